From an optimization exercise on the open Yosys and OpenROAD flow, aimed at small area; shortcuts taken in it are not production practice.
Where RTL was checked, it was by simulation tests only, not by an equivalence proof against the original.
Order is by start time. A run may have started before the one above it ended, and the first run may already hold edits.
Some runs may be left out. An edit can pass the tests and still lose a function that they never use.
Only the layout flow was run in run 3; the RTL was not checked for function there.
Power figures rest on the tool's default switching activity, not on a simulated workload.

`flow/config.mk`:
```
export PLATFORM = sky130hd
export DESIGN_NAME = cmvga
export DESIGN_NICKNAME = cmvga
export VERILOG_FILES = /design/flow/design.v
export SDC_FILE = /design/flow/constraint.sdc
export NUM_CORES = 4
export LEC_CHECK = 0
export CAP_MARGIN = 20
export CORE_MARGIN = 2
export CORE_UTILIZATION = 40
export PLACE_DENSITY = 0.6
export SLEW_MARGIN = 20
```
`flow/design.v`:
```
module CM_Counter
	#(parameter UART_DATA_WIDTH =8,
parameter WORD_WIDTH =16,
parameter c_addr_WIDTH = 4,
parameter c_data_WIDTH = 14,
parameter CONFIG_NOTIFICATION_WIDTH = 4,
parameter CONFIG_STATUS_WIDTH = 8,
parameter CONFIG_ERROR_WIDTH = 4,
parameter STATE_WIDTH =3,
parameter COUNTER_WIDTH = 10,
parameter VGA_NOTIFICATION_WIDTH = 4,
parameter DATA_WIDTH = 12, 
parameter BACKPORCH_WIDTH=8,
parameter FRONTPORCH_WIDTH=10,
parameter QUADRAN_WIDTH = 2,
parameter c_data_CONFIG_WIDTH = 2,
parameter CONFIG_BOUDRATE_WIDTH 	= 3,
parameter CONFIG_PARITY_WIDTH		= 2,
parameter CONFIG_REZOLUTION_WIDTH 	= 2,
parameter CONFIG_QUADRAN_WIDTH 		= 2) 
	(input clk,
	input rst_n,
	input[BACKPORCH_WIDTH-1:0] BackPorch,
	input[FRONTPORCH_WIDTH-1:0] FrontPorch,
	input Sync,
	output  Counter_Valid,
	output  [FRONTPORCH_WIDTH-1:0] CounterP);
	reg							Counter_Valid_reg, Counter_Valid_nxt;	
	reg	[FRONTPORCH_WIDTH-1:0]  	Count_reg, Count_nxt;
	reg [FRONTPORCH_WIDTH-1:0]    Count_intern_reg, Count_intern_nxt;
	always@(posedge clk or negedge rst_n)
	begin
		if(~rst_n)
		begin
			Counter_Valid_reg	<= 1'b0;
			Count_reg		 	<= 'b0;
			Count_intern_reg 	<= 'b0;
		end
		else begin
			Counter_Valid_reg	<= Counter_Valid_nxt;
			Count_reg			<= Count_nxt;
			Count_intern_reg 	<= Count_intern_nxt;
		end
	end
	always@*
	begin
		Count_nxt = Count_reg;
		Count_intern_nxt = Count_intern_reg;
		Counter_Valid_nxt = Counter_Valid_reg;
		if(!Sync)
		begin
			Count_nxt = 'b0;
			Count_intern_nxt = 'b0;
		end
		else begin
			Count_intern_nxt = Count_intern_reg + 1'b1;
			if((Count_intern_reg < FrontPorch) & (Count_intern_reg > BackPorch))
			begin
				Count_nxt = Count_reg + 1'b1;
				Counter_Valid_nxt = 1'b1;
			end
			else begin
				Counter_Valid_nxt = 1'b0;
				Count_nxt = 'b0;
			end
		end
	end
	assign Counter_Valid = Counter_Valid_reg;
	assign CounterP		 = Count_reg;
endmodule
module CM_Config_Manager
	#(parameter UART_DATA_WIDTH =8,
parameter WORD_WIDTH =16,
parameter c_addr_WIDTH = 4,
parameter c_data_WIDTH = 14,
parameter CONFIG_NOTIFICATION_WIDTH = 4,
parameter CONFIG_STATUS_WIDTH = 8,
parameter CONFIG_ERROR_WIDTH = 4,
parameter STATE_WIDTH =3,
parameter COUNTER_WIDTH = 10,
parameter VGA_NOTIFICATION_WIDTH = 4,
parameter DATA_WIDTH = 12, 
parameter BACKPORCH_WIDTH=8,
parameter FRONTPORCH_WIDTH=10,
parameter QUADRAN_WIDTH = 2,
parameter c_data_CONFIG_WIDTH = 2,
parameter CONFIG_BOUDRATE_WIDTH 	= 3,
parameter CONFIG_PARITY_WIDTH		= 2,
parameter CONFIG_REZOLUTION_WIDTH 	= 2,
parameter CONFIG_QUADRAN_WIDTH 		= 2,
	  parameter ADDR_WIDTH = 4,
parameter [ADDR_WIDTH-1:0] ADDR_VGA_CONFIG 		=  4'b1011,
parameter [ADDR_WIDTH-1:0] ADDR_VGA_QUADRAN		=  4'b1010,
parameter [ADDR_WIDTH-1:0] ADDR_VGA_COLOR 		=  4'b1000,
parameter ADDR_UART_BOUDRATE 				=  4'b0100,
parameter [ADDR_WIDTH-1:0] ADDR_UART_PARITY = 4'b1001,
parameter [ADDR_WIDTH-1:0] ADDR_UART_STOP 	= 4'b0110,
	  parameter [BACKPORCH_WIDTH-1:0] V_BackPorch_RD      =  'b11110,    
	  parameter [BACKPORCH_WIDTH-1:0] V_BackPorch_R8x6    =  'b10110,    
    parameter [BACKPORCH_WIDTH-1:0] V_BackPorch_R10x7   =  'b11100,    
	  parameter [BACKPORCH_WIDTH-1:0] H_BackPorch_RD      =  'b00101111,    
    parameter [BACKPORCH_WIDTH-1:0] H_BackPorch_R8x6    =  'b01010111,    
    parameter [BACKPORCH_WIDTH-1:0] H_BackPorch_R10x7   =  'b10011111,    
	parameter [FRONTPORCH_WIDTH-1:0] V_FrontPorch_RD     =  10'b0111011111,     
	parameter [FRONTPORCH_WIDTH-1:0] V_FrontPorch_R8x6   =  10'b1001010111,	    
    parameter [FRONTPORCH_WIDTH-1:0] V_FrontPorch_R10x7  =  10'b1011111111,     
	parameter [FRONTPORCH_WIDTH-1:0] H_FrontPorch_RD     =  10'b1001111111,    
    parameter [FRONTPORCH_WIDTH-1:0] H_FrontPorch_R8x6   =  10'b1100011111,    
    parameter [FRONTPORCH_WIDTH-1:0] H_FrontPorch_R10x7  =  10'b1111111111,    
	parameter DEFAULT_CONFIG = 8'b01000000,
	parameter NOTIFICATION_PARITY_START = 4,
	parameter NOTIFICATION_STOP_POSITION = 2, 
	parameter BOUDRATE2400   = 3'b000, 
	parameter BOUDRATE4800   = 3'b001, 
    parameter BOUDRATE9600   = 3'b010, 
    parameter BOUDRATE19200  = 3'b011, 
    parameter BOUDRATE57600  = 3'b100, 
    parameter BOUDRATE112000 = 3'b101,
	parameter PARITYOFF  = 2'b00,
	parameter PARITYODD  = 2'b11,            
    parameter PARITYEVEN = 2'b10, 
	parameter R6X4  = 2'b00,
	parameter R8X6  = 2'b01,
	parameter R10X7 = 2'b10,
	parameter FAILED_CONFIGURATION_ADDRESS = 4'b0011,
	parameter FAILED_BAUDRATE_CONFIGURATION = 4'b0100,
	parameter FAILED_PARITYBIT_CONFIGURATION = 4'b0101,
	parameter FAILED_QUADRAN_CONFIGURATION = 4'b0110,
	parameter FAILED_RESOLUTION_CONFIGURATION = 4'b0111,
	parameter CORRECT_BAUDRATE_CONFIGURATION = 4'b1100,
	parameter CORRECT_PARITYBIT_CONFIGURATION = 4'b1101,
	parameter CORRECT_STOPBIT_CONFIGURATION = 4'b1110,
	parameter CORRECT_RESOLUTION_CONFIGURATION = 4'b1111,
	parameter CONFIG_BOUDRATE = 2'b00,
	parameter CONFIG_PARITY = 2'b01,
	parameter CONFIG_STOP_BIT = 2'b10,
	parameter CONFIG_REZOLUTON = 2'b11,
	parameter CONFIG_QUADRAN= 2'b10,
	parameter ADDR_MODULE_START=14,
	parameter ADDR_MODULE_STOP=13,
	parameter ADDR_REG_START=12,
	parameter ADDR_REG_STOP=11,
	parameter DATA_BOUDRATE_START=10,
	parameter DATA_STOP=8,
	parameter DATA_PARITY_START=9,
	parameter DATA_REZOLUTION_START=9,
	parameter DATA_QUADRAN_START=9,
	parameter IDLE 			= 3'b000,
	parameter READ 			= 3'b001,
	parameter PROCESS 	    = 3'b011,
	parameter DELIVER_DATA  = 3'b100,
	parameter WAIT			= 3'b101,
	parameter ERR 		    = 3'b111,
	parameter FIRST_HALF_WORD_START  = 15,
	parameter FIRST_HALF_WORD_STOP 	 = 8,
	parameter SECOND_HALF_WORD_START = 7,
	parameter SECOND_HALF_WORD_STOP  = 0,
	parameter STATE0SPLIT 			 = 2'b00,
	parameter STATE2VERTICAL_SPLIT	 = 2'b01,
	parameter STATE2HORIZONTAL_SPLIT = 2'b10,
	parameter STATE4SPLIT 	    	 = 2'b11,
	parameter QLEFTUP 	 = 2'b00,
	parameter QRIGHTUP 	 = 2'b01,
	parameter QLEFTDOWN	 = 2'b10,
	parameter QRIGHTDOWN = 2'b11,
	parameter  Left_UP_debug 		= 12'b111101111001,
	parameter  Left_DOWN_debug 	= 12'b011111111001,
	parameter  Right_UP_debug 		= 12'b111101100000,
	parameter  Right_DOWN_debug 	=12'b011111110000,
	parameter STATE0SPLIT_CHANGE 		= 4'b1000,
	parameter STATE2VERTICAL_CHANGE 	= 4'b1001,
	parameter STATE2HORIZONTAL_CHANGE 	= 4'b1010,
	parameter STATE4SPLIT_CHANGE 		= 4'b1011)
	(input clk, 
	input rst_n,
	input Empty,
	input c_ready,
	input [UART_DATA_WIDTH-1:0] RXD_Data,
	output [c_addr_WIDTH-1:0] c_addr,
	output [c_data_WIDTH-1:0] c_data,
	output c_valid,
	output [CONFIG_STATUS_WIDTH-1:0] Config_Status,
	output [CONFIG_NOTIFICATION_WIDTH-1:0] Config_Notification,
	output Config_Notification_Valid,
	output [CONFIG_ERROR_WIDTH-1:0] Config_Error,
	output Error_Valid);
	reg [STATE_WIDTH-1:0] State_reg, State_nxt;
	reg Err_reg, Err_nxt;
	reg [WORD_WIDTH-1:0] RXD_Data_reg, RXD_Data_nxt;
	reg [c_addr_WIDTH-1:0] c_addr_reg, c_addr_nxt;
	reg [c_data_WIDTH-1:0] c_data_reg, c_data_nxt;
	reg c_valid_reg, c_valid_nxt;
	reg [CONFIG_STATUS_WIDTH-1:0] Config_Status_reg, Config_Status_nxt;
	reg [CONFIG_NOTIFICATION_WIDTH-1:0] Config_Notification_reg, Config_Notification_nxt;
	reg Config_Notification_Valid_reg, Config_Notification_Valid_nxt;
	reg [CONFIG_ERROR_WIDTH-1:0] Config_Error_reg, Config_Error_nxt;
	reg Error_Valid_reg, Error_Valid_nxt;
	always@(posedge clk or negedge rst_n)
	begin
		if(~rst_n)
		begin
			State_reg						<= IDLE;
			Err_reg 						<= 0;			
			RXD_Data_reg 					<= 0;
			c_addr_reg   					<= 0;
			c_data_reg   					<= 0;
			c_valid_reg 					<= 0;			
			Config_Status_reg    			<= DEFAULT_CONFIG;
			Config_Notification_reg 		<= 0;
			Config_Notification_Valid_reg 	<= 0;
			Config_Error_reg 				<= 0;
			Error_Valid_reg 				<= 0;
		end
		else
		begin
			State_reg						<= State_nxt;
			Err_reg 						<= Err_nxt;			
			RXD_Data_reg 					<= RXD_Data_nxt;
			c_addr_reg   					<= c_addr_nxt;
			c_data_reg   					<= c_data_nxt;
			c_valid_reg 					<= c_valid_nxt;			
			Config_Status_reg				<= Config_Status_nxt;
			Config_Notification_reg 		<= Config_Notification_nxt;
			Config_Notification_Valid_reg 	<= Config_Notification_Valid_nxt;
			Config_Error_reg 				<= Config_Error_nxt;
			Error_Valid_reg 				<= Error_Valid_nxt;
		end
	end
	always@*
	begin
		State_nxt 					= State_reg;
		Err_nxt 						= 0;
		RXD_Data_nxt 					= RXD_Data_reg;
		c_addr_nxt   					= c_addr_reg;
		c_data_nxt   					= c_data_reg;
		c_valid_nxt 					= 0;
		Config_Status_nxt 				= Config_Status_reg;
		Config_Notification_nxt 		= Config_Notification_reg;
		Config_Notification_Valid_nxt 	= 0;
		Config_Error_nxt 				= Config_Error_reg;
		Error_Valid_nxt 				= 0;	
		case(State_reg)
			IDLE:
			begin
				if(Empty)
				begin
					State_nxt=IDLE;
				end
				else begin
					State_nxt=READ;
					RXD_Data_nxt={RXD_Data,8'b0}; 
				end
			end
			READ:
			begin
				if(Empty)
				begin
					State_nxt = READ;	
				end
				else begin
					State_nxt = PROCESS;	
					RXD_Data_nxt={RXD_Data_reg[FIRST_HALF_WORD_START:FIRST_HALF_WORD_STOP], RXD_Data};
				end
			end
			PROCESS:
			begin
				if(RXD_Data_reg[WORD_WIDTH-1])  
				begin
					case(RXD_Data_reg[ADDR_MODULE_START:ADDR_REG_STOP])
						ADDR_UART_BOUDRATE:
						begin
							c_addr_nxt = ADDR_UART_BOUDRATE;
							case(RXD_Data_reg[DATA_BOUDRATE_START:DATA_STOP])
								BOUDRATE2400,BOUDRATE4800,BOUDRATE9600,BOUDRATE19200,BOUDRATE57600,BOUDRATE112000: begin
									c_data_nxt[CONFIG_BOUDRATE_WIDTH-1:0] = RXD_Data_reg[DATA_BOUDRATE_START:DATA_STOP];
									Config_Status_nxt[CONFIG_STATUS_WIDTH-1:NOTIFICATION_PARITY_START+1]= RXD_Data_reg[DATA_BOUDRATE_START:DATA_STOP];
									Config_Notification_Valid_nxt = 1;
									Config_Notification_nxt = CORRECT_BAUDRATE_CONFIGURATION;
								end
								default: begin
									Config_Error_nxt = FAILED_BAUDRATE_CONFIGURATION;
									Err_nxt = 1;
								end
							endcase
						end						
						ADDR_UART_PARITY:
						begin
							c_addr_nxt = ADDR_UART_PARITY;
							case(RXD_Data_reg[DATA_PARITY_START:DATA_STOP])
								PARITYOFF, PARITYODD, PARITYEVEN: begin
									c_data_nxt[CONFIG_PARITY_WIDTH-1:0] = RXD_Data_reg[DATA_PARITY_START:DATA_STOP];
									Config_Status_nxt[NOTIFICATION_PARITY_START-1:NOTIFICATION_STOP_POSITION+1]= RXD_Data_reg[DATA_PARITY_START:DATA_STOP];
									Config_Notification_Valid_nxt = 1;
									Config_Notification_nxt = CORRECT_PARITYBIT_CONFIGURATION;
								end
								default: begin
									Config_Error_nxt = FAILED_PARITYBIT_CONFIGURATION;
									Err_nxt = 1;
								end
							endcase
						end
						ADDR_UART_STOP: begin
							c_addr_nxt = ADDR_UART_STOP;
							c_data_nxt[0]=RXD_Data_reg[DATA_STOP];
							Config_Status_nxt[NOTIFICATION_STOP_POSITION]= RXD_Data_reg[DATA_STOP];
							Config_Notification_nxt = CORRECT_STOPBIT_CONFIGURATION;
							Config_Notification_Valid_nxt = 1;
						end
						ADDR_VGA_CONFIG: begin
							c_addr_nxt = ADDR_VGA_CONFIG;
							case(RXD_Data_reg[DATA_REZOLUTION_START:DATA_STOP])
								R6X4, R8X6, R10X7: begin
									c_data_nxt[CONFIG_REZOLUTION_WIDTH-1:0] = RXD_Data_reg[DATA_REZOLUTION_START:DATA_STOP];
									Config_Status_nxt[NOTIFICATION_STOP_POSITION-1:0] = RXD_Data_reg[DATA_REZOLUTION_START:DATA_STOP];
									Config_Notification_Valid_nxt = 1;
									Config_Notification_nxt = CORRECT_RESOLUTION_CONFIGURATION;																
								end
								default: begin
									Config_Error_nxt = FAILED_RESOLUTION_CONFIGURATION;
									Err_nxt = 1;
								end
							endcase
						end
						ADDR_VGA_QUADRAN:
						begin
							c_addr_nxt = ADDR_VGA_QUADRAN;
							case(RXD_Data_reg[DATA_QUADRAN_START:DATA_STOP])
								STATE0SPLIT, STATE2HORIZONTAL_SPLIT, STATE2VERTICAL_SPLIT: begin
									c_data_nxt[CONFIG_QUADRAN_WIDTH:0] = RXD_Data_reg[DATA_QUADRAN_START:DATA_STOP];
								end
								default: begin
									Config_Error_nxt = FAILED_QUADRAN_CONFIGURATION;
									Err_nxt = 1;
								end
							endcase
						end
						default: begin
							Err_nxt = 1;
							Config_Error_nxt = FAILED_CONFIGURATION_ADDRESS;
						end
					endcase
				end
				else begin
					if(RXD_Data_reg[WORD_WIDTH-2])
					begin
						Err_nxt = 1;
						Config_Error_nxt = FAILED_CONFIGURATION_ADDRESS; 		
					end
					else begin
						c_addr_nxt = ADDR_VGA_COLOR;
						c_data_nxt = RXD_Data_reg[WORD_WIDTH-3:0]; 
					end
				end
				State_nxt=WAIT;
			end
			WAIT: begin
				if(Err_reg)
					State_nxt=ERR;
				else
					State_nxt=DELIVER_DATA;
			end
			DELIVER_DATA: begin
				if(c_ready === 1'b1)
				begin
					c_valid_nxt = 1;
					Config_Notification_Valid_nxt = 1;
					State_nxt=IDLE;
				end
				else begin
					State_nxt = DELIVER_DATA;
				end
			end
			ERR: begin
				State_nxt=IDLE;
				Error_Valid_nxt = 1;
			end
		endcase
	end
	assign c_addr  						= c_addr_reg;
	assign c_data  						= c_data_reg;
	assign c_valid 						= c_valid_reg;
	assign Config_Status				= Config_Status_reg;
	assign Config_Notification 			= Config_Notification_reg;
	assign Config_Notification_Valid	= Config_Notification_Valid_reg;
	assign Config_Error 				= Config_Error_reg;
	assign Error_Valid 					= Error_Valid_reg;
endmodule
module CM_Assign_Data
	#(parameter UART_DATA_WIDTH =8,
parameter WORD_WIDTH =16,
parameter c_addr_WIDTH = 4,
parameter c_data_WIDTH = 14,
parameter CONFIG_NOTIFICATION_WIDTH = 4,
parameter CONFIG_STATUS_WIDTH = 8,
parameter CONFIG_ERROR_WIDTH = 4,
parameter STATE_WIDTH =3,
parameter COUNTER_WIDTH = 10,
parameter VGA_NOTIFICATION_WIDTH = 4,
parameter DATA_WIDTH = 12, 
parameter BACKPORCH_WIDTH=8,
parameter FRONTPORCH_WIDTH=10,
parameter QUADRAN_WIDTH = 2,
parameter c_data_CONFIG_WIDTH = 2,
parameter CONFIG_BOUDRATE_WIDTH 	= 3,
parameter CONFIG_PARITY_WIDTH		= 2,
parameter CONFIG_REZOLUTION_WIDTH 	= 2,
parameter CONFIG_QUADRAN_WIDTH 		= 2,
	  parameter [BACKPORCH_WIDTH-1:0] V_BackPorch_RD      =  'b11110,    
	  parameter [BACKPORCH_WIDTH-1:0] V_BackPorch_R8x6    =  'b10110,    
    parameter [BACKPORCH_WIDTH-1:0] V_BackPorch_R10x7   =  'b11100,    
	  parameter [BACKPORCH_WIDTH-1:0] H_BackPorch_RD      =  'b00101111,    
    parameter [BACKPORCH_WIDTH-1:0] H_BackPorch_R8x6    =  'b01010111,    
    parameter [BACKPORCH_WIDTH-1:0] H_BackPorch_R10x7   =  'b10011111,    
	parameter [FRONTPORCH_WIDTH-1:0] V_FrontPorch_RD     =  10'b0111011111,     
	parameter [FRONTPORCH_WIDTH-1:0] V_FrontPorch_R8x6   =  10'b1001010111,	    
    parameter [FRONTPORCH_WIDTH-1:0] V_FrontPorch_R10x7  =  10'b1011111111,     
	parameter [FRONTPORCH_WIDTH-1:0] H_FrontPorch_RD     =  10'b1001111111,    
    parameter [FRONTPORCH_WIDTH-1:0] H_FrontPorch_R8x6   =  10'b1100011111,    
    parameter [FRONTPORCH_WIDTH-1:0] H_FrontPorch_R10x7  =  10'b1111111111,    
	parameter DEFAULT_CONFIG = 8'b01000000,
	parameter NOTIFICATION_PARITY_START = 4,
	parameter NOTIFICATION_STOP_POSITION = 2, 
	parameter BOUDRATE2400   = 3'b000, 
	parameter BOUDRATE4800   = 3'b001, 
    parameter BOUDRATE9600   = 3'b010, 
    parameter BOUDRATE19200  = 3'b011, 
    parameter BOUDRATE57600  = 3'b100, 
    parameter BOUDRATE112000 = 3'b101,
	parameter PARITYOFF  = 2'b00,
	parameter PARITYODD  = 2'b11,            
    parameter PARITYEVEN = 2'b10, 
	parameter R6X4  = 2'b00,
	parameter R8X6  = 2'b01,
	parameter R10X7 = 2'b10,
	parameter FAILED_CONFIGURATION_ADDRESS = 4'b0011,
	parameter FAILED_BAUDRATE_CONFIGURATION = 4'b0100,
	parameter FAILED_PARITYBIT_CONFIGURATION = 4'b0101,
	parameter FAILED_QUADRAN_CONFIGURATION = 4'b0110,
	parameter FAILED_RESOLUTION_CONFIGURATION = 4'b0111,
	parameter CORRECT_BAUDRATE_CONFIGURATION = 4'b1100,
	parameter CORRECT_PARITYBIT_CONFIGURATION = 4'b1101,
	parameter CORRECT_STOPBIT_CONFIGURATION = 4'b1110,
	parameter CORRECT_RESOLUTION_CONFIGURATION = 4'b1111,
	parameter CONFIG_BOUDRATE = 2'b00,
	parameter CONFIG_PARITY = 2'b01,
	parameter CONFIG_STOP_BIT = 2'b10,
	parameter CONFIG_REZOLUTON = 2'b11,
	parameter CONFIG_QUADRAN= 2'b10,
	parameter ADDR_MODULE_START=14,
	parameter ADDR_MODULE_STOP=13,
	parameter ADDR_REG_START=12,
	parameter ADDR_REG_STOP=11,
	parameter DATA_BOUDRATE_START=10,
	parameter DATA_STOP=8,
	parameter DATA_PARITY_START=9,
	parameter DATA_REZOLUTION_START=9,
	parameter DATA_QUADRAN_START=9,
	parameter IDLE 			= 3'b000,
	parameter READ 			= 3'b001,
	parameter PROCESS 	    = 3'b011,
	parameter DELIVER_DATA  = 3'b100,
	parameter WAIT			= 3'b101,
	parameter ERR 		    = 3'b111,
	parameter FIRST_HALF_WORD_START  = 15,
	parameter FIRST_HALF_WORD_STOP 	 = 8,
	parameter SECOND_HALF_WORD_START = 7,
	parameter SECOND_HALF_WORD_STOP  = 0,
	parameter STATE0SPLIT 			 = 2'b00,
	parameter STATE2VERTICAL_SPLIT	 = 2'b01,
	parameter STATE2HORIZONTAL_SPLIT = 2'b10,
	parameter STATE4SPLIT 	    	 = 2'b11,
	parameter QLEFTUP 	 = 2'b00,
	parameter QRIGHTUP 	 = 2'b01,
	parameter QLEFTDOWN	 = 2'b10,
	parameter QRIGHTDOWN = 2'b11,
	parameter  Left_UP_debug 		= 12'b111101111001,
	parameter  Left_DOWN_debug 	= 12'b011111111001,
	parameter  Right_UP_debug 		= 12'b111101100000,
	parameter  Right_DOWN_debug 	=12'b011111110000,
	parameter STATE0SPLIT_CHANGE 		= 4'b1000,
	parameter STATE2VERTICAL_CHANGE 	= 4'b1001,
	parameter STATE2HORIZONTAL_CHANGE 	= 4'b1010,
	parameter STATE4SPLIT_CHANGE 		= 4'b1011,
	  parameter ADDR_WIDTH = 4,
parameter [ADDR_WIDTH-1:0] ADDR_VGA_CONFIG 		=  4'b1011,
parameter [ADDR_WIDTH-1:0] ADDR_VGA_QUADRAN		=  4'b1010,
parameter [ADDR_WIDTH-1:0] ADDR_VGA_COLOR 		=  4'b1000,
parameter ADDR_UART_BOUDRATE 				=  4'b0100,
parameter [ADDR_WIDTH-1:0] ADDR_UART_PARITY = 4'b1001,
parameter [ADDR_WIDTH-1:0] ADDR_UART_STOP 	= 4'b0110)
	(input clk,
	input rst_n,
	input [c_addr_WIDTH-1:0] c_addr,
	input [c_data_WIDTH-1:0] c_data,
	input 					 c_valid,
	input Vertical_Split,
	input Horizontal_Split,
	input VGA_debug,
	input 						Counter_X_Valid,
	input [COUNTER_WIDTH-1:0] 	Counter_X,
	input 					 	Counter_Y_Valid,
	input [COUNTER_WIDTH-1:0]	Counter_Y,
	output 					  c_ready,
	output [VGA_NOTIFICATION_WIDTH-1:0] VGA_Notification,
	output 								VGA_Notification_Valid,
	output [DATA_WIDTH-1:0]   Data_VGA,
	output [BACKPORCH_WIDTH-1:0]  H_BackPorch,
	output [FRONTPORCH_WIDTH-1:0] H_FrontPorch,
	output [BACKPORCH_WIDTH-1:0]  V_BackPorch,
	output [FRONTPORCH_WIDTH-1:0] V_FrontPorch);
	reg c_ready_reg, c_ready_nxt;
	reg	VGA_Notification_Valid_reg, VGA_Notification_Valid_nxt;
	reg [VGA_NOTIFICATION_WIDTH-1:0] VGA_Notification_reg, VGA_Notification_nxt;
	reg [DATA_WIDTH-1:0]   Data_VGA_reg, Data_VGA_nxt;
	reg [BACKPORCH_WIDTH-1:0]  H_BackPorch_reg, H_BackPorch_nxt;
	reg [FRONTPORCH_WIDTH-1:0] H_FrontPorch_reg, H_FrontPorch_nxt;
	reg [BACKPORCH_WIDTH-1:0]  V_BackPorch_reg, V_BackPorch_nxt;
	reg [FRONTPORCH_WIDTH-1:0] V_FrontPorch_reg, V_FrontPorch_nxt;
	reg [DATA_WIDTH-1:0] Left_UP_reg, Left_UP_nxt;
	reg [DATA_WIDTH-1:0] Left_DOWN_reg, Left_DOWN_nxt;
	reg [DATA_WIDTH-1:0] Right_UP_reg, Right_UP_nxt;
	reg [DATA_WIDTH-1:0] Right_DOWN_reg, Right_DOWN_nxt;
	reg [COUNTER_WIDTH-1:0] HalfX_reg, HalfX_nxt;
	reg [COUNTER_WIDTH-1:0] HalfY_reg, HalfY_nxt;
	reg [QUADRAN_WIDTH-1:0] Current_Qudran_Config_reg, Current_Qudran_Config_nxt;
	reg [QUADRAN_WIDTH-1:0] Previous_Qudran_Config_reg, Previous_Qudran_Config_nxt;
	always@(posedge clk or negedge rst_n)
	begin
		if(~rst_n)
		begin		
			c_ready_reg <= 1; 
			VGA_Notification_Valid_reg <= 0;
			VGA_Notification_reg   <= 0;
			Data_VGA_reg 	 <= 0;
			Left_UP_reg 	<= 0;
			Left_DOWN_reg	<= 0;
			Right_UP_reg 	<= 0;
			Right_DOWN_reg  <= 0;
			Current_Qudran_Config_reg  <= STATE0SPLIT;
			Previous_Qudran_Config_reg <= STATE0SPLIT;
			H_BackPorch_reg  <= H_BackPorch_RD;
			H_FrontPorch_reg <= H_FrontPorch_RD;
			V_BackPorch_reg  <= V_BackPorch_RD;
			V_FrontPorch_reg <= V_FrontPorch_RD;
			HalfX_reg <= H_FrontPorch_RD>>1;
			HalfY_reg <= V_FrontPorch_RD>>1;
		end
		else begin
			c_ready_reg <= c_ready_nxt;
			VGA_Notification_Valid_reg <= VGA_Notification_Valid_nxt;
			VGA_Notification_reg   <= VGA_Notification_nxt;
			Data_VGA_reg 	 <= Data_VGA_nxt;
			H_BackPorch_reg  <= H_BackPorch_nxt;
			H_FrontPorch_reg <= H_FrontPorch_nxt;
			V_BackPorch_reg  <=  V_BackPorch_nxt;
			V_FrontPorch_reg <= V_FrontPorch_nxt;
			Left_UP_reg 	<= Left_UP_nxt;
			Left_DOWN_reg	<= Left_DOWN_nxt;
			Right_UP_reg 	<= Right_UP_nxt;
			Right_DOWN_reg  <= Right_DOWN_nxt;
			HalfX_reg <= HalfX_nxt;
			HalfY_reg <= HalfY_nxt;
			Current_Qudran_Config_reg  <= Current_Qudran_Config_nxt;
			Previous_Qudran_Config_reg <= Previous_Qudran_Config_nxt;
		end
	end
	always@*
	begin
		c_ready_nxt = 1;
		VGA_Notification_Valid_nxt  = 0;
		VGA_Notification_nxt    = VGA_Notification_reg;
		Data_VGA_nxt 	  = Data_VGA_reg;
		H_BackPorch_nxt   = H_BackPorch_reg;
		H_FrontPorch_nxt  = H_FrontPorch_reg;
		V_BackPorch_nxt   =  V_BackPorch_reg;
		V_FrontPorch_nxt  = V_FrontPorch_reg;
		Left_UP_nxt 	 = Left_UP_reg;
		Left_DOWN_nxt	 = Left_DOWN_reg;
		Right_UP_nxt 	 = Right_UP_reg;
		Right_DOWN_nxt   = Right_DOWN_reg;
		HalfX_nxt = HalfX_reg;
		HalfY_nxt = HalfY_reg;
		Current_Qudran_Config_nxt  = Current_Qudran_Config_reg;
		Previous_Qudran_Config_nxt = Previous_Qudran_Config_reg;
		if(VGA_debug)
		begin
			if(Counter_X_Valid && Counter_Y_Valid)
			begin
				if(Counter_X < HalfX_reg && Counter_Y < HalfY_reg)  
				begin
					Data_VGA_nxt=Left_UP_debug;
				end
				else begin
					if(Counter_X < HalfX_reg && Counter_Y >= HalfY_reg)  
					begin
						Data_VGA_nxt=Left_DOWN_debug;
					end
					else begin
						if(Counter_X >= HalfX_reg && Counter_Y >= HalfY_reg)  
						begin
							Data_VGA_nxt=Right_DOWN_debug;
						end
						else begin
							if(Counter_X >= HalfX_reg && Counter_Y < HalfY_reg)  
							begin
								Data_VGA_nxt=Right_UP_debug;
							end
						end
					end
				end
			end
		end
		else begin
			if(c_addr == ADDR_VGA_CONFIG && c_valid == 1'b1) 
			begin	
				case (c_data[c_data_CONFIG_WIDTH-1:0])	
					R6X4: begin
						H_BackPorch_nxt  = H_BackPorch_RD;
						H_FrontPorch_nxt = H_FrontPorch_RD;
						V_BackPorch_nxt  = V_BackPorch_RD;
						V_FrontPorch_nxt = V_FrontPorch_RD;
						HalfX_nxt = H_FrontPorch_RD>>1;
						HalfY_nxt = V_FrontPorch_RD>>1;
						c_ready_nxt = 0;
					end
					R8X6: begin
						H_BackPorch_nxt  = H_BackPorch_R8x6;
						H_FrontPorch_nxt = H_FrontPorch_R8x6;
						V_BackPorch_nxt  = V_BackPorch_R8x6;
						V_FrontPorch_nxt = V_FrontPorch_R8x6;
						HalfX_nxt = H_FrontPorch_R8x6>>1;
						HalfY_nxt = V_FrontPorch_R8x6>>1;
						c_ready_nxt = 0;
					end
					R10X7: begin
						H_BackPorch_nxt  = H_BackPorch_R10x7;
						H_FrontPorch_nxt = H_FrontPorch_R10x7;
						V_BackPorch_nxt  = V_BackPorch_R10x7;
						V_FrontPorch_nxt = V_FrontPorch_R10x7;
						HalfX_nxt = H_FrontPorch_R10x7>>1;
						HalfY_nxt = V_FrontPorch_R10x7>>1;
						c_ready_nxt = 0;
					end	
				endcase
			end
			if(c_addr == ADDR_VGA_COLOR && c_valid == 1'b1) 
			begin
				case(c_data[c_data_WIDTH-1:c_data_WIDTH-2])  
					QLEFTUP: begin
						Left_UP_nxt = c_data[c_data_WIDTH-3:0];
					end					
					QRIGHTUP: begin
						Right_UP_nxt = c_data[c_data_WIDTH-3:0]; 
					end
					QLEFTDOWN: begin
						Left_DOWN_nxt = c_data[c_data_WIDTH-3:0]; 
					end
					QRIGHTDOWN: begin
						Right_DOWN_nxt = c_data[c_data_WIDTH-3:0]; 
					end
				endcase
				c_ready_nxt = 0;
			end
			if(Horizontal_Split | Vertical_Split)
			begin
				Current_Qudran_Config_nxt = {Horizontal_Split,Vertical_Split};
				Previous_Qudran_Config_nxt = Current_Qudran_Config_reg;
			end
			else begin
				if((c_addr == ADDR_VGA_QUADRAN) & (c_valid == 1'b1)) 
				begin
					Current_Qudran_Config_nxt = c_data[c_data_CONFIG_WIDTH-1:0];
					Previous_Qudran_Config_nxt = Current_Qudran_Config_reg;
					c_ready_nxt = 0;
				end
			end
			if(Previous_Qudran_Config_reg != Current_Qudran_Config_reg)
			begin
				case(Current_Qudran_Config_reg)
					STATE0SPLIT: begin
						VGA_Notification_nxt = STATE0SPLIT_CHANGE;
					end
					STATE2VERTICAL_SPLIT: begin
						VGA_Notification_nxt = STATE2VERTICAL_CHANGE;
					end
					STATE2HORIZONTAL_SPLIT: begin
						VGA_Notification_nxt = STATE2HORIZONTAL_CHANGE;
					end
					STATE4SPLIT: begin
						VGA_Notification_nxt = STATE4SPLIT_CHANGE;
					end
				endcase
				VGA_Notification_Valid_nxt = 1;
			end
			if(Counter_X_Valid && Counter_Y_Valid)
			begin
				case(Current_Qudran_Config_reg)
					STATE0SPLIT: begin
						Data_VGA_nxt=Left_UP_reg;
					end
					STATE2VERTICAL_SPLIT: begin
						if(Counter_X < HalfX_reg)  
						begin
							Data_VGA_nxt=Left_UP_reg;
						end
						else begin
							Data_VGA_nxt=Right_UP_reg;
						end
					end
					STATE2HORIZONTAL_SPLIT: begin
						if(Counter_Y < HalfY_reg)  
						begin
							Data_VGA_nxt=Left_UP_reg;
						end
						else begin
							Data_VGA_nxt=Left_DOWN_reg;
						end
					end
					STATE4SPLIT: begin
						if((Counter_X < HalfX_reg) && (Counter_Y < HalfY_reg))  
						begin
							Data_VGA_nxt=Left_UP_reg;
						end
						else begin
							if((Counter_X < HalfX_reg) && (Counter_Y >= HalfY_reg))  
							begin
								Data_VGA_nxt=Left_DOWN_reg;
							end
							else begin
								if((Counter_X >= HalfX_reg) && (Counter_Y < HalfY_reg))  
								begin
									Data_VGA_nxt=Right_UP_reg;
								end
								else begin
									Data_VGA_nxt=Right_DOWN_reg;
								end
							end
						end
					end
				endcase
			end				
		end
	end
	assign c_ready = c_ready_reg;
	assign VGA_Notification_Valid = VGA_Notification_Valid_reg;
	assign VGA_Notification = VGA_Notification_reg;
	assign Data_VGA = Data_VGA_reg;
	assign H_BackPorch = H_BackPorch_reg;
	assign H_FrontPorch = H_FrontPorch_reg;
	assign V_BackPorch = V_BackPorch_reg;
	assign V_FrontPorch = V_FrontPorch_reg;
endmodule
module CM
#(parameter UART_DATA_WIDTH =8,
parameter WORD_WIDTH =16,
parameter c_addr_WIDTH = 4,
parameter c_data_WIDTH = 14,
parameter CONFIG_NOTIFICATION_WIDTH = 4,
parameter CONFIG_STATUS_WIDTH = 8,
parameter CONFIG_ERROR_WIDTH = 4,
parameter STATE_WIDTH =3,
parameter COUNTER_WIDTH = 10,
parameter VGA_NOTIFICATION_WIDTH = 4,
parameter DATA_WIDTH = 12, 
parameter BACKPORCH_WIDTH=8,
parameter FRONTPORCH_WIDTH=10,
parameter QUADRAN_WIDTH = 2,
parameter c_data_CONFIG_WIDTH = 2,
parameter CONFIG_BOUDRATE_WIDTH 	= 3,
parameter CONFIG_PARITY_WIDTH		= 2,
parameter CONFIG_REZOLUTION_WIDTH 	= 2,
parameter CONFIG_QUADRAN_WIDTH 		= 2)
   (input clk,
	input rst_n,
	input Empty,
	input c_ready,
	input [UART_DATA_WIDTH-1:0] RXD_Data,
	input Vertical_Split,
	input Horizontal_Split,
	input VGA_debug,
	input HSync,
	input VSync,
	output [c_addr_WIDTH-1:0] c_addr,
	output [c_data_WIDTH-1:0] c_data,
	output c_valid,
	output [CONFIG_STATUS_WIDTH-1:0] Config_Status,
	output [CONFIG_NOTIFICATION_WIDTH-1:0] Config_Notification,
	output Config_Notification_Valid,
	output [CONFIG_ERROR_WIDTH-1:0] Config_Error,
	output Error_Valid,
	output [VGA_NOTIFICATION_WIDTH-1:0] VGA_Notification,
	output 								VGA_Notification_Valid,
	output [DATA_WIDTH-1:0]   Data_VGA);
	wire [BACKPORCH_WIDTH-1:0]  H_BackPorch;
	wire [FRONTPORCH_WIDTH-1:0] H_FrontPorch;
	wire [BACKPORCH_WIDTH-1:0]  V_BackPorch;
	wire [FRONTPORCH_WIDTH-1:0] V_FrontPorch;
	wire						Counter_X_Valid;
	wire [COUNTER_WIDTH-1:0] 	Counter_X;
	wire 					 	Counter_Y_Valid;
	wire [COUNTER_WIDTH-1:0]	Counter_Y;
	wire 					    c_ready_Assign;
	CM_Config_Manager configCM(.clk(clk),
							.rst_n(rst_n),
							.Empty(Empty),
							.c_ready(c_ready & c_ready_Assign),
							.RXD_Data(RXD_Data),
							.c_addr(c_addr),
							.c_data(c_data),
							.c_valid(c_valid),
							.Config_Status(Config_Status),
							.Config_Notification(Config_Notification),
							.Config_Notification_Valid(Config_Notification_Valid),
							.Config_Error(Config_Error),
							.Error_Valid(Error_Valid));
	CM_Assign_Data assignCM(.clk(clk),
						.rst_n(rst_n),
						.c_addr(c_addr),
						.c_data(c_data),
						.c_valid(c_valid),
						.Vertical_Split(Vertical_Split),
						.Horizontal_Split(Horizontal_Split),
						.VGA_debug(VGA_debug),
						.Counter_X_Valid(Counter_X_Valid),
						.Counter_X(Counter_X),
						.Counter_Y_Valid(Counter_Y_Valid),
						.Counter_Y(Counter_Y),
						.c_ready(c_ready_Assign),
						.VGA_Notification(VGA_Notification),
						.VGA_Notification_Valid(VGA_Notification_Valid),
						.Data_VGA(Data_VGA),
						.H_BackPorch(H_BackPorch),
						.H_FrontPorch(H_FrontPorch),
						.V_BackPorch(V_BackPorch),
						.V_FrontPorch(V_FrontPorch));
	CM_Counter counterH(.clk(clk),
				 .rst_n(rst_n),
				 .BackPorch(H_BackPorch),
				 .FrontPorch(H_FrontPorch), 
				 .Sync(HSync),
				 .Counter_Valid(Counter_X_Valid),
				 .CounterP(Counter_X));
	CM_Counter counterV(.clk(clk),
				 .rst_n(rst_n),
				 .BackPorch(V_BackPorch),
				 .FrontPorch(V_FrontPorch), 
				 .Sync(VSync),
				 .Counter_Valid(Counter_Y_Valid),
				 .CounterP(Counter_Y));
endmodule
module VGA_Config
	#(parameter CONFIG_WIDTH  	=  2,
parameter COLOR_WIDTH   	=  4,
parameter VL_MARGIN_WIDTH 	=  6,
parameter PULSE_WIDTH   	=  8,
parameter HL_MARGIN_WIDTH 	=  9,
parameter VR_MARGIN_WIDTH 	= 10,
parameter HR_MARGIN_WIDTH 	= 11,
parameter REZ_MAX_WIDTH 	= 12,
parameter DATA_WIDTH    	= 12
 ,
	parameter [VL_MARGIN_WIDTH-1:0] V_Left_Margin_RD      =  6'b100001,    
	parameter [VL_MARGIN_WIDTH-1:0] V_Left_Margin_R8x6    =  6'b011011,    
    parameter [VL_MARGIN_WIDTH-1:0] V_Left_Margin_R10x7   =  6'b100011,    
	parameter [HL_MARGIN_WIDTH-1:0] H_Left_Margin_RD      =  9'b010010000,    
    parameter [HL_MARGIN_WIDTH-1:0] H_Left_Margin_R8x6    =  9'b011010100,    
    parameter [HL_MARGIN_WIDTH-1:0] H_Left_Margin_R10x7   =  9'b100101000,    
	parameter [VR_MARGIN_WIDTH-1:0] V_Right_Margin_RD     =  10'b1000000001,     
	parameter [VR_MARGIN_WIDTH-1:0] V_Right_Margin_R8x6   =  10'b1001110011,	 
    parameter [VR_MARGIN_WIDTH-1:0] V_Right_Margin_R10x7  =  10'b1100100011,    
	parameter [HR_MARGIN_WIDTH-1:0] H_Right_Margin_RD     =  11'b01100010000,    
    parameter [HR_MARGIN_WIDTH-1:0] H_Right_Margin_R8x6   =  11'b01111111000,    
    parameter [HR_MARGIN_WIDTH-1:0] H_Right_Margin_R10x7  =  11'b10100101000,    
	parameter [PULSE_WIDTH-1:0] H_Sync_Pulse_RD    =  8'b01011110,   
	parameter [PULSE_WIDTH-1:0] V_Sync_Pulse_RD    =  8'b00000000,   
	parameter [PULSE_WIDTH-1:0] H_Sync_Pulse_R8x6  =  8'b01111110,   
    parameter [PULSE_WIDTH-1:0] V_Sync_Pulse_R8x6  =  8'b00000010,   
	parameter [PULSE_WIDTH-1:0] H_Sync_Pulse_R10x7 =  8'b10000110,   
	parameter [PULSE_WIDTH-1:0] V_Sync_Pulse_R10x7 =  8'b00000100,   
    parameter [REZ_MAX_WIDTH-1:0] V_Count_Max_RD    =  12'b001000001100,    
    parameter [REZ_MAX_WIDTH-1:0] H_Count_Max_RD    =  12'b001100100000,    
    parameter [REZ_MAX_WIDTH-1:0] V_Count_Max_R8x6  =  12'b001001110100,    
    parameter [REZ_MAX_WIDTH-1:0] H_Count_Max_R8x6  =  12'b010000100000,    
	parameter [REZ_MAX_WIDTH-1:0] V_Count_Max_R10x7 =  12'b001100100110,    
    parameter [REZ_MAX_WIDTH-1:0] H_Count_Max_R10x7 =  12'b101010000000,     
	  parameter ADDR_WIDTH = 4,
parameter [ADDR_WIDTH-1:0] ADDR_VGA_CONFIG 		=  4'b1011,
parameter [ADDR_WIDTH-1:0] ADDR_VGA_QUADRAN		=  4'b1010,
parameter [ADDR_WIDTH-1:0] ADDR_VGA_COLOR 		=  4'b1000,
parameter ADDR_UART_BOUDRATE 				=  4'b0100,
parameter [ADDR_WIDTH-1:0] ADDR_UART_PARITY = 4'b1001,
parameter [ADDR_WIDTH-1:0] ADDR_UART_STOP 	= 4'b0110)
	(input clk,
	input rst_n,
	input Valid,
	input [ADDR_WIDTH-1:0] Addr,
	input [CONFIG_WIDTH-1:0] Data,
	output Load_config,
	output Load_next,
	output [PULSE_WIDTH-1:0]   		H_sync_pulse,
	output [PULSE_WIDTH-1:0]   		V_sync_pulse,
	output [REZ_MAX_WIDTH-1:0]  	H_count_max,
	output [REZ_MAX_WIDTH-1:0]  	V_count_max,
	output [HL_MARGIN_WIDTH-1:0] 	H_left_margin,
	output [HR_MARGIN_WIDTH-1:0] 	H_right_margin,
	output [VL_MARGIN_WIDTH-1:0] 	V_left_margin,
	output [VR_MARGIN_WIDTH-1:0] 	V_right_margin);
	reg 							Load_reg, Load_nxt;
	reg		[HL_MARGIN_WIDTH-1:0]		H_Left_Margin_reg, H_Left_Margin_nxt;
	reg 	[VL_MARGIN_WIDTH-1:0]		V_Left_Margin_reg, V_Left_Margin_nxt;
	reg		[HR_MARGIN_WIDTH-1:0] 		H_Right_Margin_reg, H_Right_Margin_nxt;
	reg		[VR_MARGIN_WIDTH-1:0] 		V_Right_Margin_reg, V_Right_Margin_nxt;
	reg     [PULSE_WIDTH-1:0]  		H_Sync_Pulse_reg, H_Sync_Pulse_nxt;
	reg     [PULSE_WIDTH-1:0]  		V_Sync_Pulse_reg, V_Sync_Pulse_nxt;
	reg     [REZ_MAX_WIDTH-1:0] 	H_Count_Max_reg, H_Count_Max_nxt;
	reg     [REZ_MAX_WIDTH-1:0]  	V_Count_Max_reg, V_Count_Max_nxt;
	always@(posedge clk or negedge rst_n)
	begin
		if(~rst_n)
		begin
			Load_reg    		<= 1;
			H_Left_Margin_reg   <= H_Left_Margin_RD;
			V_Left_Margin_reg   <= V_Left_Margin_RD;
			H_Right_Margin_reg  <= H_Right_Margin_RD;
			V_Right_Margin_reg	<= V_Right_Margin_RD;
			H_Sync_Pulse_reg  	<= H_Sync_Pulse_RD;
			V_Sync_Pulse_reg  	<= V_Sync_Pulse_RD;
			H_Count_Max_reg 	<= H_Count_Max_RD;
			V_Count_Max_reg 	<= V_Count_Max_RD;
		end
		else
		begin
			Load_reg    		<= Load_nxt;
			H_Left_Margin_reg   <= H_Left_Margin_nxt;
			V_Left_Margin_reg   <= V_Left_Margin_nxt;
			H_Right_Margin_reg  <= H_Right_Margin_nxt;
			V_Right_Margin_reg	<= V_Right_Margin_nxt;
			H_Sync_Pulse_reg  	<= H_Sync_Pulse_nxt;
			V_Sync_Pulse_reg  	<= V_Sync_Pulse_nxt;
			H_Count_Max_reg 	<= H_Count_Max_nxt;
			V_Count_Max_reg 	<= V_Count_Max_nxt;
		end
	end
	always @*
	begin
		H_Left_Margin_nxt   = H_Left_Margin_reg;
		V_Left_Margin_nxt   = V_Left_Margin_reg;
		H_Right_Margin_nxt  = H_Right_Margin_reg;
		V_Right_Margin_nxt	= V_Right_Margin_reg;
		H_Sync_Pulse_nxt  	= H_Sync_Pulse_reg;
		V_Sync_Pulse_nxt  	= V_Sync_Pulse_reg;
		H_Count_Max_nxt 	= H_Count_Max_reg;
		V_Count_Max_nxt 	= V_Count_Max_reg;
		Load_nxt    		= 0;
		if(Addr == ADDR_VGA_CONFIG && Valid == 1'b1)
		begin	
			case (Data)	
				2'b00:
				begin
					H_Left_Margin_nxt   = H_Left_Margin_RD;
					V_Left_Margin_nxt   = V_Left_Margin_RD;
					H_Right_Margin_nxt  = H_Right_Margin_RD;
					V_Right_Margin_nxt	= V_Right_Margin_RD;
					H_Sync_Pulse_nxt  	= H_Sync_Pulse_RD;
					V_Sync_Pulse_nxt  	= V_Sync_Pulse_RD;
					H_Count_Max_nxt 	= H_Count_Max_RD;
					V_Count_Max_nxt 	= V_Count_Max_RD;
					Load_nxt    		= 1;
				end
				2'b01:
				begin
					H_Left_Margin_nxt 	= H_Left_Margin_R8x6;
					V_Left_Margin_nxt	= V_Left_Margin_R8x6;
					H_Right_Margin_nxt	= H_Right_Margin_R8x6;
					V_Right_Margin_nxt 	= V_Right_Margin_R8x6;
					H_Sync_Pulse_nxt 	= H_Sync_Pulse_R8x6; 
					V_Sync_Pulse_nxt 	= V_Sync_Pulse_R8x6; 
					H_Count_Max_nxt 	= H_Count_Max_R8x6;
					V_Count_Max_nxt 	= V_Count_Max_R8x6;
					Load_nxt			= 1;
				end
				2'b10:
				begin
					H_Left_Margin_nxt 	= H_Left_Margin_R10x7;
					V_Left_Margin_nxt	= V_Left_Margin_R10x7;
					H_Right_Margin_nxt	= H_Right_Margin_R10x7;
					V_Right_Margin_nxt 	= V_Right_Margin_R10x7;
					H_Sync_Pulse_nxt 	= H_Sync_Pulse_R10x7; 
					V_Sync_Pulse_nxt 	= V_Sync_Pulse_R10x7; 
					H_Count_Max_nxt 	= H_Count_Max_R10x7;
					V_Count_Max_nxt 	= V_Count_Max_R10x7;
					Load_nxt			= 1;
				end	
			endcase
		end
		else
		begin
			H_Left_Margin_nxt   = H_Left_Margin_reg;
			V_Left_Margin_nxt   = V_Left_Margin_reg;
			H_Right_Margin_nxt  = H_Right_Margin_reg;
			V_Right_Margin_nxt	= V_Right_Margin_reg;
			H_Sync_Pulse_nxt  	= H_Sync_Pulse_reg;
			V_Sync_Pulse_nxt  	= V_Sync_Pulse_reg;
			H_Count_Max_nxt 	= H_Count_Max_reg;
			V_Count_Max_nxt 	= V_Count_Max_reg; 
			Load_nxt    		= 0;
		end
		if(Load_reg == 1)
			Load_nxt = 0;
	end
	assign Load_config   	= Load_reg;
	assign Load_next   	= Load_nxt;
	assign H_count_max   	= H_Count_Max_reg;
	assign H_sync_pulse  	= H_Sync_Pulse_reg;
	assign V_count_max   	= V_Count_Max_reg;
	assign V_sync_pulse  	= V_Sync_Pulse_reg;
	assign H_left_margin 	= H_Left_Margin_reg;
	assign H_right_margin   = H_Right_Margin_reg;
	assign V_left_margin 	= V_Left_Margin_reg;
	assign V_right_margin  	= V_Right_Margin_reg;
	endmodule
module VGA_Counter
	#(parameter CONFIG_WIDTH  	=  2,
parameter COLOR_WIDTH   	=  4,
parameter VL_MARGIN_WIDTH 	=  6,
parameter PULSE_WIDTH   	=  8,
parameter HL_MARGIN_WIDTH 	=  9,
parameter VR_MARGIN_WIDTH 	= 10,
parameter HR_MARGIN_WIDTH 	= 11,
parameter REZ_MAX_WIDTH 	= 12,
parameter DATA_WIDTH    	= 12
 )
	(input clk,
	input rst_n,
	input clr,
	input en,
	input [PULSE_WIDTH-1:0] Sync_pulse,
	input [REZ_MAX_WIDTH-1:0] Count_max,
	output  Counter_sync,
	output  Counter_sync_next,
	output  [REZ_MAX_WIDTH-1:0] CounterP);
	reg							Sync_State_reg, Sync_State_nxt;	
	reg	[REZ_MAX_WIDTH-1:0]  	Count_reg, Count_nxt;
	always@(posedge clk or negedge rst_n)
	begin
		if(~rst_n)
		begin
			Sync_State_reg	<= 0;
			Count_reg		<= 0;
		end
		else if(clr)
		begin
			Sync_State_reg	<= 0;
			Count_reg		<= 0;
		end
		else if(en)
		begin
			Sync_State_reg	<= Sync_State_nxt;
			Count_reg		<= Count_nxt;
		end
	end
	always@*
	begin
		Sync_State_nxt 	= Sync_State_reg;
		Count_nxt 		= Count_reg;
		if(Count_reg < Count_max)
		begin
			Count_nxt = Count_reg + 1;
			if(Count_reg > Sync_pulse)
				Sync_State_nxt = 1;
			else
				Sync_State_nxt = 0;
		end
		else
		begin 
			Count_nxt 	   = 0;
			Sync_State_nxt = 0;
		end
	end
	assign Counter_sync	= Sync_State_reg;
	assign Counter_sync_next	= Sync_State_nxt;
	assign CounterP		= Count_reg;
endmodule
module VGA_Assign_color
	#(parameter CONFIG_WIDTH  	=  2,
parameter COLOR_WIDTH   	=  4,
parameter VL_MARGIN_WIDTH 	=  6,
parameter PULSE_WIDTH   	=  8,
parameter HL_MARGIN_WIDTH 	=  9,
parameter VR_MARGIN_WIDTH 	= 10,
parameter HR_MARGIN_WIDTH 	= 11,
parameter REZ_MAX_WIDTH 	= 12,
parameter DATA_WIDTH    	= 12
 )
	(input clk,
	input rst_n,
	input  [DATA_WIDTH-1:0]     	Data,
	input  [REZ_MAX_WIDTH-1:0]  	Count_h,
	input  [REZ_MAX_WIDTH-1:0]  	Count_v,
	input  [HL_MARGIN_WIDTH-1:0] 	H_left_margin,
	input  [HR_MARGIN_WIDTH-1:0] 	H_right_margin,
	input  [VL_MARGIN_WIDTH-1:0] 	V_left_margin,
	input  [VR_MARGIN_WIDTH-1:0] 	V_right_margin,
	output [COLOR_WIDTH-1:0] 	RED,
	output [COLOR_WIDTH-1:0] 	GREEN,
	output [COLOR_WIDTH-1:0] 	BLUE);
	reg   Active_reg, Active_nxt;
	always@(posedge clk or negedge rst_n)
	begin
		if(~rst_n)
		begin
			Active_reg   <= 0;
		end
		else begin
			Active_reg   <= Active_nxt;
		end
	end
	always@*
	begin
		if(Count_h>=H_left_margin && Count_h<=H_right_margin && Count_v>=V_left_margin && Count_v<=V_right_margin)
			Active_nxt = 1;
		else
			Active_nxt = 0;	
	end
	assign RED   = Active_reg?Data[3:0] :4'b0000;
    assign GREEN = Active_reg?Data[7:4] :4'b0000;
    assign BLUE  = Active_reg?Data[11:8]:4'b0000;
endmodule
module VGA
	#(parameter CONFIG_WIDTH  	=  2,
parameter COLOR_WIDTH   	=  4,
parameter VL_MARGIN_WIDTH 	=  6,
parameter PULSE_WIDTH   	=  8,
parameter HL_MARGIN_WIDTH 	=  9,
parameter VR_MARGIN_WIDTH 	= 10,
parameter HR_MARGIN_WIDTH 	= 11,
parameter REZ_MAX_WIDTH 	= 12,
parameter DATA_WIDTH    	= 12
 )
	(input clk,
	input rst_n,
	input c_valid,
	input [3:0] c_addr,
	input [CONFIG_WIDTH-1:0] c_data,
	input [DATA_WIDTH-1:0]  data_in,
	output 	c_ready,
	output  HSync,
	output  VSync,
	output [COLOR_WIDTH-1:0] RED,
	output [COLOR_WIDTH-1:0] GREEN,
	output [COLOR_WIDTH-1:0] BLUE);
	wire Load_config;
	wire Load_next;
	wire Counter_clr;
	wire HSync_next;
	wire HSync_rise;
	wire [HL_MARGIN_WIDTH-1:0] 	H_left_margin;
	wire [HR_MARGIN_WIDTH-1:0] 	H_right_margin;
	wire [VL_MARGIN_WIDTH-1:0] 	V_left_margin;
	wire [VR_MARGIN_WIDTH-1:0] 	V_right_margin;
	wire [REZ_MAX_WIDTH-1:0] H_count_max;
	wire [PULSE_WIDTH-1:0]   H_sync_pulse;
	wire [REZ_MAX_WIDTH-1:0] V_count_max;
	wire [PULSE_WIDTH-1:0]   V_sync_pulse;
	wire  [REZ_MAX_WIDTH-1:0]  	Count_h;
	wire  [REZ_MAX_WIDTH-1:0]  	Count_v;
	VGA_Config config1(	.clk(clk), 
					.rst_n(rst_n),
					.Valid(c_valid),
					.Addr(c_addr),
					.Data(c_data),
					.Load_config(Load_config),
					.Load_next(Load_next),
					.H_left_margin(H_left_margin),
					.H_right_margin(H_right_margin),
					.V_left_margin(V_left_margin),
					.V_right_margin(V_right_margin),
					.H_count_max(H_count_max),
					.H_sync_pulse(H_sync_pulse),
					.V_count_max(V_count_max),
					.V_sync_pulse(V_sync_pulse));
	assign Counter_clr = Load_next | Load_config;
	assign HSync_rise  = HSync_next & ~HSync & ~Counter_clr;
	VGA_Counter CounterH(.clk(clk),
					.rst_n(rst_n),
					.clr(Counter_clr),
					.en(1'b1),
					.Sync_pulse(H_sync_pulse),
					.Count_max(H_count_max), 
					.Counter_sync(HSync),
					.Counter_sync_next(HSync_next),
					.CounterP(Count_h));
	VGA_Counter CounterV(.clk(clk),
					.rst_n(rst_n),
					.clr(Counter_clr),
					.en(HSync_rise),
					.Sync_pulse(V_sync_pulse),
					.Count_max(V_count_max), 
					.Counter_sync(VSync),
					.Counter_sync_next(),
					.CounterP(Count_v));
	VGA_Assign_color assgncolor(.clk(clk),
							.rst_n(rst_n),
							.Data(data_in),
							.Count_h(Count_h),
							.Count_v(Count_v),
							.H_left_margin(H_left_margin),
							.H_right_margin(H_right_margin),
							.V_left_margin(V_left_margin),
							.V_right_margin(V_right_margin),
							.RED(RED),
							.GREEN(GREEN),
							.BLUE(BLUE));
    assign c_ready = ~Load_config;
endmodule
module cmvga(
	input clk,
	input rst_n,
	input Empty,
	input [7:0] RXD_Data,
	input c_ready_ext,
	input Vertical_Split,
	input Horizontal_Split,
	input VGA_debug,
	output HSYNC,
	output VSYNC,
	output [3:0] RED,
	output [3:0] GREEN,
	output [3:0] BLUE,
	output [3:0] c_addr,
	output [13:0] c_data,
	output c_valid,
	output [7:0] Config_Status,
	output [3:0] Config_Notification,
	output Config_Notification_Valid,
	output [3:0] Config_Error,
	output Error_Valid,
	output [3:0] VGA_Notification,
	output VGA_Notification_Valid);
	wire [11:0] Data_VGA;
	wire c_ready_vga;
	CM cm(.clk(clk), .rst_n(rst_n),
		.Empty(Empty), .RXD_Data(RXD_Data),
		.c_ready(c_ready_ext & c_ready_vga), .c_addr(c_addr),
		.c_data(c_data), .c_valid(c_valid),
		.Vertical_Split(Vertical_Split), .Horizontal_Split(Horizontal_Split),
		.VGA_debug(VGA_debug),
		.HSync(HSYNC), .VSync(VSYNC),
		.Config_Status(Config_Status),
		.Config_Notification(Config_Notification), .Config_Notification_Valid(Config_Notification_Valid),
		.Config_Error(Config_Error), .Error_Valid(Error_Valid),
		.VGA_Notification(VGA_Notification), .VGA_Notification_Valid(VGA_Notification_Valid),
		.Data_VGA(Data_VGA));
	VGA vga(.clk(clk), .rst_n(rst_n),
		.data_in(Data_VGA),
		.c_valid(c_valid), .c_addr(c_addr),
		.c_data(c_data[1:0]), .c_ready(c_ready_vga),
		.RED(RED), .GREEN(GREEN), .BLUE(BLUE),
		.HSync(HSYNC), .VSync(VSYNC));
endmodule
```
`flow/run.sh`:
```
#!/bin/bash
# synth_recipe.tcl (not shown) runs the flow's synth.tcl, then flattens the netlist and writes it again
# the make line also repeats each setting of config.mk as NAME=value (left out here)
make -C /OpenROAD-flow-scripts/flow DESIGN_CONFIG=/design/flow/config.mk WORK_HOME=/design/flow/orfs CLKGATE_MAP_FILE= SYNTH_SCRIPT=/design/flow/synth_recipe.tcl finish
```
`flow/constraint.sdc`:
```
create_clock -name core_clock -period 10.0 [get_ports {clk}]
set_input_delay 2.0000 -clock core_clock [delete_from_list [all_inputs] [get_ports {clk}]]
set_output_delay 2.0000 -clock core_clock [all_outputs]
set_load 0.01 [all_outputs]
```
==> run notes, run 1 <==
The filler-free cell count of the finished design came out at 1433. The number of placed instances with taps included is 1392. Entering global routing, the biggest net connects 96 pins. The number of global-route vias before repair came out at 7732. The number of antenna-violating nets in the routed design is 0. The total wirelength of the detailed-routed design came out at 23980 microns.

The final number of hold-violating endpoints is 0. The worst relative slew slack came out at 0.3091. Dividing total power by cell area gives a power density of 201.6 mW/mm^2. Setup repair after global routing left no endpoint under its margin. The parity-gate share of the synthesized area counting xor and xnor cells is 0.03627.

In this run, the number of DRC markers left after iteration 0 of detailed routing was 406. The HPWL after detailed placement is 16980 microns. The root buffer cell chosen for the clock tree is sky130_fd_sc_hd__clkbuf_16. The count of buffers added on input and output ports is 67. The worst setup path is captured at a flip-flop. The worst-case register-to-register setup slack came out at 6.96 ns. For the final database, setup skew stands at 0.02364 ns.

The insertion delay of the later-clocked pin in the worst-skew pair came out at 0.53 ns. The post-layout instance area came out at 0.01237 sq mm. The top cell types in the final layout, fill and taps aside, are sky130_fd_sc_hd__dfrtp_1, sky130_fd_sc_hd__nor2_1, sky130_fd_sc_hd__nand2_1. The post-cts hold buffer count is 0. The die is 167.0 microns wide.

The signal arrival time at the worst endpoint came out at 4.49 ns. The total power draw is 2.494 mW. The type of the worst setup path is in -> reg. The clock-pin slew reported for the worst setup and hold paths after clock tree synthesis is 0.06 ns.

The number of enable flip-flop cells after synthesis is 0. In this run the worst setup path terminates at cm.assignCM.Left_UP_reg[2]. For this design, the sink count on the clock tree is 205. The number of flip-flops under the largest register name is 16.

The final number of setup-violating endpoints is 0. The adder and majority cell fraction of the synthesized area is 0.07653. The post-placement cell area came out at 0.01159 sq mm. The synthesized area divided by synthesized cell count came out at 10.45 sq um. The fraction of the mapped netlist area in simple logic gates came out at 0.1611.

The static leakage power is 5.679 nW. The share of post-route cells with drive strength above 1 came out at 0.09389. The number of warnings reported in the yosys synthesis log came out at 6. Dividing the final minimum period by the clock period gives 0.4087. The number of vias in the routed layout is 7653. The area of the core is 0.02606 sq mm. The cell depth of the worst flop-to-flop path is 8.

After clock tree synthesis, the setup repair step added 0 buffers. In this run the number of H-tree levels came out at 1. The count of mapped cells out of synthesis is 1017.

In this run the worst path has a maximum fanout of 14. The sum of negative setup slack is 0 ns. The number of core rows came out at 59. TritonCTS built the clock tree. The detailed-router iteration count before antenna repair is 4. The effective utilization at floorplan is 0.4078.

The number of clock buffers inserted by TritonCTS came out at 24. The total number of nets in the final design came out at 1163. For this run, the total global-route usage over all layers was measured as 0.1776.

The path class of the tightest hold or removal check is reg -> reg. Leaving out fill and tap cells, the most frequent cell in the layout is sky130_fd_sc_hd__dfrtp_1. In the final routed layout, each cell accounts on average for 16.73 microns. The endpoint required time on the critical path came out at 10.40 ns.

The initial antenna violation count is 2. The ratio of routed vias to standard cells came out at 5.341. The top-level I/O count came out at 71. The area overhead of the layout relative to synthesis came out at 16.41%.

Summed over all layers, the global routing overflow is 0. The post-layout minimum cycle time is 4.087 ns. The number of filler instances in the final layout came out at 2422.

The count of distinct cell types in the synthesized netlist came out at 75. The worst setup path is launched from an input pin. The die covers 0.02789 sq mm.

The fraction of the mapped netlist area in compound gates came to 0.1164. The multiplexer fraction of the synthesized cell area came out at 0.09196. The first-pass GRT wire length is 41130 microns. The endpoint identified for the worst register-to-register timing path is cm.assignCM.Data_VGA_reg[11].

In this run the deepest clock path goes through 3 buffers. The netlist area before placement came out at 0.01063 sq mm. The peak supply drop came out at 155.6 uV. The final-report max-slew violation count came out at 0. The sequential element share of the synthesized area came out at 0.4838. The flow ran to the end and the layout has no timing, DRC or antenna violations.

For this run, design rule violations remaining after detail routing come to 0. Tracing the worst setup path back leads to its startpoint at VGA_debug. The worst register-to-register path begins at cm.assignCM.H_BackPorch_reg[3]. The transition time at the pin with the least slew margin is 1.032 ns. The final weighted congestion in routability-driven placement came out at 0.8899. After synthesis, the share of flip-flops with an asynchronous set or reset is 1.000. At the end of the flow the core is filled with cells to 0.4747. The most used flip-flop cell after synthesis is sky130_fd_sc_hd__dfrtp_1. The post-cts resize count came out at 0. The main combinational cell family by area after synthesis is simple AND/OR/NAND/NOR gates. For this run, the top clock speed supported by timing is 244.7 MHz. The overall die height is 167.0 microns. Across the run, the number of max-cap violations was 0. Counting flops and latches in the post-synthesis netlist gives 205.
==> worst max-delay path, stage by stage <==
cell	delay, ns
sky130_fd_sc_hd__clkdlybuf4s50_1	0.71
sky130_fd_sc_hd__nor4_2	0.47
sky130_fd_sc_hd__nor3b_2	0.90
sky130_fd_sc_hd__mux2_1	0.40
==> through the flow <==
stage                     hold WS, ns  setup slack [ns]
after floorplan                0.4315             6.627
after global placement         0.4523             5.416
after detailed placement       0.4559             5.313
after CTS                      0.4659             5.866
after global routing           0.4755             5.776
final                          0.4585             5.913
==> final cells by class <==
cell class                      count  area (sq um)  share of cell area
Inverter                           51         191.4             0.01547
Timing Repair Buffer               70         696.9             0.05634
Clock inverter                      5         66.31            0.005361
Tap cell                          335         419.2             0.03388
Clock buffer                       35         711.9             0.05755
Sequential cell                   205          5141              0.4156
Multi-Input combinational cell    731          5141              0.4156
Antenna cell                        1         2.502           0.0002023
==> report_power, final <==
group | total [mW] | leakage, nW | internal, mW | switching, mW
Combinational | 0.499 | 2.61 | 0.243 | 0.256
Clock | 0.861 | 0.376 | 0.516 | 0.345
Sequential | 1.13 | 2.69 | 0.967 | 0.166
Total | 2.49 | 5.68 | 1.73 | 0.767
==> routing by layer <==
metal  wire length (microns)  track usage  vias up
met2                   10670       0.2764      129
met5                      13            0        -
met4                     463      0.04685        2
li1                        -            -     3732
met3                    1243      0.03874       42
met1                   11590       0.2516     3748
==> worst min-delay path by stage <==
stage	cells after the start	slack (ns)	start	endpoint
after global placement	2	0.45	cm.configCM.RXD_Data_reg[4]	cm.configCM.RXD_Data_reg[4]
after global routing	1	0.48	cm.counterH.Count_reg[0]	cm.counterH.Count_reg[0]
final	1	0.46	cm.counterH.Count_reg[0]	cm.counterH.Count_reg[0]
after CTS	1	0.47	cm.counterH.Count_reg[0]	cm.counterH.Count_reg[0]
after detailed placement	2	0.46	cm.configCM.RXD_Data_reg[4]	cm.configCM.RXD_Data_reg[4]
after floorplan	2	0.43	cm.configCM.RXD_Data_reg[7]	cm.configCM.RXD_Data_reg[7]
==> cell usage after synthesis, types with 9 or more instances <==
cell,number,share of area
sky130_fd_sc_hd__mux2i_1,20,0.019
sky130_fd_sc_hd__xor2_1,19,0.016
sky130_fd_sc_hd__a21oi_1,27,0.013
sky130_fd_sc_hd__dfrtp_1,196,0.46
sky130_fd_sc_hd__mux2_1,47,0.050
sky130_fd_sc_hd__clkbuf_1,21,0.0074
sky130_fd_sc_hd__xnor2_1,25,0.021
sky130_fd_sc_hd__nand3_1,51,0.024
sky130_fd_sc_hd__inv_1,50,0.018
sky130_fd_sc_hd__or3_1,11,0.0065
sky130_fd_sc_hd__nor2_1,96,0.034
sky130_fd_sc_hd__dfstp_2,9,0.022
sky130_fd_sc_hd__o21ai_1,20,0.0094
sky130_fd_sc_hd__o21ai_0,37,0.017
sky130_fd_sc_hd__and2_1,24,0.014
sky130_fd_sc_hd__nor3_1,16,0.0075
sky130_fd_sc_hd__and3_1,14,0.0082
sky130_fd_sc_hd__mux2_2,22,0.023
sky130_fd_sc_hd__ha_1,65,0.077
sky130_fd_sc_hd__nand2_1,86,0.030
==> cell families after synthesis <==
kind of cell / after synthesis
flip-flops: 205
AND/OR/NAND/NOR: 348
adder cells (fa/ha/maj): 65
other: 1
buffers and inverters: 83
XOR/XNOR: 44
AO/OA/AOI/OAI: 182
multiplexers: 89
==> run 2, diff against run 1 <==
==> flow/design.v (replaced) <==
module cmvga(
	input clk,
	input rst_n,
	input Empty,
	input [7:0] RXD_Data,
	input c_ready_ext,
	input Vertical_Split,
	input Horizontal_Split,
	input VGA_debug,
	output HSYNC,
	output VSYNC,
	output [3:0] RED,
	output [3:0] GREEN,
	output [3:0] BLUE,
	output [3:0] c_addr,
	output [13:0] c_data,
	output c_valid,
	output [7:0] Config_Status,
	output [3:0] Config_Notification,
	output Config_Notification_Valid,
	output [3:0] Config_Error,
	output Error_Valid,
	output [3:0] VGA_Notification,
	output VGA_Notification_Valid);
	localparam [2:0] S_IDLE  = 3'd0,
	                 S_READ  = 3'd1,
	                 S_PROC  = 3'd2,
	                 S_WNOT  = 3'd3,   
	                 S_WSIL  = 3'd4,   
	                 S_WERR  = 3'd5,   
	                 S_DELIV = 3'd6,
	                 S_ERR   = 3'd7;
	reg [2:0]  st;
	reg        cval, ev;
	reg [15:0] rxd;
	reg [3:0]  caddr;
	reg [13:0] cdata;
	reg [2:0]  cs_baud;
	reg        cs_par, cs_stop;
	reg [1:0]  cs_res;
	reg        cn_hi;
	reg [1:0]  cn_lo;
	reg [2:0]  ce;
	always @(posedge clk) begin
		if (st == S_IDLE && !Empty)
			rxd[15:8] <= RXD_Data;
		if (st == S_READ && !Empty)
			rxd[7:0] <= RXD_Data;
	end
	always @(posedge clk or negedge rst_n) begin
		if (!rst_n) begin
			st      <= S_IDLE;
			cval    <= 1'b0;
			ev      <= 1'b0;
			caddr   <= 4'b0000;
			cdata   <= 14'd0;
			cs_baud <= 3'b010;
			cs_par  <= 1'b0;
			cs_stop <= 1'b0;
			cs_res  <= 2'b00;
			cn_hi   <= 1'b0;
			cn_lo   <= 2'b00;
			ce      <= 3'b000;
		end else begin
			cval <= 1'b0;
			ev   <= 1'b0;
			case (st)
				S_IDLE:  if (!Empty) st <= S_READ;
				S_READ:  if (!Empty) st <= S_PROC;
				S_PROC: begin
					st <= S_WERR;
					if (rxd[15]) begin
						case (rxd[14:11])
							4'b0100: begin
								caddr <= 4'b0100;
								if (rxd[10:8] <= 3'd5) begin
									cdata[2:0] <= rxd[10:8];
									cs_baud <= rxd[10:8];
									cn_hi <= 1'b1; cn_lo <= 2'b00;
									st <= S_WNOT;
								end else
									ce <= 3'd4;
							end
							4'b1001: begin
								caddr <= 4'b1001;
								if (rxd[9:8] != 2'b01) begin
									cdata[1:0] <= rxd[9:8];
									cs_par <= rxd[8];
									cn_hi <= 1'b1; cn_lo <= 2'b01;
									st <= S_WNOT;
								end else
									ce <= 3'd5;
							end
							4'b0110: begin
								caddr <= 4'b0110;
								cdata[0] <= rxd[8];
								cs_stop <= rxd[8];
								cn_hi <= 1'b1; cn_lo <= 2'b10;
								st <= S_WNOT;
							end
							4'b1011: begin
								caddr <= 4'b1011;
								if (rxd[9:8] != 2'b11) begin
									cdata[1:0] <= rxd[9:8];
									cs_res <= rxd[9:8];
									cn_hi <= 1'b1; cn_lo <= 2'b11;
									st <= S_WNOT;
								end else
									ce <= 3'd7;
							end
							4'b1010: begin
								caddr <= 4'b1010;
								if (rxd[9:8] != 2'b11) begin
									cdata[2:0] <= {1'b0, rxd[9:8]};
									st <= S_WSIL;
								end else
									ce <= 3'd6;
							end
							default: ce <= 3'd3;
						endcase
					end else if (rxd[14]) begin
						ce <= 3'd3;
					end else begin
						caddr <= 4'b1000;
						cdata <= rxd[13:0];
						st <= S_WSIL;
					end
				end
				S_WNOT, S_WSIL: st <= S_DELIV;
				S_WERR: st <= S_ERR;
				S_DELIV: if (c_ready_ext) begin
					cval <= 1'b1;
					st <= S_IDLE;
				end
				S_ERR: begin
					ev <= 1'b1;
					st <= S_IDLE;
				end
			endcase
		end
	end
	assign c_addr = caddr;
	assign c_data = cdata;
	assign c_valid = cval;
	assign Config_Status = {cs_baud, 1'b0, cs_par, cs_stop, cs_res};
	assign Config_Notification = {cn_hi, cn_hi, cn_lo};
	assign Config_Notification_Valid = cval | (st == S_WNOT);
	assign Config_Error = {1'b0, ce};
	assign Error_Valid = ev;
	wire bus_res   = cval & caddr[1] & caddr[0];
	wire bus_col   = cval & caddr[3] & ~caddr[1] & ~caddr[0];
	wire bus_quad  = cval & caddr[3] & caddr[1] & ~caddr[0];
	reg [1:0]  vres;           
	reg        load;
	reg [11:0] hcnt;
	reg [9:0]  vcnt;
	reg        hs, vs, act;
	wire load_nxt = bus_res;
	wire clr = load | load_nxt;
	reg [11:0] h_max, h_sp1, h_lm, h_rm;
	reg [9:0]  v_max, v_sp1, v_lm, v_rm;
	reg [7:0]  h_off;
	always @* begin
		case (vres)
			2'b01: begin
				h_max = 12'd1056; h_sp1 = 12'd127; h_lm = 12'd212; h_rm = 12'd1016;
				v_max = 10'd628;  v_sp1 = 10'd3;   v_lm = 10'd27;  v_rm = 10'd627;
				h_off = 8'd128;
			end
			2'b10: begin
				h_max = 12'd2688; h_sp1 = 12'd135; h_lm = 12'd296; h_rm = 12'd1320;
				v_max = 10'd806;  v_sp1 = 10'd5;   v_lm = 10'd35;  v_rm = 10'd803;
				h_off = 8'd136;
			end
			default: begin
				h_max = 12'd800;  h_sp1 = 12'd95;  h_lm = 12'd144; h_rm = 12'd784;
				v_max = 10'd524;  v_sp1 = 10'd1;   v_lm = 10'd33;  v_rm = 10'd513;
				h_off = 8'd96;
			end
		endcase
	end
	wire h_end = (hcnt == h_max);
	wire h_rise = (hcnt == h_sp1);
	wire en_v = h_rise & ~clr;
	wire v_end = (vcnt == v_max);
	always @(posedge clk) begin
		if (clr | h_end)
			hcnt <= 12'd0;
		else
			hcnt <= hcnt + 12'd1;
		if (clr)
			vcnt <= 10'd0;
		else if (en_v)
			vcnt <= v_end ? 10'd0 : vcnt + 10'd1;
	end
	always @(posedge clk or negedge rst_n) begin
		if (!rst_n) begin
			vres <= 2'b00;
			load <= 1'b1;
			hs   <= 1'b0;
			vs   <= 1'b0;
			act  <= 1'b0;
		end else begin
			if (bus_res)
				vres <= cdata[1:0];
			load <= load_nxt;
			hs <= ~clr & (hs ? ~h_end : h_rise);
			if (clr)
				vs <= 1'b0;
			else if (en_v)
				vs <= vs ? ~v_end : (vcnt == v_sp1);
			act <= ~load & (hcnt >= h_lm) & (hcnt <= h_rm)
			             & (vcnt >= v_lm) & (vcnt <= v_rm);
		end
	end
	assign HSYNC = hs;
	assign VSYNC = vs;
	reg [1:0] cmres;          
	reg [9:0] cx, cy, iy;
	reg       vx, vy;
	reg [9:0] x_bp, x_fp, y_bp, y_fp, x_half, y_half;
	always @* begin
		case (cmres)
			2'b01: begin
				x_bp = 10'd87;  x_fp = 10'd799;  y_bp = 10'd22; y_fp = 10'd599;
				x_half = 10'd399; y_half = 10'd299;
			end
			2'b10: begin
				x_bp = 10'd159; x_fp = 10'd1023; y_bp = 10'd28; y_fp = 10'd767;
				x_half = 10'd511; y_half = 10'd383;
			end
			default: begin
				x_bp = 10'd47;  x_fp = 10'd639;  y_bp = 10'd30; y_fp = 10'd479;
				x_half = 10'd319; y_half = 10'd239;
			end
		endcase
	end
	wire [9:0] ix = hcnt[9:0] - {2'b00, h_off};
	wire in_x = (ix > x_bp) & (ix < x_fp);
	wire in_y = (iy > y_bp) & (iy < y_fp);
	always @(posedge clk) begin
		cx <= (hs & in_x) ? cx + 10'd1 : 10'd0;
		cy <= (vs & in_y) ? cy + 10'd1 : 10'd0;
		iy <= vs ? iy + 10'd1 : 10'd0;
	end
	always @(posedge clk or negedge rst_n) begin
		if (!rst_n) begin
			vx <= 1'b0;
			vy <= 1'b0;
		end else begin
			if (hs) vx <= in_x;
			if (vs) vy <= in_y;
		end
	end
	reg [11:0] col0, col1, col2, col3, dvga;
	reg [1:0]  cur;
	reg        diff;
	reg        vn_hi;
	reg [1:0]  vn_lo;
	reg        vnv;
	wire xl = cx < x_half;
	wire yl = cy < y_half;
	wire right = ~xl & (cur[0] | VGA_debug);
	wire down  = ~yl & (cur[1] | VGA_debug);
	reg [11:0] pick;
	always @* begin
		case ({VGA_debug, down, right})
			3'b000: pick = col0;
			3'b001: pick = col1;
			3'b010: pick = col2;
			3'b011: pick = col3;
			3'b100: pick = 12'hF79;
			3'b101: pick = 12'hF60;
			3'b110: pick = 12'h7F9;
			default: pick = 12'h7F0;
		endcase
	end
	wire sw = Horizontal_Split | Vertical_Split;
	wire [1:0] qnew = sw ? {Horizontal_Split, Vertical_Split} : cdata[1:0];
	wire qupd = ~VGA_debug & (sw | bus_quad);
	always @(posedge clk or negedge rst_n) begin
		if (!rst_n) begin
			cmres <= 2'b00;
			col0 <= 12'd0; col1 <= 12'd0; col2 <= 12'd0; col3 <= 12'd0;
			dvga <= 12'd0;
			cur <= 2'b00;
			diff <= 1'b0;
			vn_hi <= 1'b0;
			vn_lo <= 2'b00;
			vnv <= 1'b0;
		end else begin
			if (~VGA_debug & bus_res)
				cmres <= cdata[1:0];
			if (~VGA_debug & bus_col) begin
				case (cdata[13:12])
					2'b00: col0 <= cdata[11:0];
					2'b01: col1 <= cdata[11:0];
					2'b10: col2 <= cdata[11:0];
					2'b11: col3 <= cdata[11:0];
				endcase
			end
			if (qupd) begin
				cur <= qnew;
				diff <= (qnew != cur);
			end
			vnv <= ~VGA_debug & diff;
			if (~VGA_debug & diff) begin
				vn_hi <= 1'b1;
				vn_lo <= cur;
			end
			if (vx & vy)
				dvga <= pick;
		end
	end
	assign VGA_Notification = {vn_hi, 1'b0, vn_lo};
	assign VGA_Notification_Valid = vnv;
	assign RED   = act ? dvga[3:0]  : 4'b0000;
	assign GREEN = act ? dvga[7:4]  : 4'b0000;
	assign BLUE  = act ? dvga[11:8] : 4'b0000;
endmodule
==> run 2 against run 1 <==
Still clean. Register-to-register slack got worse by 0.92 ns. Final area fell by 11%. Count of clock-buffer cells in the layout fell by 18. Critical path depth did not move. First-iteration DRC count fell by 23%. Sequential power barely moved. Sequential share of layout area fell by 2.1 points. Maximum frequency fell by 2.2%. Global-route usage rose by 0.22 points. Die area fell by 10%. Via count fell by 9.6%. Area after synthesis fell by 11%.
==> run notes, run 2 <==
Outcome: complete, no violations (unchanged). The routed length on met3 came out at 909 microns (was 1243 microns). The total number of nets in the final design is 1058 (was 1163).

The share of post-route cells with drive strength above 1 came out at 0.1223 (was 0.09389). The endpoint of the lowest-slack register-to-register path was vx (was cm.assignCM.Data_VGA_reg[11]). The power per cell area was 240.9 mW/mm^2 (was 201.6 mW/mm^2). The clock-pin slew reported for the worst setup and hold paths after clock tree synthesis is 0.08 ns (was 0.06 ns).

The share of Yosys cell area claimed by the top area cell type came out at 0.2928 (was 0.4616). The count of unresolved DRC violations after routing is 0 (unchanged). The post-cts hold buffer count is 0 (unchanged). The routed length on met1 was 10470 microns (was 11590 microns). The area overhead of the layout relative to synthesis came out at 16.33% (was 16.41%). The first-pass GRT wire length came to 35370 microns (was 41130 microns). The clock tree from TritonCTS is yes (unchanged). The part of the cycle the worst path needs was 0.4177 (was 0.4087).

The quantity of I/O buffers inserted on ports came to 67 (unchanged). The number of warnings reported in the yosys synthesis log came out at 1 (was 6). The number of global-route vias before repair came to 6846 (was 7732).

The worst-case register-to-register setup slack came out at 6.04 ns (was 6.96 ns). The number of antenna-violating nets in the routed design is 0 (unchanged). Top area cells in the synthesized netlist: sky130_fd_sc_hd__dfrtp_1, sky130_fd_sc_hd__dfxtp_1, sky130_fd_sc_hd__mux2_2 (was sky130_fd_sc_hd__dfrtp_1, sky130_fd_sc_hd__ha_1, sky130_fd_sc_hd__mux2_1). The number of clock buffers inserted by TritonCTS is 17 (was 24). The number of clock sinks seen by CTS came out at 181 (was 205). The detailed-route wire length per cell is 16.02 microns (was 16.73 microns).

The signal arrival time at the worst endpoint came to 4.50 ns (was 4.49 ns). The root cell of the clock tree was sky130_fd_sc_hd__clkbuf_16 (unchanged). The peak supply drop is 108.3 uV (was 155.6 uV). The final number of setup-violating endpoints came out at 0 (unchanged). The number of core rows is 56 (was 59).

The final-report max-slew violation count was 0 (unchanged). The global router's overall resource usage is 0.1798 (was 0.1776). The total power draw came out at 2.658 mW (was 2.494 mW). The top-level I/O count came to 71 (unchanged). The total wirelength of the detailed-routed design is 21270 microns (was 23980 microns). Leading post-synthesis cells by instance count: sky130_fd_sc_hd__dfrtp_1, sky130_fd_sc_hd__nor2_1, sky130_fd_sc_hd__nand2_1 (unchanged). The top cell type by total area after synthesis is sky130_fd_sc_hd__dfrtp_1 (unchanged).

The worst relative slew slack is 0.3556 (was 0.3091). The area of the core was 0.02340 sq mm (was 0.02606 sq mm). The pin count of the biggest net entering global routing came to 76 (was 96). The synthesized area divided by synthesized cell count is 10.07 sq um (was 10.45 sq um). The leading register cell type out of synthesis was sky130_fd_sc_hd__dfrtp_1 (unchanged).

The reg-to-reg startpoint is vres[0] (was cm.assignCM.H_BackPorch_reg[3]). The die extent in x came out at 158 microns (was 167.0 microns). The deepest clock path buffer count came out at 2 (was 3). The register bit total from synthesis came out at 181 (was 205). The cell with the most instances after synthesis is sky130_fd_sc_hd__dfrtp_1 (unchanged). The number of flip-flops under the largest register name came out at 16 (unchanged). The cell depth of the worst flop-to-flop path came out at 13 (was 8). The global-route congestion overflow total was 0 (unchanged). The maximum operating frequency came to 239.4 MHz (was 244.7 MHz). The post-cts resize count is 0 (unchanged). The floorplan die area is 0.02496 sq mm (was 0.02789 sq mm). The transition time at the pin with the least slew margin was 0.9666 ns (was 1.032 ns). The post-CTS setup-driven buffer insertion count is 0 (unchanged). The insertion delay of the later-clocked pin in the worst-skew pair is 0.44 ns (was 0.53 ns). The timing endpoint of the critical path is col0[7] (was cm.assignCM.Left_UP_reg[2]). The endpoint required time on the critical path is 10.32 ns (was 10.40 ns). Commonest non-fill, non-tap cells in the layout: sky130_fd_sc_hd__dfrtp_1, sky130_fd_sc_hd__nor2_1, sky130_fd_sc_hd__clkdlybuf4s50_1 (was sky130_fd_sc_hd__dfrtp_1, sky130_fd_sc_hd__nor2_1, sky130_fd_sc_hd__nand2_1). The maximum fanout count along the critical path is 20 (was 14).

The sum of negative setup slack is 0 ns (unchanged). The HPWL reported at the end of detailed placement came out at 15430 microns (was 16980 microns). The post-layout minimum cycle time is 4.177 ns (was 4.087 ns). The static leakage power was 4.814 nW (was 5.679 nW). RSZ-0062 raised after global routing: false (unchanged). The class of the tightest hold or removal check is reg -> reg (unchanged).

The number of filler instances in the final layout came out at 2268 (was 2422). The number of vias in the routed layout came out at 6918 (was 7653). The ratio of routed vias to standard cells came to 5.213 (was 5.341). The max-cap violation count came out at 0 (unchanged). The number of enable flip-flop cells after synthesis came out at 16 (was 0). The count of distinct cell types in the synthesized netlist was 83 (was 75). The violation count after the first detailed-route iteration came out at 311 (was 406). The count of mapped cells out of synthesis came to 942 (was 1017). The final weighted congestion in routability-driven placement came to 0.7984 (was 0.8899).

The effective utilization at floorplan came to 0.4054 (was 0.4078). The beginning of the critical path was VGA_debug (unchanged). The sequential element share of the synthesized area is 0.4587 (was 0.4838).

The total met2 wirelength after detailed routing came out at 9621 microns (was 10670 microns). The startpoint type of the worst setup path is an input pin (unchanged). The detailed-router iteration count before antenna repair is 5 (was 4). The share of synthesized registers carrying an async set or reset is 0.6243 (was 1.000). The final number of hold-violating endpoints is 0 (unchanged). The type of the worst setup path is in -> reg (unchanged). The overall die height came out at 158 microns (was 167.0 microns).

The depth of the CTS H-tree is 4 (was 1). The worst setup skew after layout is 0.01013 ns (was 0.02364 ns). The leading cell type in the layout, fill and taps excluded is sky130_fd_sc_hd__dfrtp_1 (unchanged). The initial antenna violation count is 2 (unchanged).

The highest metal layer with signal wires is met5 (unchanged). The capturing element type of the critical path is a flip-flop (unchanged). The netlist area before placement is 0.009487 sq mm (was 0.01063 sq mm).
==> run 2: cell types whose count changed after synthesis, sizes merged, moves of 16 or more <==
cell / change
dfxtp: +52
nand2: -22
o21ai: -21
dfrtp: -85
a21oi: +17
nand3: -18
edfxtp: +16
==> run 2: metrics by stage <==
stage | worst slack (ns) | area [sq um] | instances | util | hold WS [ns]
final | 5.823 | 11040 | 1327 | 0.4716 | 0.4643
after detailed placement | 5.363 | 10390 | 1293 | 0.4441 | 0.4512
after floorplan | 6.634 | 9494 | 944 | - | 0.4260
after CTS | 5.831 | 11030 | 1325 | 0.4713 | 0.4677
after global routing | 5.600 | 11030 | 1325 | 0.4713 | 0.4848
after global placement | 5.448 | 10390 | 1293 | 0.4441 | 0.4425
==> run 2: metal layers <==
metal	vias to the layer above	track usage
met5	-	0
met1	3315	0.2501
met3	21	0.04626
met4	2	0.05191
li1	3469	-
met2	111	0.2770
==> run 2: logic make-up (layout without fill, tap and decap cells) <==
group	count (synthesis)	in the layout	share of synthesized area
other cells	1	5	0.0003953
fa+ha+maj	50	50	0.06595
mux	80	80	0.09298
simple gates	316	316	0.1697
buf+inv	86	148	0.03996
compound gates	171	171	0.1196
xor+xnor	57	57	0.05262
flops	181	181	0.4587
==> run 2: report_power, final <==
part	internal (mW)	total, mW	switching, mW	leakage (nW)
combinational	0.422	0.846	0.424	2.47
clock	0.349	0.703	0.354	0.305
sequential	0.907	1.11	0.202	2.04
total	1.68	2.66	0.980	4.81
==> run 2: worst min-delay path by stage <==
stage | from | end | slack [ns] | cells after the start
finish | cy[0] | cy[0] | 0.46 | 1
global route | cy[0] | cy[0] | 0.48 | 1
CTS | cy[0] | cy[0] | 0.47 | 1
detailed placement | cy[0] | cy[0] | 0.45 | 1
global placement | cy[0] | cy[0] | 0.44 | 1
floorplan | cy[0] | cy[0] | 0.43 | 1
==> run 2: critical path, cell delays in order <==
cell and delay, ns:
sky130_fd_sc_hd__clkdlybuf4s50_1 0.78, sky130_fd_sc_hd__nor3_1 0.51, sky130_fd_sc_hd__nor3b_2 0.79, sky130_fd_sc_hd__mux2_2 0.41
==> run 2: layout make-up <==
type | instances | area [sq um] | area share
Sequential cell | 181 | 4352 | 0.3943
Clock inverter | 15 | 211.5 | 0.01916
Tap cell | 319 | 399.1 | 0.03617
Inverter | 43 | 161.4 | 0.01463
Timing Repair Buffer | 73 | 713.2 | 0.06463
Antenna cell | 2 | 5.005 | 0.0004535
Clock buffer | 17 | 425.4 | 0.03855
Multi-Input combinational cell | 677 | 4768 | 0.4321
==> run 3, diff against run 2 <==
--- a/flow/design.v
+++ b/flow/design.v
@@ -254,4 +254,6 @@
 	end
 	reg [11:0] col0, col1, col2, col3, dvga;
+	reg [3:0]  cw;
+	reg        dz;
 	reg [1:0]  cur;
 	reg        diff;
@@ -264,4 +266,5 @@
 	wire down  = ~yl & (cur[1] | VGA_debug);
 	reg [11:0] pick;
+	reg        pick_w;
 	always @* begin
 		case ({VGA_debug, down, right})
@@ -275,13 +278,28 @@
 			default: pick = 12'h7F0;
 		endcase
+		case ({down, right})
+			2'b00: pick_w = cw[0];
+			2'b01: pick_w = cw[1];
+			2'b10: pick_w = cw[2];
+			default: pick_w = cw[3];
+		endcase
 	end
 	wire sw = Horizontal_Split | Vertical_Split;
 	wire [1:0] qnew = sw ? {Horizontal_Split, Vertical_Split} : cdata[1:0];
 	wire qupd = ~VGA_debug & (sw | bus_quad);
+	wire colw = ~VGA_debug & bus_col;
+	wire dload = vx & vy;
+	always @(posedge clk) begin
+		if (colw & (cdata[13:12] == 2'b00)) col0 <= cdata[11:0];
+		if (colw & (cdata[13:12] == 2'b01)) col1 <= cdata[11:0];
+		if (colw & (cdata[13:12] == 2'b10)) col2 <= cdata[11:0];
+		if (colw & (cdata[13:12] == 2'b11)) col3 <= cdata[11:0];
+		if (dload) dvga <= pick;
+	end
 	always @(posedge clk or negedge rst_n) begin
 		if (!rst_n) begin
 			cmres <= 2'b00;
-			col0 <= 12'd0; col1 <= 12'd0; col2 <= 12'd0; col3 <= 12'd0;
-			dvga <= 12'd0;
+			cw <= 4'b0000;
+			dz <= 1'b1;
 			cur <= 2'b00;
 			diff <= 1'b0;
@@ -292,12 +310,8 @@
 			if (~VGA_debug & bus_res)
 				cmres <= cdata[1:0];
-			if (~VGA_debug & bus_col) begin
-				case (cdata[13:12])
-					2'b00: col0 <= cdata[11:0];
-					2'b01: col1 <= cdata[11:0];
-					2'b10: col2 <= cdata[11:0];
-					2'b11: col3 <= cdata[11:0];
-				endcase
-			end
+			if (colw)
+				cw[cdata[13:12]] <= 1'b1;
+			if (dload)
+				dz <= ~VGA_debug & ~pick_w;
 			if (qupd) begin
 				cur <= qnew;
@@ -309,12 +323,11 @@
 				vn_lo <= cur;
 			end
-			if (vx & vy)
-				dvga <= pick;
 		end
 	end
+	wire show = act & ~dz;
 	assign VGA_Notification = {vn_hi, 1'b0, vn_lo};
 	assign VGA_Notification_Valid = vnv;
-	assign RED   = act ? dvga[3:0]  : 4'b0000;
-	assign GREEN = act ? dvga[7:4]  : 4'b0000;
-	assign BLUE  = act ? dvga[11:8] : 4'b0000;
+	assign RED   = show ? dvga[3:0]  : 4'b0000;
+	assign GREEN = show ? dvga[7:4]  : 4'b0000;
+	assign BLUE  = show ? dvga[11:8] : 4'b0000;
 endmodule
--- a/flow/config.mk
+++ b/flow/config.mk
@@ -9,4 +9,5 @@
 export CORE_MARGIN = 2
 export CORE_UTILIZATION = 40
+export CTS_BUF_LIST = sky130_fd_sc_hd__clkbuf_8
 export PLACE_DENSITY = 0.6
 export SLEW_MARGIN = 20
==> run 3 against run 2 <==
Synthesized cell count fell by 7.7%. Count of clock-buffer cells in the layout did not move. Global-route usage fell by 0.84 points. Non-clock buffer count fell by 2. Largest cell class is now sequential cells. Power fell by 18%. Cell count fell by 5.5%. Utilization fell by 1.4 points. Routed wire length fell by 5.7%. Sequential power barely moved. Critical endpoint is now dvga[7]. First-iteration DRC count rose by 16%.
==> run notes, run 3 <==
Outcome: complete, no violations (unchanged). Worst-path cell chain: clkdlybuf4s50_1 -> nor2_1 -> a21oi_1 -> a2bb2oi_2 -> buf_4 -> mux2i_1 -> a22o_1 -> a221oi_2 (was clkdlybuf4s50_1 -> nor3_1 -> nor3b_2 -> mux2_2). The number of enable flip-flop cells after synthesis is 76 (was 16).

The quantity of I/O buffers inserted on ports came out at 67 (unchanged). The post-layout minimum cycle time is 4.170 ns (was 4.177 ns). The total number of nets in the final design is 987 (was 1058). The clock-pin slew reported for the worst setup and hold paths after clock tree synthesis came out at 0.10 ns (was 0.08 ns). The overall die height was 157.3 microns (was 158 microns). The cell internal power dissipation was 1.432 mW (was 1.678 mW). The worst setup skew after layout came out at 0.01351 ns (was 0.01013 ns). The count of unresolved DRC violations after routing is 0 (unchanged).

The part of the cycle the worst path needs came to 0.4170 (was 0.4177). The area of the core came out at 0.02326 sq mm (was 0.02340 sq mm). The insertion delay of the later-clocked pin in the worst-skew pair is 0.46 ns (was 0.44 ns).

The first-pass GRT wire length was 33400 microns (was 35370 microns). The violation count after the first detailed-route iteration is 362 (was 311). The net switching power was 0.7555 mW (was 0.9798 mW). Leading post-synthesis cells by instance count: sky130_fd_sc_hd__edfxtp_1, sky130_fd_sc_hd__nor2_1, sky130_fd_sc_hd__dfrtp_1 (was sky130_fd_sc_hd__dfrtp_1, sky130_fd_sc_hd__nor2_1, sky130_fd_sc_hd__nand2_1). The final number of setup-violating endpoints came out at 0 (unchanged).

The power per cell area is 205.6 mW/mm^2 (was 240.9 mW/mm^2). The max-cap violation count is 0 (unchanged). The register bit total from synthesis is 186 (was 181). The transition time at the pin with the least slew margin came out at 0.9899 ns (was 0.9666 ns). The largest incremental delay on the critical path is 0.81 ns (was 0.79 ns). The pin count of the biggest net entering global routing came out at 59 (was 76). The share of post-route cells with drive strength above 1 is 0.08449 (was 0.1223). The sum of negative setup slack came to 0 ns (unchanged).

The antenna diode count came out at 0 (was 2). The number of antenna-violating nets in the routed design was 0 (unchanged). The maximum operating frequency came to 239.8 MHz (was 239.4 MHz). The leading register cell type out of synthesis is sky130_fd_sc_hd__edfxtp_1 (was sky130_fd_sc_hd__dfrtp_1). The worst-case register-to-register setup slack was 6.14 ns (was 6.04 ns). The endpoint of the lowest-slack register-to-register path was cx[9] (was vx).

The number of flip-flops under the largest register name is 16 (unchanged). The detailed-router iteration count before antenna repair came out at 5 (unchanged). The final number of hold-violating endpoints came out at 0 (unchanged).

The multi-input logic area is 0.004274 sq mm (was 0.004768 sq mm). The number of placed instances with taps included came out at 1222 (was 1293). Top area cells in the synthesized netlist: sky130_fd_sc_hd__edfxtp_1, sky130_fd_sc_hd__dfrtp_1, sky130_fd_sc_hd__dfxtp_1 (was sky130_fd_sc_hd__dfrtp_1, sky130_fd_sc_hd__dfxtp_1, sky130_fd_sc_hd__mux2_2). The depth of the CTS H-tree is 4 (unchanged). The beginning of the worst hold path is iy[0] (was cy[0]).

Commonest non-fill, non-tap cells in the layout: sky130_fd_sc_hd__nor2_1, sky130_fd_sc_hd__edfxtp_1, sky130_fd_sc_hd__clkdlybuf4s50_1 (was sky130_fd_sc_hd__dfrtp_1, sky130_fd_sc_hd__nor2_1, sky130_fd_sc_hd__clkdlybuf4s50_1). The top-level I/O count is 71 (unchanged). The static leakage power is 4.223 nW (was 4.814 nW). The signal arrival time at the worst endpoint came out at 4.35 ns (was 4.50 ns). The number of buffer and inverter instances along the worst setup path is 2 (was 1). The die extent in x is 157.3 microns (was 158 microns).

The post-placement cell area was 0.01029 sq mm (was 0.01039 sq mm). The post-CTS setup-driven buffer insertion count is 0 (unchanged). The final-report max-slew violation count came out at 0 (unchanged). The total wirelength of the detailed-routed design is 20050 microns (was 21270 microns).

The post-cts resize count is 0 (unchanged). The top cell type by total area after synthesis is sky130_fd_sc_hd__edfxtp_1 (was sky130_fd_sc_hd__dfrtp_1). The detailed-route wire length per cell came to 15.98 microns (was 16.02 microns). The number of vias in the routed layout came out at 6539 (was 6918).

The number of core rows came out at 56 (unchanged). The post-cts hold buffer count is 0 (unchanged). The maximum fanout count along the critical path came out at 21 (was 20). The ratio of routed vias to standard cells is 5.215 (was 5.213). The top cell family by delay on the critical path was buffers and inverters (was simple AND/OR/NAND/NOR gates). The reg-to-reg startpoint is vres[0] (unchanged). The global router's overall resource usage is 0.1715 (was 0.1798). The clock power share is 0.210 (was 0.265). The share of Yosys cell area claimed by the top area cell type is 0.2427 (was 0.2928). The endpoint required time on the critical path came out at 10.18 ns (was 10.32 ns).

The capturing element type of the critical path is a flip-flop (unchanged). The number of cells on the worst hold path is 1 (unchanged). The total power draw was 2.188 mW (was 2.658 mW). The deepest clock path buffer count is 2 (unchanged).

The sink of the worst hold path is iy[0] (was cy[0]). The synthesized area divided by synthesized cell count came out at 10.82 sq um (was 10.07 sq um). The floorplan die area is 0.02475 sq mm (was 0.02496 sq mm). The setup slack after layout came out at 5.830 ns (was 5.823 ns). The final weighted congestion in routability-driven placement came out at 0.8126 (was 0.7984).

The count of distinct cell types in the synthesized netlist came to 82 (was 83). The share of synthesized registers carrying an async set or reset is 0.3118 (was 0.6243). The peak supply drop came out at 117.0 uV (was 108.3 uV). The effective utilization at floorplan came to 0.4042 (was 0.4054).

The type of the worst setup path is in -> reg (unchanged). The sequential element share of the synthesized area came out at 0.5083 (was 0.4587). The class of the tightest hold or removal check was reg -> reg (unchanged). The sequential cell area came out at 0.004778 sq mm (was 0.004352 sq mm).

The number of clock sinks seen by CTS is 186 (was 181). RSZ-0062 raised after global routing: false (unchanged). The clock tree from TritonCTS was yes (unchanged). The initial antenna violation count was 2 (unchanged). The share of the core filled with cells in the final layout is 0.4575 (was 0.4716). The share of total power consumed by net switching came out at 0.3453 (was 0.3686). The worst relative slew slack was 0.3376 (was 0.3556). The worst hold-check slack came out at 0.4770 ns (was 0.4643 ns). The cell depth of the worst flop-to-flop path is 13 (unchanged). The filler-free cell count of the finished design was 1254 (was 1327).

The sequential share of power is 0.501 (was 0.417). The global-route congestion overflow total is 0 (unchanged). The area overhead of the layout relative to synthesis came out at 13.19% (was 16.33%). The post-placement worst setup slack came to 5.352 ns (was 5.363 ns). The post-layout instance area is 0.01064 sq mm (was 0.01104 sq mm).

The number of filler instances in the final layout is 2250 (was 2268). The netlist area before placement came to 0.009402 sq mm (was 0.009487 sq mm). The number of warnings reported in the yosys synthesis log came out at 1 (unchanged). The HPWL reported at the end of detailed placement is 14290 microns (was 15430 microns).

The root cell of the clock tree is sky130_fd_sc_hd__clkbuf_8 (was sky130_fd_sc_hd__clkbuf_16). The logic gate share of total power came out at 0.290 (was 0.318). The number of clock buffers inserted by TritonCTS came to 17 (unchanged). The number of global-route vias before repair is 6409 (was 6846). The slowest stage cell on the critical path is sky130_fd_sc_hd__clkdlybuf4s50_1 (was sky130_fd_sc_hd__nor3b_2). The count of mapped cells out of synthesis was 869 (was 942).

The startpoint type of the worst setup path is an input pin (unchanged).
run 3: cells by family (layout without fill, tap and decap cells):
group | count (synthesis) | after routing | share of synthesized area
DFF | 186 | 186 | 0.5083
other | 1 | 3 | 0.0003989
buffers and inverters | 76 | 140 | 0.03846
xor gates and xnor gates | 54 | 54 | 0.05031
AOI/OAI and AO/OA | 145 | 145 | 0.1046
and+or+nand+nor | 311 | 311 | 0.1763
adders and majority gates | 51 | 51 | 0.06774
muxes | 45 | 45 | 0.05390
run 3: cell type report:
class                      instances  area share
clock buffer                      17     0.02199
clock inverter                    15     0.01140
inverter                          37     0.01305
multi-input combinational        609      0.4016
sequential                       186      0.4490
tap                              319     0.03751
timing repair buffer              71     0.06537
run 3: power by group through the flow:
stage	combinational [mW]	sequential [mW]	clock, mW
global placement	0.626	1.12	0
global route	0.710	1.12	0.507
CTS	0.637	1.10	0.474
finish	0.634	1.10	0.459
floorplan	0.416	1.06	0
detailed placement	0.632	1.11	0
run 3: worst max path at each step:
stage,startpoint,to,slack [ns],cells after the start
2_1_floorplan,VGA_debug,col0[0],6.09,3
3_3_place_gp,VGA_debug,dvga[7],5.44,8
3_5_place_dp,VGA_debug,dvga[7],5.35,8
4_1_cts,act,RED[3],5.76,3
5_1_grt,VGA_debug,dvga[7],5.61,8
6_report,VGA_debug,dvga[7],5.83,8
run 3: routing by layer:
metal	vias up	global-route usage	routed length, microns
met1	3155	0.2462	9923
li1	3238	-	-
met3	15	0.04543	964
met5	-	0	27
met4	4	0.04372	146
met2	127	0.2574	8983
run 3: worst reg2reg max path: cells and delay by family (launching register included):
kind / cells / cell delay, ns
DFF: 1 / 0.38
adders and majority gates: 3 / 1.26
AOI/OAI and AO/OA: 6 / 1.68
and+or+nand+nor: 2 / 0.17
buffers and inverters: 2 / 0.23
==> run 4, diff against run 3 <==
--- a/flow/design.v
+++ b/flow/design.v
@@ -23,4 +23,43 @@
 	output [3:0] VGA_Notification,
 	output VGA_Notification_Valid);
+	wire bus_res, bus_col, bus_quad;
+	wire [9:0] ix;
+	wire hs, vs, act, vx, vy, xl, yl;
+	cm_cmd u_cmd(.clk(clk), .rst_n(rst_n), .Empty(Empty), .RXD_Data(RXD_Data),
+		.c_ready_ext(c_ready_ext), .c_addr(c_addr), .c_data(c_data), .c_valid(c_valid),
+		.Config_Status(Config_Status), .Config_Notification(Config_Notification),
+		.Config_Notification_Valid(Config_Notification_Valid),
+		.Config_Error(Config_Error), .Error_Valid(Error_Valid),
+		.bus_res(bus_res), .bus_col(bus_col), .bus_quad(bus_quad));
+	vga_tim u_vga(.clk(clk), .rst_n(rst_n), .bus_res(bus_res), .cdata(c_data[1:0]),
+		.hs(hs), .vs(vs), .act(act), .ix(ix));
+	cm_pos u_pos(.clk(clk), .rst_n(rst_n), .res_wr(bus_res & ~VGA_debug), .cdata(c_data[1:0]),
+		.hs(hs), .vs(vs), .ix(ix), .vx(vx), .vy(vy), .xl(xl), .yl(yl));
+	cm_dat u_dat(.clk(clk), .rst_n(rst_n), .VGA_debug(VGA_debug),
+		.Horizontal_Split(Horizontal_Split), .Vertical_Split(Vertical_Split),
+		.bus_col(bus_col), .bus_quad(bus_quad), .cdata(c_data),
+		.vx(vx), .vy(vy), .xl(xl), .yl(yl), .act(act),
+		.RED(RED), .GREEN(GREEN), .BLUE(BLUE),
+		.VGA_Notification(VGA_Notification), .VGA_Notification_Valid(VGA_Notification_Valid));
+	assign HSYNC = hs;
+	assign VSYNC = vs;
+endmodule
+module cm_cmd(
+	input clk,
+	input rst_n,
+	input Empty,
+	input [7:0] RXD_Data,
+	input c_ready_ext,
+	output [3:0] c_addr,
+	output [13:0] c_data,
+	output c_valid,
+	output [7:0] Config_Status,
+	output [3:0] Config_Notification,
+	output Config_Notification_Valid,
+	output [3:0] Config_Error,
+	output Error_Valid,
+	output bus_res,
+	output bus_col,
+	output bus_quad);
 	localparam [2:0] S_IDLE  = 3'd0,
 	                 S_READ  = 3'd1,
@@ -148,40 +187,45 @@
 	assign Config_Error = {1'b0, ce};
 	assign Error_Valid = ev;
-	wire bus_res   = cval & caddr[1] & caddr[0];
-	wire bus_col   = cval & caddr[3] & ~caddr[1] & ~caddr[0];
-	wire bus_quad  = cval & caddr[3] & caddr[1] & ~caddr[0];
+	assign bus_res  = cval & caddr[1] & caddr[0];
+	assign bus_col  = cval & caddr[3] & ~caddr[1] & ~caddr[0];
+	assign bus_quad = cval & caddr[3] & caddr[1] & ~caddr[0];
+endmodule
+module vga_tim(
+	input clk,
+	input rst_n,
+	input bus_res,
+	input [1:0] cdata,
+	output reg hs,
+	output reg vs,
+	output reg act,
+	output [9:0] ix);
 	reg [1:0]  vres;           
 	reg        load;
 	reg [11:0] hcnt;
 	reg [9:0]  vcnt;
-	reg        hs, vs, act;
 	wire load_nxt = bus_res;
 	wire clr = load | load_nxt;
-	reg [11:0] h_max, h_sp1, h_lm, h_rm;
-	reg [9:0]  v_max, v_sp1, v_lm, v_rm;
-	reg [7:0]  h_off;
-	always @* begin
-		case (vres)
-			2'b01: begin
-				h_max = 12'd1056; h_sp1 = 12'd127; h_lm = 12'd212; h_rm = 12'd1016;
-				v_max = 10'd628;  v_sp1 = 10'd3;   v_lm = 10'd27;  v_rm = 10'd627;
-				h_off = 8'd128;
-			end
-			2'b10: begin
-				h_max = 12'd2688; h_sp1 = 12'd135; h_lm = 12'd296; h_rm = 12'd1320;
-				v_max = 10'd806;  v_sp1 = 10'd5;   v_lm = 10'd35;  v_rm = 10'd803;
-				h_off = 8'd136;
-			end
-			default: begin
-				h_max = 12'd800;  h_sp1 = 12'd95;  h_lm = 12'd144; h_rm = 12'd784;
-				v_max = 10'd524;  v_sp1 = 10'd1;   v_lm = 10'd33;  v_rm = 10'd513;
-				h_off = 8'd96;
-			end
-		endcase
-	end
-	wire h_end = (hcnt == h_max);
-	wire h_rise = (hcnt == h_sp1);
+	wire r2 = vres[1];
+	wire r1 = vres[0];
+	wire h_end = r2 ? (hcnt[11] & hcnt[9] & hcnt[7]) :
+	             r1 ? (hcnt[10] & hcnt[5]) :
+	                  (hcnt[9] & hcnt[8] & hcnt[5]);
+	wire v_end = r2 ? (vcnt[9] & vcnt[8] & vcnt[5] & vcnt[2] & vcnt[1]) :
+	             r1 ? (vcnt[9] & vcnt[6] & vcnt[5] & vcnt[4] & vcnt[2]) :
+	                  (vcnt[9] & vcnt[3] & vcnt[2]);
+	wire h_rise = ~hs & (r2 ? (hcnt[7] & hcnt[2] & hcnt[1] & hcnt[0]) :
+	                     r1 ? (&hcnt[6:0]) :
+	                          (hcnt[6] & (&hcnt[4:0])));
+	wire v_rise = r2 ? (vcnt[2] & vcnt[0]) :
+	              r1 ? (vcnt[1] & vcnt[0]) :
+	                   vcnt[0];
 	wire en_v = h_rise & ~clr;
-	wire v_end = (vcnt == v_max);
+	wire h_in = r2 ? (hcnt >= 12'd296 && hcnt <= 12'd1320) :
+	            r1 ? (hcnt >= 12'd212 && hcnt <= 12'd1016) :
+	                 (hcnt >= 12'd144 && hcnt <= 12'd784);
+	wire v_in = r2 ? (vcnt >= 10'd35 && vcnt <= 10'd803) :
+	            r1 ? (vcnt >= 10'd27 && vcnt <= 10'd627) :
+	                 (vcnt >= 10'd33 && vcnt <= 10'd513);
+	wire [7:0] h_off = r2 ? 8'd136 : r1 ? 8'd128 : 8'd96;
 	always @(posedge clk) begin
 		if (clr | h_end)
@@ -209,34 +253,32 @@
 				vs <= 1'b0;
 			else if (en_v)
-				vs <= vs ? ~v_end : (vcnt == v_sp1);
-			act <= ~load & (hcnt >= h_lm) & (hcnt <= h_rm)
-			             & (vcnt >= v_lm) & (vcnt <= v_rm);
+				vs <= vs ? ~v_end : v_rise;
+			act <= ~load & h_in & v_in;
 		end
 	end
-	assign HSYNC = hs;
-	assign VSYNC = vs;
+	assign ix = hcnt[9:0] - {2'b00, h_off};
+endmodule
+module cm_pos(
+	input clk,
+	input rst_n,
+	input res_wr,
+	input [1:0] cdata,
+	input hs,
+	input vs,
+	input [9:0] ix,
+	output reg vx,
+	output reg vy,
+	output xl,
+	output yl);
 	reg [1:0] cmres;          
 	reg [9:0] cx, cy, iy;
-	reg       vx, vy;
-	reg [9:0] x_bp, x_fp, y_bp, y_fp, x_half, y_half;
-	always @* begin
-		case (cmres)
-			2'b01: begin
-				x_bp = 10'd87;  x_fp = 10'd799;  y_bp = 10'd22; y_fp = 10'd599;
-				x_half = 10'd399; y_half = 10'd299;
-			end
-			2'b10: begin
-				x_bp = 10'd159; x_fp = 10'd1023; y_bp = 10'd28; y_fp = 10'd767;
-				x_half = 10'd511; y_half = 10'd383;
-			end
-			default: begin
-				x_bp = 10'd47;  x_fp = 10'd639;  y_bp = 10'd30; y_fp = 10'd479;
-				x_half = 10'd319; y_half = 10'd239;
-			end
-		endcase
-	end
-	wire [9:0] ix = hcnt[9:0] - {2'b00, h_off};
-	wire in_x = (ix > x_bp) & (ix < x_fp);
-	wire in_y = (iy > y_bp) & (iy < y_fp);
+	wire c2 = cmres[1];
+	wire c1 = cmres[0];
+	wire in_x = c2 ? (ix > 10'd159 && ix != 10'd1023) :
+	            c1 ? (ix > 10'd87 && ix < 10'd799) :
+	                 (ix > 10'd47 && ix < 10'd639);
+	wire in_y = c2 ? (iy > 10'd28 && iy < 10'd767) :
+	            c1 ? (iy > 10'd22 && iy < 10'd599) :
+	                 (iy > 10'd30 && iy < 10'd479);
 	always @(posedge clk) begin
 		cx <= (hs & in_x) ? cx + 10'd1 : 10'd0;
@@ -248,9 +290,34 @@
 			vx <= 1'b0;
 			vy <= 1'b0;
+			cmres <= 2'b00;
 		end else begin
+			if (res_wr)
+				cmres <= cdata[1:0];
 			if (hs) vx <= in_x;
 			if (vs) vy <= in_y;
 		end
 	end
+	assign xl = c2 ? (cx < 10'd511) : c1 ? (cx < 10'd399) : (cx < 10'd319);
+	assign yl = c2 ? (cy < 10'd383) : c1 ? (cy < 10'd299) : (cy < 10'd239);
+endmodule
+module cm_dat(
+	input clk,
+	input rst_n,
+	input VGA_debug,
+	input Horizontal_Split,
+	input Vertical_Split,
+	input bus_col,
+	input bus_quad,
+	input [13:0] cdata,
+	input vx,
+	input vy,
+	input xl,
+	input yl,
+	input act,
+	output [3:0] RED,
+	output [3:0] GREEN,
+	output [3:0] BLUE,
+	output [3:0] VGA_Notification,
+	output VGA_Notification_Valid);
 	reg [11:0] col0, col1, col2, col3, dvga;
 	reg [3:0]  cw;
@@ -261,6 +328,4 @@
 	reg [1:0]  vn_lo;
 	reg        vnv;
-	wire xl = cx < x_half;
-	wire yl = cy < y_half;
 	wire right = ~xl & (cur[0] | VGA_debug);
 	wire down  = ~yl & (cur[1] | VGA_debug);
@@ -299,5 +364,4 @@
 	always @(posedge clk or negedge rst_n) begin
 		if (!rst_n) begin
-			cmres <= 2'b00;
 			cw <= 4'b0000;
 			dz <= 1'b1;
@@ -308,6 +372,4 @@
 			vnv <= 1'b0;
 		end else begin
-			if (~VGA_debug & bus_res)
-				cmres <= cdata[1:0];
 			if (colw)
 				cw[cdata[13:12]] <= 1'b1;
==> run 4 against run 3 <==
Routed wire length fell by 5.0%. Combinational power fell by 14%. Area after synthesis fell by 7.4%. Setup slack got worse by 0.16 ns. Final area fell by 6.4%. Register-to-register slack improved by 0.11 ns. Flip-flop and latch count did not move. First-iteration DRC count rose by 52%. Die area fell by 7.2%. Clock power rose by 11%.
==> run notes, run 4 <==
Leading post-synthesis cells by instance count: sky130_fd_sc_hd__nor2_1, sky130_fd_sc_hd__edfxtp_1, sky130_fd_sc_hd__nand2_1 (was sky130_fd_sc_hd__edfxtp_1, sky130_fd_sc_hd__nor2_1, sky130_fd_sc_hd__dfrtp_1). The endpoint of the lowest-slack register-to-register path is u_pos.vx (was cx[9]). The post-cts hold buffer count is 0 (unchanged). The sink of the worst hold path is u_pos.cy[0] (was iy[0]). The detailed-route wire length per cell is 16.41 microns (was 15.98 microns). The first-pass GRT wire length came out at 31170 microns (was 33400 microns). The number of global-route vias before repair is 5955 (was 6409). The pin count of the biggest net entering global routing came out at 59 (unchanged). The largest incremental delay on the critical path came out at 0.99 ns (was 0.81 ns). The worst setup skew after layout came out at 0.01294 ns (was 0.01351 ns). The maximum operating frequency came out at 231.0 MHz (was 239.8 MHz). The overall die height came out at 151.5 microns (was 157.3 microns). The worst-case register-to-register setup slack was 6.25 ns (was 6.14 ns). The number of clock sinks seen by CTS is 186 (unchanged). The number of vias in the routed layout is 6211 (was 6539). The number of enable flip-flop cells after synthesis is 76 (unchanged). The total number of nets in the final design is 903 (was 987). The cell depth of the worst flop-to-flop path came out at 9 (was 13). The global router's overall resource usage came out at 0.1738 (was 0.1715). The die extent in x was 151.5 microns (was 157.3 microns). The worst relative slew slack came to 0.2958 (was 0.3376). The HPWL reported at the end of detailed placement came out at 13360 microns (was 14290 microns). The post-CTS setup-driven buffer insertion count was 0 (unchanged). The capturing element type of the critical path is a flip-flop (unchanged).

The initial antenna violation count is 1 (was 2). The cell with the most instances after synthesis is sky130_fd_sc_hd__nor2_1. The top cell family by delay on the critical path is compound AO/OA/AOI/OAI gates (was buffers and inverters). The area overhead of the layout relative to synthesis was 14.42% (was 13.19%). The power per cell area is 217.5 mW/mm^2 (was 205.6 mW/mm^2).

The quantity of I/O buffers inserted on ports is 67 (unchanged). The number of core rows is 53 (was 56). The final number of hold-violating endpoints is 0 (unchanged). The floorplan die area is 0.02296 sq mm (was 0.02475 sq mm). The synthesized area divided by synthesized cell count is 10.56 sq um (was 10.82 sq um). The number of cells on the worst hold path is 1 (unchanged). The reg-to-reg startpoint is u_vga.vres[0] (was vres[0]).

The clock-pin slew reported for the worst setup and hold paths after clock tree synthesis came out at 0.10 ns (about the same). Commonest non-fill, non-tap cells in the layout: sky130_fd_sc_hd__nor2_1, sky130_fd_sc_hd__edfxtp_1, sky130_fd_sc_hd__clkdlybuf4s50_1 (unchanged). The sequential element share of the synthesized area came out at 0.5489 (was 0.5083). Top area cells in the synthesized netlist: sky130_fd_sc_hd__edfxtp_1, sky130_fd_sc_hd__dfrtp_1, sky130_fd_sc_hd__dfxtp_1 (unchanged). The insertion delay of the later-clocked pin in the worst-skew pair came out at 0.47 ns (was 0.46 ns).

The slowest stage cell on the critical path was sky130_fd_sc_hd__o21ai_1 (was sky130_fd_sc_hd__clkdlybuf4s50_1). The leading register cell type out of synthesis is sky130_fd_sc_hd__edfxtp_1 (unchanged). The final-report max-slew violation count is 0 (unchanged). The netlist area before placement came out at 0.008705 sq mm (was 0.009402 sq mm).

The clock tree from TritonCTS is yes (unchanged). The maximum fanout count along the critical path came out at 18 (was 21). The startpoint type of the worst setup path is an input pin (unchanged).

The number of buffer and inverter instances along the worst setup path is 1 (was 2). The count of mapped cells out of synthesis came out at 824 (was 869). The max-cap violation count is 0 (unchanged). The number of warnings reported in the yosys synthesis log came out at 4 (was 1). The number of clock buffers inserted by TritonCTS is 17 (unchanged). The deepest clock path buffer count is 2 (unchanged). The count of distinct cell types in the synthesized netlist was 72 (was 82).

The total wirelength of the detailed-routed design is 19050 microns (was 20050 microns). The signal arrival time at the worst endpoint came out at 4.53 ns (was 4.35 ns). The filler-free cell count of the finished design was 1161 (was 1254). The final weighted congestion in routability-driven placement was 0.8320 (was 0.8126). The instance count on the critical path is 5 (was 8). The number of placed instances with taps included is 1128 (was 1222). Leaving out fill and tap cells, the most frequent cell in the layout is sky130_fd_sc_hd__nor2_1.

The number of antenna-violating nets in the routed design is 0 (unchanged). Outcome: complete, no violations (unchanged). The register bit total from synthesis was 186 (unchanged). The post-layout minimum cycle time is 4.328 ns (was 4.170 ns). The global-route congestion overflow total came out at 0 (unchanged). The class of the tightest hold or removal check is reg -> reg (unchanged).

RSZ-0062 raised after global routing: false (unchanged). The count of unresolved DRC violations after routing is 0 (unchanged). The total power draw came to 2.167 mW (was 2.188 mW).

The beginning of the worst hold path is u_pos.cy[0] (was iy[0]). The share of synthesized registers carrying an async set or reset came out at 0.3118 (unchanged). The violation count after the first detailed-route iteration is 551 (was 362). The endpoint required time on the critical path is 10.20 ns (was 10.18 ns). The share of post-route cells with drive strength above 1 came out at 0.08814 (was 0.08449). The post-cts resize count is 0 (unchanged). The effective utilization at floorplan is 0.4102 (was 0.4042). The type of the worst setup path is in -> reg (unchanged). The top-level I/O count came out at 71 (unchanged). The area of the core is 0.02122 sq mm (was 0.02326 sq mm).

The depth of the CTS H-tree is 4 (unchanged). Worst-path cell chain: clkdlybuf4s50_1 -> o21ai_1 -> nor2_1 -> a32oi_1 -> o211ai_1 (was clkdlybuf4s50_1 -> nor2_1 -> a21oi_1 -> a2bb2oi_2 -> buf_4 -> mux2i_1 -> a22o_1 -> a221oi_2). The peak supply drop was 108.9 uV (was 117.0 uV).

The part of the cycle the worst path needs came out at 0.4328 (was 0.4170). The root cell of the clock tree was sky130_fd_sc_hd__clkbuf_8 (unchanged). The detailed-router iteration count before antenna repair is 5 (unchanged). The ratio of routed vias to standard cells came out at 5.350 (was 5.215). The top cell type by total area after synthesis is sky130_fd_sc_hd__edfxtp_1 (unchanged). The final number of setup-violating endpoints is 0 (unchanged). The number of flip-flops under the largest register name was 16 (unchanged). The share of Yosys cell area claimed by the top area cell type was 0.2622 (was 0.2427).

The sum of negative setup slack is 0 ns (unchanged). The transition time at the pin with the least slew margin is 1.049 ns (was 0.9899 ns). The static leakage power came to 3.767 nW (was 4.223 nW). The worst hold-check slack is 0.4694 ns (was 0.4770 ns). The number of filler instances in the final layout is 1992 (was 2250).
[run 4: per-layer routing]
layer	GRT usage	vias up	part of all wire
met4	0.04074	0	0.011
met1	0.2554	2975	0.50
met5	0	-	0
met3	0.04611	17	0.055
li1	-	3058	-
met2	0.2572	161	0.43
[run 4: report_power, final]
group          internal [mW]  switching, mW  total [mW]
sequential             0.937          0.174        1.11
combinational          0.278          0.268       0.546
clock                  0.228          0.282       0.510
total                   1.44          0.724        2.17
[run 4: cells by family (layout without fill, tap and decap cells)]
family | after synthesis | count (layout) | share of synthesized area
compound gates | 155 | 155 | 0.1193
xor+xnor | 42 | 42 | 0.04226
fa+ha+maj | 16 | 16 | 0.02300
buf+inv | 80 | 139 | 0.03953
flops | 186 | 186 | 0.5489
mux | 40 | 40 | 0.05002
other cells | 1 | 4 | 0.0004308
simple gates | 304 | 304 | 0.1765
[run 4: stage by stage]
stage | setup slack, ns | utilization | area, sq um
final | 5.672 | 0.4693 | 9960
after detailed placement | 5.279 | 0.4503 | 9555
after global placement | 5.346 | 0.4503 | 9555
after global routing | 5.536 | 0.4692 | 9957
after CTS | 5.777 | 0.4692 | 9957
after floorplan | 6.027 | - | 8712
[run 4: worst max path at each step]
stage | start | to | slack (ns)
2_1_floorplan | VGA_debug | u_dat.col1[0] | 6.03
3_3_place_gp | VGA_debug | u_dat.dvga[8] | 5.35
3_5_place_dp | VGA_debug | u_dat.dvga[8] | 5.28
4_1_cts | VGA_debug | u_dat.dvga[8] | 5.78
5_1_grt | VGA_debug | u_dat.dvga[8] | 5.54
6_report | VGA_debug | u_dat.dvga[8] | 5.67
[run 4: final cells by class]
cell class | instances | area (sq um) | area share
Inverter | 37 | 138.9 | 0.01394
Tap cell | 275 | 344.1 | 0.03455
Multi-Input combinational cell | 560 | 3606 | 0.3621
Timing Repair Buffer | 70 | 688.2 | 0.06910
Clock buffer | 17 | 234.0 | 0.02349
Clock inverter | 15 | 167.7 | 0.01683
Antenna cell | 1 | 2.502 | 0.0002513
Sequential cell | 186 | 4778 | 0.4798
[run 4: worst reg2reg max path: cells and delay by family (launching register included)]
kind	cells	cell delay, ns
DFF	1	0.61
AOI/OAI and AO/OA	5	1.52
adders and majority gates	1	0.38
xor gates and xnor gates	1	0.21
and+or+nand+nor	2	0.89

==> re-timing with driven ports <==
The results above use ideal ports. As a check the final layouts listed here were re-extracted and re-timed, cells and wires unchanged.
Step 1 sets driving cells, clkbuf_16 on the clock port and buf_2 on the other inputs (assumed; they add their load-dependent delay and slew).
Step 2 times the ports against the registers' clock, not the clock port: input delays grow and output delays shrink by t, the midpoint of the rising clock arrivals with the driver on.
Slacks: no drivers / after step 1 / after step 2; pairs: no drivers / after step 1.
run	shift t [ns]	setup slack, ns	latest minus earliest clock arrival (ns)
run 1	0.566	5.913 / 5.914 / 5.348	0.025 / 0.025
run 2	0.477	5.823 / 5.807 / 5.329	0.014 / 0.013
run 3	0.495	5.830 / 5.833 / 5.346	0.017 / 0.017
run 4	0.502	5.672 / 5.646 / 5.144	0.013 / 0.013
After both steps setup and hold are still met in every run listed. The setup slack of run 1, which loses most, moves by +0.001 ns with the drivers and by -0.565 ns with both steps.
